From an optimization exercise on the open Yosys and OpenROAD flow, aimed at small area; shortcuts taken in it are not production practice.
At most, simulation tests tie the RTL to the original design; equivalence was not proved.
Runs are listed by start time; runs that overlapped did not see each other's results, and the first one shown may already differ from the original design.
Not every run is shown, and edits may drop behaviour that the tests do not exercise.
No functional check of the RTL was part of runs 3 and 4.
Power and IR drop assume default switching activity.

`constraint.sdc`:
```
create_clock -name core_clock -period 10.0 [get_ports {clk}]
set_input_delay 2.0000 -clock core_clock [delete_from_list [all_inputs] [get_ports {clk}]]
set_output_delay 2.0000 -clock core_clock [all_outputs]
set_load 0.01 [all_outputs]
```
`run.sh`:
```
#!/bin/bash
# synth_recipe.tcl (not shown) runs the flow's synth.tcl, then flattens the netlist and writes it again
# the make line also repeats each setting of config.mk as NAME=value (left out here)
make -C /OpenROAD-flow-scripts/flow DESIGN_CONFIG=/design/flow/config.mk WORK_HOME=/design/flow/orfs CLKGATE_MAP_FILE= SYNTH_SCRIPT=/design/flow/synth_recipe.tcl finish
```
`design.v`:
```
`timescale 1ns / 1ps
module serial_tx #(
        parameter CLK_PER_BIT = 5208 
    )(
        input clk,
        input rst,
        output tx,
        input [7:0] data,
        input send
    );
    parameter CTR_SIZE = $clog2(CLK_PER_BIT);
    localparam STATE_SIZE = 2;
    localparam IDLE 	  = 2'd0,
			   START_BIT  = 2'd1,
			   DATA 	  = 2'd2,
			   STOP_BIT   = 2'd3;
    reg [CTR_SIZE-1:0] ctr_d, ctr_q;
    reg [2:0] bit_ctr_d, bit_ctr_q;
    reg [7:0] data_d, data_q;
    reg [STATE_SIZE-1:0] state_d, state_q;
    reg tx_d, tx_q;
    assign tx = tx_q;
    always @(*) begin
        tx_d = 1'b1;
        ctr_d = ctr_q;
        bit_ctr_d = bit_ctr_q;
        data_d = data_q;
        state_d = state_q;
        case (state_q)
            IDLE: begin
                    tx_d = 1'b1;
                    bit_ctr_d = 3'b0;
                    ctr_d = 1'b0;
                    if (send) begin
                        data_d = data;
                        state_d = START_BIT;
                    end
            end
            START_BIT: begin
                ctr_d = ctr_q + 1'b1;
                tx_d = 1'b0;
                if (ctr_q == CLK_PER_BIT - 1) begin
                    ctr_d = 1'b0;
                    state_d = DATA;
                end
            end
            DATA: begin
                tx_d = data_q[bit_ctr_q];
                ctr_d = ctr_q + 1'b1;
                if (ctr_q == CLK_PER_BIT - 1) begin
                    ctr_d = 1'b0;
                    bit_ctr_d = bit_ctr_q + 1'b1;
                    if (bit_ctr_q == 7) begin
                        state_d = STOP_BIT;
                    end
                end
            end
            STOP_BIT: begin
                tx_d = 1'b1;
                ctr_d = ctr_q + 1'b1;
                if (ctr_q == CLK_PER_BIT - 1) begin
                    state_d = IDLE;
                end
            end
            default: begin
                state_d = IDLE;
            end
        endcase
    end
    always @(posedge clk) begin
        if (rst) begin
            state_q <= IDLE;
            tx_q <= 1'b1;
        end else begin
            state_q <= state_d;
            tx_q <= tx_d;
        end
        data_q <= data_d;
        bit_ctr_q <= bit_ctr_d;
        ctr_q <= ctr_d;
    end
endmodule
`timescale 1ns / 1ps
module serial_rx #(
    parameter CLK_PER_BIT = 5208
  )(
    input clk,
    input rst,
    input rx,
    output [7:0] data,
    output new_data
  );
  parameter CTR_SIZE = $clog2(CLK_PER_BIT);
  localparam STATE_SIZE = 2;
  localparam IDLE 		= 2'd0,
			 WAIT_HALF  = 2'd1,
			 WAIT_FULL  = 2'd2,
			 WAIT_HIGH  = 2'd3;
  reg [CTR_SIZE-1:0] ctr_d, ctr_q;
  reg [2:0] bit_ctr_d, bit_ctr_q;
  reg [7:0] data_d, data_q;
  reg new_data_d, new_data_q;
  reg [STATE_SIZE-1:0] state_d, state_q;
  reg rx_d, rx_q;
  assign new_data = new_data_q;
  assign data = data_q;
  always @(*) begin
    rx_d = rx;
    state_d = state_q;
    ctr_d = ctr_q;
    bit_ctr_d = bit_ctr_q;
    data_d = data_q;
    new_data_d = 1'b0;
    case (state_q)
      IDLE: begin
        bit_ctr_d = 3'b0;
        ctr_d = 1'b0;
        if (rx_q == 1'b0) begin
          state_d = WAIT_HALF;
        end
      end
      WAIT_HALF: begin
        ctr_d = ctr_q + 1'b1;
        if (ctr_q == (CLK_PER_BIT >> 1)) begin
          ctr_d = 1'b0;
          state_d = WAIT_FULL;
        end
      end
      WAIT_FULL: begin
        ctr_d = ctr_q + 1'b1;
        if (ctr_q == CLK_PER_BIT - 1) begin
          data_d = {rx_q, data_q[7:1]};
          bit_ctr_d = bit_ctr_q + 1'b1;
          ctr_d = 1'b0;
          if (bit_ctr_q == 3'd7) begin
            state_d = WAIT_HIGH;
            new_data_d = 1'b1;
          end
        end
      end
      WAIT_HIGH: begin
        if (rx_q == 1'b1) begin
          state_d = IDLE;
        end
      end
      default: begin
        state_d = IDLE;
      end
    endcase
  end
  always @(posedge clk) begin
    if (rst) begin
      ctr_q <= 1'b0;
      bit_ctr_q <= 3'b0;
      new_data_q <= 1'b0;
      state_q <= IDLE;
    end else begin
      ctr_q <= ctr_d;
      bit_ctr_q <= bit_ctr_d;
      new_data_q <= new_data_d;
      state_q <= state_d;
    end
    rx_q <= rx_d;
    data_q <= data_d;
  end
endmodule
`timescale 1ns / 1ps
module servo (
    input clk,
    input rst,
    input [7:0] position,
    output pwm_out
  );
  reg pwm_d, pwm_q;
  reg [19:0] ctr_d, ctr_q;
  assign pwm_out = pwm_q;
  always @(*) begin
    ctr_d = ctr_q + 1'b1;
    if (position + 9'd165 > ctr_q[19:8])
      pwm_d = 1'b1;
    else
      pwm_d = 1'b0;
  end
  always @(posedge clk) begin
    if (rst) begin
      ctr_q <= 1'b0;
    end else begin
      ctr_q <= ctr_d;
    end
    pwm_q <= pwm_d;
  end
endmodule
`timescale 1ns / 1ps
module position(
	input clk,
	input rst,
	input [7:0] action,
	output [7:0] location_1,
	output [7:0] location_2,
	output [7:0] location_3,
	output [7:0] location_4,	
	output [7:0] ledOut
    );
assign ledOut[7:0] = led_indicate[7:0];
reg [7:0] led_indicate;
reg [26:0] ctr_d, ctr_q;    
reg [7:0] servo_pos_1_d, servo_pos_1_q;
reg [7:0] servo_pos_2_d, servo_pos_2_q;
reg [7:0] servo_pos_3_d, servo_pos_3_q;
reg [7:0] servo_pos_4_d, servo_pos_4_q;
assign location_1 = servo_pos_1_q;
assign location_2 = servo_pos_2_q;
assign location_3 = servo_pos_3_q;
assign location_4 = servo_pos_4_q;
localparam  MOTOR1_FWD = 8'b0011_0001,
 		    MOTOR1_REV = 8'b0011_0010,
		    MOTOR2_FWD = 8'b0011_0011,
 		    MOTOR2_REV = 8'b0011_0100,		    
		    MOTOR3_FWD = 8'b0011_0101,
 		    MOTOR3_REV = 8'b0011_0110,
		    MOTOR4_FWD = 8'b0011_0111,
 		    MOTOR4_REV = 8'b0011_1000,		    
		    MOTOR_IDLE = 8'b0011_0000;		  
wire tick = ~rst & (ctr_q[18:0] == 19'h3FFFF);
always @(posedge clk) begin
	if (rst) begin
		led_indicate <= MOTOR_IDLE;
		servo_pos_1_d <= 8'd128;
		servo_pos_2_d <= 8'd128;
		servo_pos_3_d <= 8'd128;
		servo_pos_4_d <= 8'd128;
	end else if (tick)
	case(action)
		MOTOR_IDLE : begin
		led_indicate <= MOTOR_IDLE;
		servo_pos_1_d <= servo_pos_1_q;
		servo_pos_2_d <= servo_pos_2_q;
		servo_pos_3_d <= servo_pos_3_q;
		servo_pos_4_d <= servo_pos_4_q;		
		end
		MOTOR1_FWD : begin
		led_indicate <= MOTOR1_FWD;
		if (servo_pos_1_q == 8'd255) servo_pos_1_d <= 8'd255;
		else servo_pos_1_d <= servo_pos_1_q + 1;
		end
		MOTOR1_REV : begin
		led_indicate <= MOTOR1_REV;
		if (servo_pos_1_q == 8'd1) servo_pos_1_d <= 8'd1;
		else servo_pos_1_d <= servo_pos_1_q - 1;
		end
		MOTOR2_FWD : begin              
		led_indicate <= MOTOR2_FWD;
		if (servo_pos_2_q == 8'd200) servo_pos_2_d <= 8'd200;
		else servo_pos_2_d <= servo_pos_2_q + 1;
		end
		MOTOR2_REV : begin              
		led_indicate <= MOTOR2_REV;
		if (servo_pos_2_q == 8'd35) servo_pos_2_d <= 8'd35;
		else servo_pos_2_d <= servo_pos_2_q - 1;
		end		
		MOTOR3_FWD : begin              
		led_indicate <= MOTOR1_FWD;
		if (servo_pos_3_q == 8'd180) servo_pos_3_d <= 8'd180;
		else servo_pos_3_d <= servo_pos_3_q + 1;
		end
		MOTOR3_REV : begin              
		led_indicate <= MOTOR1_REV;
		if (servo_pos_3_q == 8'd70) servo_pos_3_d <= 8'd70;
		else servo_pos_3_d <= servo_pos_3_q - 1;
		end
		MOTOR4_FWD : begin            
		led_indicate <= MOTOR2_FWD;
		if (servo_pos_4_q == 8'd190) servo_pos_4_d <= 8'd190;
		else servo_pos_4_d <= servo_pos_4_q + 1;
		end
		MOTOR4_REV : begin            
		led_indicate <= MOTOR2_REV;
		if (servo_pos_4_q == 8'd120) servo_pos_4_d <= 8'd120;
		else servo_pos_4_d <= servo_pos_4_q - 1;
		end
		default : begin
		led_indicate <= MOTOR_IDLE;	
		servo_pos_1_d <= 8'd128;
		servo_pos_2_d <= 8'd128;
		servo_pos_3_d <= 8'd128;
		servo_pos_4_d <= 8'd128;		
		end
	endcase
end
always @(ctr_q) begin
	ctr_d = ctr_q + 1;
end
always @(posedge clk) begin
	if (rst) ctr_q <= 27'b0;
	else ctr_q <= ctr_d;
	if (rst) begin
     servo_pos_1_q <= 8'd128;
     servo_pos_2_q <= 8'd128;
     servo_pos_3_q <= 8'd128;
     servo_pos_4_q <= 8'd128;
	end else begin
     servo_pos_1_q <= servo_pos_1_d;
     servo_pos_2_q <= servo_pos_2_d;
     servo_pos_3_q <= servo_pos_3_d;	
     servo_pos_4_q <= servo_pos_4_d;		
	end
end
endmodule
module mojo_top(
    input clk,              	 
    input rst_n,			 
    input cclk,			 
    output[7:0]led,			 
    input button,
    input uart_rx,
    output uart_tx,
    output pwmSignal_1,
    output pwmSignal_2,    
    output pwmSignal_3,
    output pwmSignal_4    
    );
wire [7:0] uart_data;
wire rst = ~rst_n;  
reg [7:0] motor;
reg new_data;
wire uart_new;
wire [7:0] value_1, value_2, value_3, value_4;
position my_position (
	.clk(clk),
	.rst(rst),
	.action(motor),         
	.location_1(value_1),   
	.location_2(value_2),
	.location_3(value_3),
	.location_4(value_4),	
	.ledOut(led)            
);
servo my_servo_1 (
    .clk(clk),
    .rst(rst),
    .position(value_1),      
    .pwm_out(pwmSignal_1)    
);
servo my_servo_2 (
    .clk(clk),
    .rst(rst),
    .position(value_2),       
    .pwm_out(pwmSignal_2)  
);
servo my_servo_3 (
    .clk(clk),
    .rst(rst),
    .position(value_3),      
    .pwm_out(pwmSignal_3)  
);
servo my_servo_4 (
    .clk(clk),
    .rst(rst),
    .position(value_4),      
    .pwm_out(pwmSignal_4)  
);
serial_rx my_serial_rx (
	.clk(clk),
	.rst(rst),
	.rx(uart_rx),
	.data(uart_data),
	.new_data(uart_new)
);
always @(posedge clk) begin
	if (rst) motor <= 8'd0;
	else if (uart_new) motor <= uart_data;
end
serial_tx my_serial_tx (
	.clk(clk),
	.rst(rst),
	.tx(uart_tx),
	.data(8'b0010_1110),     
	.send(~button)          
);
endmodule
```
`config.mk`:
```
export PLATFORM = sky130hd
export DESIGN_NAME = mojo_top
export DESIGN_NICKNAME = mojo_top
export VERILOG_FILES = /design/flow/design.v
export SDC_FILE = /design/flow/constraint.sdc
export NUM_CORES = 4
export LEC_CHECK = 0
export CAP_MARGIN = 20
export CORE_MARGIN = 2
export CORE_UTILIZATION = 40
export SLEW_MARGIN = 20
```
==> notes.md, run 1 <==
PwrDens=153 mW/mm^2; clk slew on worst S/H paths=60 ps; CP Data Arrival Time=4570 ps; gr usage total=0.150; crit path max fanout=76; Post-Syn Area=0.0120 sq mm; initial antenna violation count=0; # hold bufs at CTS=0; area growth from synthesis to layout=10.3%; global route overflow=0; final setup fails=0; post-synthesis adder-cell area fraction=0.0719; H-tree depth=1; worst setup path class=in -> reg; GR peak layer=met2; drt pass-1 iters=5; Tcrit/Tclk final=0.420; Yosys Warn Count=5; HP Class=reg -> reg; via count=9323; Slew Limit Fails=0; largest family of logic cells by synthesized area=simple AND/OR/NAND/NOR gates; DIE WIDTH=177 um; register bit total from synthesis=225; Worst-Margin Slew=913 ps; Static Leak=4.68 nW; n_diodes=0; Rows=63; crit-path max cell delay=640 ps; async set-reset flop share out of synthesis=0; hpwl dp=16000 um; Slew HR=0.387; WP data required=10370 ps; syn_area_per_cell=8.59 sq um; post-layout net count=1453; Skew-Pair Late Insertion Delay=540 ps; Max Buffers Root-to-Sink=3; Mapped Cells=1397; hold slack=417 ps; final WL=23500 um; Starting Density=0.406; post-synth top area share=0.357; Port Buffer Count=11; final hold vios=0; WL per Instance=13.2 um; CP top delay family=simple AND/OR/NAND/NOR gates; setup bufs post-CTS=0; prevailing post-synth register cell=dfxtp_1; unrepaired setup endpoints after global routing=false; CTS buffer count=25; Root Buffer=clkbuf_16; status=timing/DRC/antenna clean; crit path buf inv count=1; sequential share of the synthesized area=0.384; post-synthesis cell type count=76; Compound-Gate Fraction of Synth Area=0.129; CTS tree=done; cell accounting for the most synthesized area=dfxtp_1; first-pass GRT wire length=40400 um; GR Util met1=0.207; Final min period=4200 ps; Via density=5.21; vias in the first global route=8660; M2 GR Usage=0.245; Gates resized, CTS repair=0; end-of-flow core utilization=0.448; startpoint types=primary input; Residual DRC=0; element type at the critical path end=flop; clk sinks=225; Max VDD drop=0.000128 V; post-route clock skew=15.8 ps; max-cap violation count=0; grt met3 use=0.0195; largest net degree at the start of global routing=84; most area-consuming cells after synthesis=dfxtp_1 (36%), ha_1 (7.2%), xnor2_1 (7.0%); CP Cell Sequence=buf_4, or3b_1, or4_4, a21oi_1, and3b_1, o21ai_0; Setup TNS=0 ps; top cells by count, synth=dfxtp_1 (214), xnor2_1 (96), nand2_1 (93), and2_1 (88), nor2_1 (87); core area=0.0296 sq mm; most instantiated library cell after synthesis=dfxtp_1; post-synthesis mux area share=0.0126; fmax=238 MHz; I/O pins=18; slowest library cell on the worst path=a21oi_1; fraction of synthesized cell area in xor and xnor cells=0.0963; placer congestion estimate=0.821; DR iter-0 viols=574; Die Footprint=0.0314 sq mm; Die H=177 um; ANT nets after route=0; simple-gate portion of the synthesized area=0.258; Post-synth EDFFs=11; fraction of layout cells with a size suffix above 1=0.0494
## flip-flops by register name (all words and copies together) (netlist names), 13 cells and up
register,count
my_servo_4.ctr_q,20
my_servo_1.ctr_q,20
my_servo_3.ctr_q,20
my_servo_2.ctr_q,20
my_position.ctr_q,19
my_serial_tx.ctr_q,13
my_serial_rx.ctr_q,13
## path summary, 6_finish.rpt
kind                                                   from                                   endpoint  slack [ps]  cells after the start
hold / removal    my_position.servo_pos_1_d[7]$_SDFFE_PN1P_    my_position.servo_pos_1_q[7]$_SDFF_PN1_         420                      2
setup reg to reg    my_position.servo_pos_1_q[0]$_SDFF_PN0_                   my_servo_1.pwm_q$_DFF_P_        7160                     10
setup / recovery                                      rst_n  my_position.servo_pos_3_d[7]$_SDFFE_PN1P_        5800                      6
hold reg to reg   my_position.servo_pos_1_d[7]$_SDFFE_PN1P_    my_position.servo_pos_1_q[7]$_SDFF_PN1_         420                      2
## through the flow
step	setup WS [ps]	total power [mW]	area, sq um	instances
after global placement	5240	1.11	12400	1742
after detailed placement	5210	1.12	12400	1742
after CTS	5760	2.06	13200	1788
final	5800	2.03	13200	1788
after floorplan	6210	1.08	12000	1400
after global routing	5590	2.12	13200	1788
## layout by cell type, fill, tap and decap left out, types with 28 or more instances in the layout
master     n
ha_1      69
nor2b_1   39
nand3_1   65
a21oi_1   50
dfxtp_1  214
xor2_1    36
or3_1     28
xnor2_1   96
nor3_1    38
nand4_1   34
o21ai_0   58
and2_1    88
nand2_1   93
nor2_1    87
inv_1     84
## worst register-to-register path, stage by stage (launching register included)
cell and delay [ps]:
dfxtp_1 440, ha_1 330, or2_2 320, a31oi_1 270, xnor2_1 100, ha_1 320
nand4_1 120, nor2_1 60, a2111oi_0 520, nand2_1 90, o21ai_0 200
## where the power goes
part | switching, mW | internal [mW] | total [mW] | leakage, nW
clock network | 0.372 | 0.563 | 0.935 | 0.416
registers | 0.0186 | 0.929 | 0.947 | 1.83
logic | 0.0864 | 0.0617 | 0.148 | 2.43
## routing by layer
metal / vias up / wire [um]
met5: - / 0
met4: 0 / 610
met3: 40 / 779
met2: 150 / 10400
met1: 4305 / 11700
li1: 4828 / -
## cell type report
| class | count | area, sq um |
|---|---|---|
| Fill cell | 2925 | 16300 |
| Multi-Input combinational cell | 1027 | 6840 |
| Sequential cell | 225 | 4610 |
| Clock buffer | 36 | 737 |
| Tap cell | 390 | 488 |
| Inverter | 85 | 319 |
| Timing Repair Buffer | 15 | 138 |
| Clock inverter | 10 | 109 |
## cells by family (layout without fill, tap and decap cells)
kind of cell    count (synthesis)  after routing
compound gates                237            237
fa+ha+maj                      69             69
flops                         225            225
other cells                     2              5
buf+inv                       148            146
simple gates                  569            569
xor+xnor                      132            132
mux                            15             15
==> run 2, diff against run 1 <==
==> design.v (replaced) <==
module mojo_top(
    input clk,
    input rst_n,
    input cclk,
    output [7:0] led,
    input button,
    input uart_rx,
    output uart_tx,
    output pwmSignal_1,
    output pwmSignal_2,
    output pwmSignal_3,
    output pwmSignal_4
    );
wire rst = ~rst_n;
reg [19:0] ctr;
always @(posedge clk)
    if (rst) ctr <= 20'd0;
    else ctr <= ctr + 1'b1;
wire tick = ~rst & ~ctr[18] & (&ctr[17:0]);    
reg rx_q;
reg [3:0] rn;
reg [12:0] rctr;
reg [3:0] nib;      
reg [3:0] motor;    
wire r_idle = rn[3] & rn[1];
wire r_high = rn[3] & ~rn[1] & rn[0];
wire r_run  = ~rn[3] | ~rn[0];
wire r_term = rctr[12] & rctr[10] & rctr[6] & rctr[4] & rctr[2] & rctr[1] & rctr[0];  
wire r_smp  = r_run & r_term;
wire r_low  = ~rn[3] & (~rn[2] | (rn[1:0] == 2'b00));        
wire r_exp  = ~rn[3] & ~(rn[1] & rn[0]);                     
always @(posedge clk) begin
    rx_q <= uart_rx;
    if (rst | (r_high & rx_q)) rn <= 4'd15;
    else if (r_smp | (r_idle & ~rx_q)) rn <= rn + 1'b1;
    if (r_idle) rctr <= 13'd2603;
    else if (r_term) rctr <= 13'd0;
    else rctr <= rctr + 1'b1;
    if (r_smp) begin
        if (r_low) nib <= {rx_q, nib[3:1]};
        else if (rx_q != r_exp) begin
            nib[3] <= 1'b1;
            nib[0] <= 1'b1;
        end
    end
    if (rst) motor <= 4'd15;
    else if (r_high) motor <= nib;
end
reg [7:0] p1, p2, p3, p4;
reg [2:0] ledc;
assign led = {5'b00110, ledc};
always @(posedge clk) begin
    if (rst) begin
        ledc <= 3'd0;
        p1 <= 8'd128; p2 <= 8'd128; p3 <= 8'd128; p4 <= 8'd128;
    end else if (tick) begin
        case (motor)
        4'd0: ledc <= 3'd0;
        4'd1: begin ledc <= 3'd1; if (p1 != 8'd255) p1 <= p1 + 1'b1; end
        4'd2: begin ledc <= 3'd2; if (p1 != 8'd1)   p1 <= p1 - 1'b1; end
        4'd3: begin ledc <= 3'd3; if (p2 != 8'd200) p2 <= p2 + 1'b1; end
        4'd4: begin ledc <= 3'd4; if (p2 != 8'd35)  p2 <= p2 - 1'b1; end
        4'd5: begin ledc <= 3'd1; if (p3 != 8'd180) p3 <= p3 + 1'b1; end
        4'd6: begin ledc <= 3'd2; if (p3 != 8'd70)  p3 <= p3 - 1'b1; end
        4'd7: begin ledc <= 3'd3; if (p4 != 8'd190) p4 <= p4 + 1'b1; end
        4'd8: begin ledc <= 3'd4; if (p4 != 8'd120) p4 <= p4 - 1'b1; end
        default: begin
            ledc <= 3'd0;
            p1 <= 8'd128; p2 <= 8'd128; p3 <= 8'd128; p4 <= 8'd128;
        end
        endcase
    end
end
reg pw1, pw2, pw3, pw4;
always @(posedge clk) begin
    pw1 <= (p1 + 9'd165 > ctr[19:8]);
    pw2 <= (p2 + 9'd165 > ctr[19:8]);
    pw3 <= (p3 + 9'd165 > ctr[19:8]);
    pw4 <= (p4 + 9'd165 > ctr[19:8]);
end
assign pwmSignal_1 = pw1;
assign pwmSignal_2 = pw2;
assign pwmSignal_3 = pw3;
assign pwmSignal_4 = pw4;
reg [3:0] tn;
reg [12:0] tctr;
reg tx_q;
wire t_idle = tn[3] & tn[1];
wire t_stop = tn[3] & ~tn[1] & tn[0];
wire t_term = tctr[12] & tctr[10] & tctr[6] & tctr[4] & tctr[2] & tctr[1] & tctr[0];
reg t_bit;
always @(*)
    case (tn)
    4'd0, 4'd1, 4'd5, 4'd7, 4'd8: t_bit = 1'b0;
    default: t_bit = 1'b1;
    endcase
always @(posedge clk) begin
    if (rst | (t_stop & t_term)) tn <= 4'd15;
    else if (t_idle ? ~button : t_term) tn <= tn + 1'b1;
    if (t_idle | t_term) tctr <= 13'd0;
    else tctr <= tctr + 1'b1;
    if (rst) tx_q <= 1'b1;
    else tx_q <= t_bit;
end
assign uart_tx = tx_q;
endmodule
==> run 2 against run 1 <==
- largest cell class unchanged
- power is 47% lower
- global-route usage up 2.3 points
- maximum frequency decreased by 5.3%
- critical endpoint is now p1[5]$_SDFFE_PN0P_
- critical path depth grew 2
- die area decreased by 41%
- still clean on timing, DRC and antenna
- register-to-register slack got worse by 470 ps
- non-clock buffer count up 1
- combinational power rose by 36%
- largest power group unchanged
- synthesized cell count decreased by 40%
- sequential share of layout area decreased by 7.0 points
==> notes.md, run 2 <==
status=timing/DRC/antenna clean; DP Area=0.00725 sq mm (-42%); Via density=5.29 (+1.4%); Die Footprint=0.0185 sq mm (-41%); clk sinks=103 (-54%); drt pass-1 iters=5 (unchanged); first-pass GRT wire length=26000 um (-36%); initial antenna violation count=0 (unchanged); Hold Path Origin=rctr[0]$_SDFF_PP1_; Compound-Gate Fraction of Synth Area=0.136 (+0.00763); post-synthesis adder-cell area fraction=0.140 (+0.0681); Setup TNS=0 ps (unchanged); DR iter-0 viols=313 (-45%); GR peak layer=met2; Final Cell Area=0.00755 sq mm (-43%); Switching Share=0.331 (+0.0961); Rows=48 (-24%); I/O pins=18 (unchanged); Root Buffer=clkbuf_16; post-route clock skew=7.44 ps (-8.32 ps); biggest regs=ctr: 20 flops, rctr: 13 flops, tctr: 13 flops; via count=5652 (-39%); startpoint types=primary input; final setup fails=0 (unchanged); gr usage total=0.173 (+0.0230); sequential share of the synthesized area=0.302 (-0.0820); Final min period=4430 ps (+234 ps); # hold bufs at CTS=0 (unchanged); post-layout net count=920 (-37%); critical path startpoint=rst_n; # fillers=1724 (-41%); cell accounting for the most synthesized area=dfxtp_1; WL per Instance=13.8 um (+5.3%); syn_area_per_cell=8.31 sq um (-3.3%); M2 GR Usage=0.282 (+0.0368); area growth from synthesis to layout=8.57%; n_diodes=0 (unchanged); top cells by count, synth=nor2_1 (115), dfxtp_1 (99), ha_1 (73), nand2_1 (58), a21oi_1 (57); Slew HR=0.382 (-0.00437); crit path max fanout=18 (-76%); max FFs per register=20; element type at the critical path end=flop; most area-consuming cells after synthesis=dfxtp_1 (29%), ha_1 (13%), xnor2_1 (6.6%); Skew-Pair Late Insertion Delay=350 ps (-190 ps); PwrDens=142 mW/mm^2 (-7.5%); Worst Reg-to-Reg Cells=9 (-1); HP Class=reg -> reg; H-tree depth=3 (+2); Post-Syn Area=0.00695 sq mm (-42%); Yosys Warn Count=1 (-4); CTS tree=done; prevailing post-synth register cell=dfxtp_1; most instantiated library cell after synthesis=nor2_1; max-cap violation count=0 (unchanged); WP data required=10290 ps (-80 ps); post-synthesis mux area share=0.0311 (+0.0185); placer congestion estimate=0.845 (+2.8%); fraction of layout cells with a size suffix above 1=0.0569 (+0.00752); fraction of synthesized cell area in xor and xnor cells=0.101 (+0.00448); GR Util met1=0.241 (+0.0346); Starting Density=0.406 (about the same); core area=0.0171 sq mm (-42%); worst setup path class=in -> reg; commonest non-fill, non-tap cell in the layout=nor2_1; Gates resized, CTS repair=0 (unchanged); Clk pwr share=0.337 (-0.124); Reg with most FFs=ctr; post-synthesis cell type count=76 (unchanged); final WL=14800 um (-37%); largest net degree at the start of global routing=50 (-40%); Int Power=0.716 mW (-54%); Flop pwr share=0.474 (+0.007); Psw=0.354 mW (-26%); Worst-Margin Slew=919 ps (+6.50 ps); hpwl dp=10600 um (-34%); Max Buffers Root-to-Sink=2 (-1); clk slew on worst S/H paths=70 ps (about the same); CP Data Arrival Time=4720 ps (+150 ps); Tcrit/Tclk final=0.443 (+0.0234); Die H=136 um (-23%); Port Buffer Count=11 (unchanged); hold depth=1 (-1); Max VDD drop=0.000136 V (+6.8%); unrepaired setup endpoints after global routing=false; async set-reset flop share out of synthesis=0 (unchanged); Mapped Cells=837 (-40%); final hold vios=0 (unchanged); DIE WIDTH=136 um (-23%); fmax=226 MHz (-5.3%); post-synth top area share=0.285 (-0.0718); RR Startpoint=motor[1]$_SDFFE_PN1P_; simple-gate portion of the synthesized area=0.246 (-0.0115); largest family of logic cells by synthesized area=simple AND/OR/NAND/NOR gates; ANT nets after route=0 (unchanged); setup bufs post-CTS=0 (unchanged); grt met3 use=0.0246 (+0.00506); global route overflow=0 (unchanged); Static Leak=2.82 nW (-40%); register bit total from synthesis=103 (-54%); Post-synth EDFFs=4 (-7); Residual DRC=0 (unchanged); combinational share of power=0.189 (+0.116); CTS buffer count=9 (-64%); vias in the first global route=5408 (-38%); Slew Limit Fails=0 (unchanged); commonest non-fill, non-tap cells in the layout=nor2_1 (115), dfxtp_1 (99), ha_1 (73)
-- run 2: cells by family after synthesis --
family	count (synthesis)
AO/OA/AOI/OAI	152
XOR/XNOR	80
adder cells (fa/ha/maj)	76
buffers and inverters	67
flip-flops	103
multiplexers	21
other	2
AND/OR/NAND/NOR	336
-- run 2: layout make-up --
class	instances	area, sq um	area share
Tap cell	225	282	0.0373
Multi-Input combinational cell	670	4570	0.605
Sequential cell	103	2100	0.278
Clock inverter	5	48.8	0.00646
Clock buffer	11	254	0.0336
Timing Repair Buffer	16	148	0.0196
Inverter	39	146	0.0194
-- run 2: path summary, 6_finish.rpt --
kind | slack [ps] | endpoint
hold reg to reg | 420 | rctr[0]$_SDFF_PP1_
hold / removal | 420 | rctr[0]$_SDFF_PP1_
setup / recovery | 5570 | p1[5]$_SDFFE_PN0P_
setup reg to reg | 6690 | p3[7]$_SDFFE_PN1P_
-- run 2: through the flow --
| stage | worst slack [ps] | total power [mW] | util | hold WS [ps] | instances |
|---|---|---|---|---|---|
| CTS | 5580 | 1.08 | 0.441 | 422 | 1069 |
| floorplan | 6240 | 0.667 | - | 388 | 840 |
| global route | 5380 | 1.13 | 0.441 | 430 | 1069 |
| detailed placement | 5210 | 0.720 | 0.423 | 405 | 1053 |
| global placement | 5250 | 0.717 | 0.423 | 402 | 1053 |
| finish | 5570 | 1.07 | 0.441 | 420 | 1069 |
-- run 2: power groups by stage --
| stage | Sequential, mW | Clock [mW] | Combinational (mW) |
|---|---|---|---|
| 4_1_cts | 0.506 | 0.373 | 0.206 |
| 6_report | 0.507 | 0.360 | 0.202 |
| 3_3_place_gp | 0.515 | 0 | 0.202 |
| 3_5_place_dp | 0.515 | 0 | 0.205 |
| 5_1_grt | 0.514 | 0.383 | 0.233 |
| 2_1_floorplan | 0.487 | 0 | 0.180 |
-- run 2: metal layers --
layer / vias up / share of wire
met5: - / 0
met4: 0 / 0.011
met3: 11 / 0.022
met2: 61 / 0.45
met1: 2627 / 0.52
li1: 2953 / -
-- run 2: critical path, cell delays in order --
cell             delay [ps]
clkdlybuf4s50_1         450
buf_4                   270
clkinv_1                130
nor2_1                  220
nand4_4                 210
or4b_1                  820
or3_4                   480
a21oi_2                 130
==> run 3, diff against run 2 <==
--- a/design.v
+++ b/design.v
@@ -15,7 +15,14 @@
 reg [19:0] ctr;
 always @(posedge clk)
-    if (rst) ctr <= 20'd0;
+    if (rst) ctr <= 20'hF5B08;                  
     else ctr <= ctr + 1'b1;
-wire tick = ~rst & ~ctr[18] & (&ctr[17:0]);    
+wire tick = ~rst & (ctr[18:0] == 19'h35B07);    
+wire [2:0] ph = ctr[2:0];
+wire ph0 = (ph == 3'd0);
+wire ph7 = (ph == 3'd7);
+wire g8 = (ctr[7:0] == 8'd8);                   
+wire mbit = ctr[4'd8 + ph];
+wire pw_set = g8 & (ctr[19:8] == 12'hF5B);      
+wire pw_clr = g8 & (ctr[19:16] == 4'd0);
 reg rx_q;
 reg [3:0] rn;
@@ -47,35 +54,81 @@
     else if (r_high) motor <= nib;
 end
-reg [7:0] p1, p2, p3, p4;
 reg [2:0] ledc;
+reg hi;
 assign led = {5'b00110, ledc};
-always @(posedge clk) begin
+always @(posedge clk)
     if (rst) begin
-        ledc <= 3'd0;
-        p1 <= 8'd128; p2 <= 8'd128; p3 <= 8'd128; p4 <= 8'd128;
+        ledc <= 3'd0; hi <= 1'b1;
     end else if (tick) begin
         case (motor)
-        4'd0: ledc <= 3'd0;
-        4'd1: begin ledc <= 3'd1; if (p1 != 8'd255) p1 <= p1 + 1'b1; end
-        4'd2: begin ledc <= 3'd2; if (p1 != 8'd1)   p1 <= p1 - 1'b1; end
-        4'd3: begin ledc <= 3'd3; if (p2 != 8'd200) p2 <= p2 + 1'b1; end
-        4'd4: begin ledc <= 3'd4; if (p2 != 8'd35)  p2 <= p2 - 1'b1; end
-        4'd5: begin ledc <= 3'd1; if (p3 != 8'd180) p3 <= p3 + 1'b1; end
-        4'd6: begin ledc <= 3'd2; if (p3 != 8'd70)  p3 <= p3 - 1'b1; end
-        4'd7: begin ledc <= 3'd3; if (p4 != 8'd190) p4 <= p4 + 1'b1; end
-        4'd8: begin ledc <= 3'd4; if (p4 != 8'd120) p4 <= p4 - 1'b1; end
-        default: begin
-            ledc <= 3'd0;
-            p1 <= 8'd128; p2 <= 8'd128; p3 <= 8'd128; p4 <= 8'd128;
-        end
+        4'd0: begin ledc <= 3'd0; hi <= 1'b0; end
+        4'd1: begin ledc <= 3'd1; hi <= 1'b0; end
+        4'd2: begin ledc <= 3'd2; hi <= 1'b0; end
+        4'd3: begin ledc <= 3'd3; hi <= 1'b0; end
+        4'd4: begin ledc <= 3'd4; hi <= 1'b0; end
+        4'd5: begin ledc <= 3'd1; hi <= 1'b1; end
+        4'd6: begin ledc <= 3'd2; hi <= 1'b1; end
+        4'd7: begin ledc <= 3'd3; hi <= 1'b1; end
+        4'd8: begin ledc <= 3'd4; hi <= 1'b1; end
+        default: begin ledc <= 3'd0; hi <= 1'b1; end
         endcase
     end
+wire active = |ledc;
+wire dflt = hi & ~active;
+wire up = ledc[0];
+wire [1:0] sel = {hi, ledc[2] | (ledc[1] & ledc[0])};
+reg upd;                   
+always @(posedge clk)
+    upd <= rst | tick | (upd & ~(wpass & ph7));
+wire win   = upd & (ctr[7:4] == 4'd1);
+wire cpass = win & ~ctr[3];                    
+wire wpass = win & ctr[3];                     
+reg [7:0] r1, r2, r3, r4;                      
+reg limbit;
+always @(*) begin
+    case ({sel, up})
+    3'b001: limbit = 1'b1;                     
+    3'b000: limbit = (ph == 3'd0);             
+    3'b011: limbit = (ph == 3'd3) | (ph == 3'd6) | (ph == 3'd7);   
+    3'b010: limbit = (ph == 3'd0) | (ph == 3'd1) | (ph == 3'd5);   
+    3'b101: limbit = (ph == 3'd2) | (ph == 3'd4) | (ph == 3'd5) | (ph == 3'd7);  
+    3'b100: limbit = (ph == 3'd1) | (ph == 3'd2) | (ph == 3'd6);   
+    3'b111: limbit = (ph == 3'd1) | (ph == 3'd2) | (ph == 3'd3) | (ph == 3'd4) | (ph == 3'd5) | (ph == 3'd7);  
+    default: limbit = (ph == 3'd3) | (ph == 3'd4) | (ph == 3'd5) | (ph == 3'd6);  
+    endcase
 end
+reg rsel;
+always @(*)
+    case (sel)
+    2'd0: rsel = r1[0];
+    2'd1: rsel = r2[0];
+    2'd2: rsel = r3[0];
+    default: rsel = r4[0];
+    endcase
+reg sat, cy;
+always @(posedge clk) begin
+    if (~wpass) sat <= (ph0 | sat) & (rsel == limbit);
+    cy <= (ph0 | cy) & (rsel == up);
+end
+wire nbit = rsel ^ ((ph0 | cy) & ~sat);
+wire wr   = wpass & active;
+wire dw   = wpass & dflt;
+always @(posedge clk) begin
+    r1 <= {dw ? ph7 : (wr & sel == 2'd0) ? nbit : r1[0], r1[7:1]};
+    r2 <= {dw ? ph7 : (wr & sel == 2'd1) ? nbit : r2[0], r2[7:1]};
+    r3 <= {dw ? ph7 : (wr & sel == 2'd2) ? nbit : r3[0], r3[7:1]};
+    r4 <= {dw ? ph7 : (wr & sel == 2'd3) ? nbit : r4[0], r4[7:1]};
+end
+reg e1, e2, e3, e4;        
 reg pw1, pw2, pw3, pw4;
 always @(posedge clk) begin
-    pw1 <= (p1 + 9'd165 > ctr[19:8]);
-    pw2 <= (p2 + 9'd165 > ctr[19:8]);
-    pw3 <= (p3 + 9'd165 > ctr[19:8]);
-    pw4 <= (p4 + 9'd165 > ctr[19:8]);
+    e1 <= (ph0 | e1) & (r1[0] == mbit);
+    e2 <= (ph0 | e2) & (r2[0] == mbit);
+    e3 <= (ph0 | e3) & (r3[0] == mbit);
+    e4 <= (ph0 | e4) & (r4[0] == mbit);
+    pw1 <= pw_set | (pw1 & ~(pw_clr & e1));
+    pw2 <= pw_set | (pw2 & ~(pw_clr & e2));
+    pw3 <= pw_set | (pw3 & ~(pw_clr & e3));
+    pw4 <= pw_set | (pw4 & ~(pw_clr & e4));
 end
 assign pwmSignal_1 = pw1;
==> run 3 against run 2 <==
- still clean
- hold slack worse by 92 ps
- power decreased by 5.2%
- worst setup slack better by 990 ps
- global-route usage is 3.8 points lower
- wire length fell by 50%
- first-iteration DRC count decreased by 64%
- clock skew fell by 3.7 ps
- cell count is 42% lower
- maximum frequency grew 29%
- count of clock-buffer cells in the layout down 1
- largest power group unchanged
==> notes.md, run 3 <==
CP top delay family=buffers and inverters; Tcrit/Tclk final=0.344 (-0.0993); post-layout net count=497 (-46%); first-pass GRT wire length=13000 um (-50%); sequential share of the synthesized area=0.502 (+0.200); CTS tree=done; Root Buffer=clkbuf_16; CTS buffer count=9 (unchanged); post-route clock skew=3.69 ps (-3.74 ps); Post-Layout Cell Count=624 (-42%); Residual DRC=0 (unchanged); crit path buf inv count=1 (-2); ANT nets after route=0 (unchanged); fraction of layout cells with a size suffix above 1=0.0620 (+0.00511); RR Startpoint=ctr[1]$_SDFF_PN0_; clk slew on worst S/H paths=70 ps (about the same); global route overflow=0 (unchanged); slowest library cell on the worst path=clkdlybuf4s50_1; max-cap violation count=0 (unchanged); n_diodes=0 (unchanged); Static Leak=1.87 nW (-34%); flop-to-flop setup slack=7790 ps (+1100 ps); async set-reset flop share out of synthesis=0 (unchanged); hold slack=328 ps (-92.1 ps); Worst-Margin Slew=733 ps (-186 ps); core area=0.0109 sq mm (-36%); hold depth=0 (-1); crit-path max cell delay=600 ps (-220 ps); most area-consuming cells after synthesis=dfxtp_1 (47%), xnor2_1 (5.2%), nand2_1 (3.7%); Gates resized, CTS repair=0 (unchanged); Skew-Pair Late Insertion Delay=340 ps (about the same); vias in the first global route=2974 (-45%); Hold Path Origin=r1[3]$_DFF_P_; Final min period=3440 ps (-993 ps); post-synthesis cell type count=52 (-32%); DR iter-0 viols=114 (-64%); Post-Syn Area=0.00452 sq mm (-35%); HP Class=reg -> reg; fmax=291 MHz (+29%); Critical R2R Capture=pw2$_DFF_P_; Post-synth EDFFs=5 (+1); total power draw=1.01 mW (-5.2%); top cells by count, synth=dfxtp_1 (106), nand2_1 (44), nor2_1 (40), xnor2_1 (27), o21ai_0 (24); PwrDens=202 mW/mm^2 (+43%); WP data required=8000 ps (-2290 ps); Via density=5.00 (-5.5%); CP Data Arrival Time=1440 ps (-3280 ps); commonest non-fill, non-tap cell in the layout=dfxtp_1; cell accounting for the most synthesized area=dfxtp_1; status=timing/DRC/antenna clean; Max Buffers Root-to-Sink=2 (unchanged); Max VDD drop=0.000212 V (+55%); I/O pins=18 (unchanged); CP Cell Sequence=clkdlybuf4s50_1; Worst Reg-to-Reg Cells=7 (-2); final WL=7440 um (-50%); via count=3118 (-45%); Die Footprint=0.0122 sq mm (-34%); final hold vios=0 (unchanged); Slew HR=0.510 (+0.127); H-tree depth=3 (unchanged); unrepaired setup endpoints after global routing=false; Reg with most FFs=ctr; worst setup path class=reg -> out; post-synth top area share=0.469 (+0.184); placer congestion estimate=0.792 (-6.3%); final setup fails=0 (unchanged); Setup TNS=0 ps (unchanged); largest net degree at the start of global routing=33 (-34%); register bit total from synthesis=111 (+7.8%); WL per Instance=11.9 um (-14%); Starting Density=0.414 (+0.00729); hold endpoint=r1[2]$_DFF_P_; prevailing post-synth register cell=dfxtp_1; startpoint types=flop; commonest non-fill, non-tap cells in the layout=dfxtp_1 (106), nand2_1 (44), nor2_1 (40); DP Area=0.00472 sq mm (-35%); most instantiated library cell after synthesis=dfxtp_1; biggest regs=ctr: 20 flops, rctr: 13 flops, tctr: 13 flops; drt pass-1 iters=4 (-1); Port Buffer Count=11 (unchanged); # hold bufs at CTS=0 (unchanged); max FFs per register=20 (unchanged); Inst Count DP=608 (-42%); clk sinks=111 (+7.8%); Mapped Cells=473 (-43%); setup bufs post-CTS=0 (unchanged); gr usage total=0.135 (-0.0383); initial antenna violation count=0 (unchanged); crit path max fanout=8 (-10); Slew Limit Fails=0 (unchanged); DIE WIDTH=110 um (-19%); syn_area_per_cell=9.56 sq um (+15%); Final Cell Area=0.00502 sq mm (-34%); Yosys Warn Count=1 (unchanged); Rows=38 (-21%); element type at the critical path end=output pin; Die H=110 um (-19%); area growth from synthesis to layout=11.0%; hpwl dp=5070 um (-52%)
==> run 3: cell types whose count changed in the layout (fill, tap and decap cells not counted), sizes merged, moves of 14 or more <==
| cell | before | now |
|---|---|---|
| ha | 73 | 13 |
| a21oi | 58 | 11 |
| xnor2 | 52 | 27 |
| o21ai | 38 | 24 |
| inv | 40 | 23 |
| nand2 | 59 | 44 |
| nor2 | 118 | 40 |
==> run 3: area by class of cell <==
cell class | count | area [sq um]
flip-flops and latches | 111 | 2270
multi-input cells | 325 | 2090
repair buffers | 11 | 105
fillers | 1060 | 5920
well taps | 140 | 175
inverters | 21 | 78.8
clock buffers | 10 | 250
clock inverters | 6 | 50.0
==> run 3: through the flow <==
stage,util,setup slack [ps]
final,0.459,6560
after CTS,0.459,6410
after detailed placement,0.432,6040
after global placement,0.432,6080
after global routing,0.459,6490
after floorplan,-,7450
==> run 3: power breakdown <==
group / internal (mW) / switching, mW / total [mW]
clock network: 0.187 / 0.165 / 0.352
registers: 0.480 / 0.0352 / 0.515
logic: 0.0668 / 0.0801 / 0.147
total: 0.734 / 0.280 / 1.01
==> run 3: how the worst max path moves through the flow <==
stage / from / cells past startpoint / endpoint / slack [ps]
6_report: ledc[0]$_SDFFE_PN0P_ / 1 / led[0] / 6560
4_1_cts: rst_n / 3 / rn[1]$_SDFFE_PP1P_ / 6410
3_5_place_dp: rst_n / 3 / rn[1]$_SDFFE_PP1P_ / 6040
5_1_grt: ledc[0]$_SDFFE_PN0P_ / 1 / led[0] / 6490
2_1_floorplan: button / 3 / tn[2]$_SDFFE_PP1P_ / 7450
3_3_place_gp: rst_n / 3 / rn[1]$_SDFFE_PP1P_ / 6080
==> run 3: kinds of logic (layout without fill, tap and decap cells) <==
| logic type | Yosys count | after routing | synth area share |
|---|---|---|---|
| fa+ha+maj | 13 | 13 | 0.0360 |
| compound gates | 63 | 63 | 0.0858 |
| other cells | 2 | 5 | 0.00166 |
| simple gates | 186 | 186 | 0.211 |
| mux | 15 | 15 | 0.0418 |
| xor+xnor | 43 | 43 | 0.0833 |
| flops | 111 | 111 | 0.502 |
| buf+inv | 40 | 48 | 0.0385 |
==> run 3: per-layer routing <==
layer	vias to the layer above	part of all wire	GRT usage	wire length [um]
li1	1624	-	-	-
met1	1450	0.50	0.166	3730
met2	35	0.45	0.223	3340
met3	9	0.039	0.0476	292
met4	0	0.012	0.0375	87
met5	-	0	0	0
==> run 4, diff against run 3 <==
--- a/config.mk
+++ b/config.mk
@@ -6,4 +6,5 @@
 export NUM_CORES = 4
 export LEC_CHECK = 0
+export ABC_AREA = 1
 export CAP_MARGIN = 20
 export CORE_MARGIN = 2
==> run 4 against run 3 <==
- die area up 5.9%
- synthesized area up 6.1%
- wire length up 21%
- clock power about the same
- first-iteration DRC count up 50%
- still clean on timing, DRC and antenna
- global-route usage up 1.7 points
- clock skew up 4.0 ps
- combinational power up 14%
- non-clock buffer count up 1
- critical path type unchanged
- count of clock-buffer cells in the layout up 2
- design area up 6.5%
==> notes.md, run 4 <==
status=timing/DRC/antenna clean; CTS buffer count=9 (unchanged); H-tree depth=3 (unchanged); worst setup path class=reg -> out; crit path buf inv count=1 (unchanged); Yosys Warn Count=1 (unchanged); Root Buffer=clkbuf_16; CP Data Arrival Time=1390 ps (-50 ps); hold slack=327 ps (-1.26 ps); final setup fails=0 (unchanged); final WL=8990 um (+21%); DIE WIDTH=114 um (+2.9%); CTS tree=done; slowest library cell on the worst path=clkdlybuf4s50_1; async set-reset flop share out of synthesis=0 (unchanged); Int Power=0.752 mW (+2.4%); Tcrit/Tclk final=0.339 (-0.00482); biggest regs=ctr: 20 flops, rctr: 13 flops, tctr: 13 flops; DR iter-0 viols=171 (+50%); element type at the critical path end=output pin; fraction of layout cells with a size suffix above 1=0.0636 (+0.00165); largest family of logic cells by synthesized area=simple AND/OR/NAND/NOR gates; Clk pwr share=0.336 (-0.011); top cells by count, synth=nand2_1 (161), dfxtp_1 (106), inv_1 (91), nor2_1 (64), nand3_1 (48); simple-gate portion of the synthesized area=0.307 (+0.0969); Starting Density=0.405 (-0.00897); clk slew on worst S/H paths=70 ps (about the same); WP data required=8000 ps (about the same); end-of-flow core utilization=0.451 (-0.00840); max-cap violation count=0 (unchanged); unrepaired setup endpoints after global routing=false; Slew Limit Fails=0 (unchanged); Rows=40 (+5.3%); ANT nets after route=0 (unchanged); CP top delay family=buffers and inverters; hpwl dp=6580 um (+30%); # hold bufs at CTS=0 (unchanged); via count=3866 (+24%); cell accounting for the most synthesized area=dfxtp_1; Via density=4.79 (-4.1%); Mapped Cells=641 (+36%); sequential share of the synthesized area=0.474 (-0.0290); Max Buffers Root-to-Sink=2 (unchanged); max FFs per register=20 (unchanged); global route overflow=0 (unchanged); post-synth top area share=0.442 (-0.0270); initial antenna violation count=0 (unchanged); syn_area_per_cell=7.49 sq um (-22%); Static Leak=2.50 nW (+34%); Skew-Pair Late Insertion Delay=350 ps (about the same); post-synthesis cell type count=38 (-27%); final hold vios=0 (unchanged); register bit total from synthesis=111 (unchanged); n_diodes=0 (unchanged); gr usage total=0.151 (+0.0167); Gates resized, CTS repair=0 (unchanged); setup bufs post-CTS=0 (unchanged); Residual DRC=0 (unchanged); most instantiated library cell after synthesis=nand2_1; placer congestion estimate=0.894 (+13%); crit-path max cell delay=590 ps (about the same); HP Class=reg -> reg; clk sinks=111 (unchanged); crit path max fanout=6 (-2); CP Cell Sequence=clkdlybuf4s50_1; core area=0.0119 sq mm (+8.5%); prevailing post-synth register cell=dfxtp_1; combinational share of power=0.160 (+0.015); post-route clock skew=7.70 ps (+4.01 ps); total power draw=1.04 mW (+2.9%); post-layout net count=674 (+36%); Worst-Margin Slew=965 ps (+232 ps); Setup TNS=0 ps (unchanged); Port Buffer Count=11 (unchanged); Compound-Gate Fraction of Synth Area=0.0801 (-0.00573); vias in the first global route=3611 (+21%); Reg with most FFs=ctr; area growth from synthesis to layout=11.4%; first-pass GRT wire length=15800 um (+21%); most area-consuming cells after synthesis=dfxtp_1 (44%), nand2_1 (13%), inv_1 (7.1%); Final min period=3390 ps (-48.2 ps); WL per Instance=11.1 um (-6.6%); Die Footprint=0.0129 sq mm (+5.9%); Psw=0.292 mW (+4.2%); post-synthesis adder-cell area fraction=0.0339 (-0.00207); Max VDD drop=0.000127 V (-40%); DP Area=0.00504 sq mm (+6.8%); PwrDens=195 mW/mm^2 (-3.3%); Final Cell Area=0.00534 sq mm (+6.5%); fmax=295 MHz (+1.4%); Flop pwr share=0.503 (-0.005); commonest non-fill, non-tap cells in the layout=nand2_1 (161), dfxtp_1 (106), inv_1 (91); Slew HR=0.353 (-0.157); startpoint types=flop; post-synthesis mux area share=0 (-0.0418); commonest non-fill, non-tap cell in the layout=nand2_1; I/O pins=18 (unchanged); Die H=114 um (+2.9%); largest net degree at the start of global routing=24 (-27%); Post-Syn Area=0.00480 sq mm (+6.1%); Post-synth EDFFs=5 (unchanged); fraction of synthesized cell area in xor and xnor cells=0.0164 (-0.0669); drt pass-1 iters=4 (unchanged); Switching Share=0.280 (+0.00357)
## run 4: per-stage QoR
stage	cells	setup slack [ps]
2_1_floorplan	644	7450
3_3_place_gp	792	6570
3_5_place_dp	792	6540
4_1_cts	807	6580
5_1_grt	807	6540
6_report	807	6610
## run 4: logic make-up (layout without fill, tap and decap cells)
logic type	count (synthesis)	after routing
adder cells (fa/ha/maj)	13	13
AND/OR/NAND/NOR	329	329
buffers and inverters	104	120
XOR/XNOR	9	9
other	2	5
flip-flops	111	111
AO/OA/AOI/OAI	73	73
## run 4: worst register-to-register path, stage by stage (launching register included)
cell     delay [ps]
dfxtp_1         410
nand4_1         170
o21ai_1         780
nand2_1         230
xor2_1          200
nand2_1          60
## run 4: area by class of cell
| cell class | instances | area [sq um] |
|---|---|---|
| Clock buffer | 12 | 278 |
| Clock inverter | 3 | 23.8 |
| Tap cell | 147 | 184 |
| Inverter | 93 | 349 |
| Fill cell | 1160 | 6520 |
| Sequential cell | 111 | 2270 |
| Multi-Input combinational cell | 429 | 2120 |
| Timing Repair Buffer | 12 | 118 |
## run 4: path summary, 6_finish.rpt
| kind | start | end | slack [ps] | cells past startpoint |
|---|---|---|---|---|
| max | ledc[2]$_SDFFE_PN0P_ | led[2] | 6610 | 1 |
| min | r1[1]$_DFF_P_ | r1[0]$_DFF_P_ | 330 | 0 |
| min reg2reg | r1[1]$_DFF_P_ | r1[0]$_DFF_P_ | 330 | 0 |
| max reg2reg | tctr[6]$_SDFF_PP0_ | tn[0]$_SDFFE_PP1P_ | 8040 | 5 |
## run 4: per-layer routing
| metal | global-route usage | routed length [um] | vias up |
|---|---|---|---|
| met1 | 0.184 | 4260 | 1741 |
| met4 | 0.0431 | 127 | 0 |
| met5 | 0 | 0 | - |
| met2 | 0.258 | 4240 | 63 |
| li1 | - | - | 2051 |
| met3 | 0.0494 | 356 | 11 |
## run 4: power groups by stage
stage          Combinational [mW]  Clock [mW]  Sequential (mW)
2_1_floorplan               0.138           0            0.527
3_3_place_gp                0.162           0            0.534
3_5_place_dp                0.167           0            0.536
4_1_cts                     0.168       0.366            0.526
5_1_grt                     0.199       0.382            0.532
6_report                    0.167       0.351            0.525
==> run 5, diff against run 4 <==
--- a/design.v
+++ b/design.v
@@ -17,5 +17,6 @@
     if (rst) ctr <= 20'hF5B08;                  
     else ctr <= ctr + 1'b1;
-wire tick = ~rst & (ctr[18:0] == 19'h35B07);    
+wire blk  = (ctr[17:8] == 10'h35B);
+wire tick = ~rst & ~ctr[18] & blk & (ctr[7:0] == 8'h07);   
 wire [2:0] ph = ctr[2:0];
 wire ph0 = (ph == 3'd0);
@@ -23,6 +24,8 @@
 wire g8 = (ctr[7:0] == 8'd8);                   
 wire mbit = ctr[4'd8 + ph];
-wire pw_set = g8 & (ctr[19:8] == 12'hF5B);      
+wire pw_set = g8 & blk & ctr[19] & ctr[18];     
 wire pw_clr = g8 & (ctr[19:16] == 4'd0);
+localparam [12:0] CB = 13'd7782, CA = 13'd7718, CT = 13'd4245;
+localparam [12:0] CM = 13'b1111100111011;
 reg rx_q;
 reg [3:0] rn;
@@ -33,5 +36,5 @@
 wire r_high = rn[3] & ~rn[1] & rn[0];
 wire r_run  = ~rn[3] | ~rn[0];
-wire r_term = rctr[12] & rctr[10] & rctr[6] & rctr[4] & rctr[2] & rctr[1] & rctr[0];  
+wire r_term = ((rctr ^ CT) & CM) == 13'd0;
 wire r_smp  = r_run & r_term;
 wire r_low  = ~rn[3] & (~rn[2] | (rn[1:0] == 2'b00));        
@@ -41,7 +44,7 @@
     if (rst | (r_high & rx_q)) rn <= 4'd15;
     else if (r_smp | (r_idle & ~rx_q)) rn <= rn + 1'b1;
-    if (r_idle) rctr <= 13'd2603;
-    else if (r_term) rctr <= 13'd0;
-    else rctr <= rctr + 1'b1;
+    if (r_idle) rctr <= CA;
+    else if (r_term) rctr <= CB;
+    else rctr <= {rctr[0] ^ rctr[3], rctr[12:1]};
     if (r_smp) begin
         if (r_low) nib <= {rx_q, nib[3:1]};
@@ -78,10 +81,7 @@
 wire up = ledc[0];
 wire [1:0] sel = {hi, ledc[2] | (ledc[1] & ledc[0])};
-reg upd;                   
-always @(posedge clk)
-    upd <= rst | tick | (upd & ~(wpass & ph7));
-wire win   = upd & (ctr[7:4] == 4'd1);
-wire cpass = win & ~ctr[3];                    
-wire wpass = win & ctr[3];                     
+wire wblk  = blk & (~ctr[18] | ctr[19]);       
+wire cpass = wblk & (ctr[7:3] == 5'd3);        
+wire wpass = wblk & (ctr[7:3] == 5'd4);        
 reg [7:0] r1, r2, r3, r4;                      
 reg limbit;
@@ -106,11 +106,11 @@
     default: rsel = r4[0];
     endcase
-reg sat, cy;
-always @(posedge clk) begin
-    if (~wpass) sat <= (ph0 | sat) & (rsel == limbit);
-    cy <= (ph0 | cy) & (rsel == up);
-end
-wire nbit = rsel ^ ((ph0 | cy) & ~sat);
-wire wr   = wpass & active;
+reg k;
+wire cin = ph0 ? ~k : k;
+always @(posedge clk)
+    if (cpass) k <= (ph0 | k) & (rsel == limbit);
+    else k <= cin & (rsel == up);
+wire nbit = rsel ^ cin;
+wire wr   = wpass & active & (~ctr[18] | ~ctr[19]);
 wire dw   = wpass & dflt;
 always @(posedge clk) begin
@@ -141,5 +141,5 @@
 wire t_idle = tn[3] & tn[1];
 wire t_stop = tn[3] & ~tn[1] & tn[0];
-wire t_term = tctr[12] & tctr[10] & tctr[6] & tctr[4] & tctr[2] & tctr[1] & tctr[0];
+wire t_term = ((tctr ^ CT) & CM) == 13'd0;
 reg t_bit;
 always @(*)
@@ -151,6 +151,6 @@
     if (rst | (t_stop & t_term)) tn <= 4'd15;
     else if (t_idle ? ~button : t_term) tn <= tn + 1'b1;
-    if (t_idle | t_term) tctr <= 13'd0;
-    else tctr <= tctr + 1'b1;
+    if (t_idle | t_term) tctr <= CB;
+    else tctr <= {tctr[0] ^ tctr[3], tctr[12:1]};
     if (rst) tx_q <= 1'b1;
     else tx_q <= t_bit;
--- a/config.mk
+++ b/config.mk
@@ -6,5 +6,4 @@
 export NUM_CORES = 4
 export LEC_CHECK = 0
-export ABC_AREA = 1
 export CAP_MARGIN = 20
 export CORE_MARGIN = 2
==> run 5 against run 4 <==
- utilization decreased by 0.34 points
- cell count down 31%
- highest routed layer unchanged
- count of clock-buffer cells in the layout decreased by 2
- sequential cell count decreased by 2
- critical path type is now in -> reg
- global-route usage decreased by 1.9 points
- critical endpoint is now ledc[2]$_SDFFE_PN0P_
- power fell by 4.8%
==> notes.md, run 5 <==
Mapped Cells=408 (-36%); DIE WIDTH=106 um (-6.8%); Flop pwr share=0.543 (+0.040); vias in the first global route=2575 (-29%); Skew-Pair Late Insertion Delay=360 ps (about the same); CP top delay family=simple AND/OR/NAND/NOR gates; cell accounting for the most synthesized area=dfxtp_1; Worst-Margin Slew=597 ps (-368 ps); RR Startpoint=ctr[0]$_SDFF_PN0_; HP Class=reg -> reg; Setup TNS=0 ps (unchanged); Root Buffer=clkbuf_8; Via density=4.94 (+3.1%); register bit total from synthesis=109 (-1.8%); prevailing post-synth register cell=dfxtp_1; Port Buffer Count=11 (unchanged); unrepaired setup endpoints after global routing=false; CP Cell Sequence=clkdlybuf4s50_1, buf_4, nor4b_1, nand4_2, or4_1, a21boi_1; ANT nets after route=0 (unchanged); crit path max fanout=32 (+26); via count=2745 (-29%); hpwl dp=4730 um (-28%); Reg with most FFs=ctr; biggest regs=ctr: 20 flops, rctr: 13 flops, tctr: 13 flops; Gates resized, CTS repair=0 (unchanged); CP Data Arrival Time=4050 ps (+2660 ps); setup bufs post-CTS=0 (unchanged); Final min period=3750 ps (+359 ps); final WL=6810 um (-24%); startpoint types=primary input; most area-consuming cells after synthesis=dfxtp_1 (51%), nand2_1 (4.1%), xnor2_1 (4.0%); gr usage total=0.133 (-0.0185); Hold Path Origin=r3[1]$_DFF_P_; max FFs per register=20 (unchanged); core area=0.0102 sq mm (-14%); clk sinks=109 (-1.8%); post-layout net count=433 (-36%); area growth from synthesis to layout=9.94%; Switching Share=0.288 (+0.00846); top cells by count, synth=dfxtp_1 (105), nand2_1 (45), xnor2_1 (19), inv_1 (18), nand2b_1 (18); max-cap violation count=0 (unchanged); WL per Instance=12.3 um (+9.9%); post-synthesis cell type count=53 (+39%); Max VDD drop=0.000124 V (-2.5%); CTS buffer count=9 (unchanged); DR iter-0 viols=107 (-37%); Tcrit/Tclk final=0.375 (+0.0359); first-pass GRT wire length=12000 um (-24%); slowest library cell on the worst path=or4_1; Post-synth EDFFs=4 (-1); crit-path max cell delay=540 ps (-50 ps); crit path buf inv count=2 (+1); initial antenna violation count=0 (unchanged); post-route clock skew=8.16 ps (+0.452 ps); critical path startpoint=rst_n; Post-Syn Area=0.00414 sq mm (-14%); Rows=37 (-7.5%); global route overflow=0 (unchanged); status=timing/DRC/antenna clean; PwrDens=218 mW/mm^2 (+12%); placer congestion estimate=0.778 (-13%); Static Leak=1.74 nW (-30%); Slew Limit Fails=0 (unchanged); most instantiated library cell after synthesis=dfxtp_1; Slew HR=0.591 (+0.238); # hold bufs at CTS=0 (unchanged); sequential share of the synthesized area=0.536 (+0.0629); final setup fails=0 (unchanged); Die Footprint=0.0112 sq mm (-13%); drt pass-1 iters=4 (unchanged); Clk pwr share=0.274 (-0.062); element type at the critical path end=flop; CTS tree=done; worst setup path class=in -> reg; Residual DRC=0 (unchanged); post-synth top area share=0.507 (+0.0652); commonest non-fill, non-tap cells in the layout=dfxtp_1 (105), nand2_1 (45), xnor2_1 (19); n_diodes=0 (unchanged); async set-reset flop share out of synthesis=0 (unchanged); Int Power=0.707 mW (-5.9%); largest net degree at the start of global routing=33 (+38%); fmax=267 MHz (-9.6%); dpl ws=5890 ps (-646 ps); I/O pins=18 (unchanged); Yosys Warn Count=1 (unchanged); final hold vios=0 (unchanged); Die H=106 um (-6.8%); setup ws final=6250 ps (-359 ps); fraction of layout cells with a size suffix above 1=0.0595 (-0.00411); Starting Density=0.407 (+0.00222); # fillers=1012 (-13%); syn_area_per_cell=10.2 sq um (+36%); clk slew on worst S/H paths=100 ps (+30 ps); Psw=0.287 mW (-1.9%); Max Buffers Root-to-Sink=2 (unchanged); WP data required=10300 ps (+2300 ps); commonest non-fill, non-tap cell in the layout=dfxtp_1; H-tree depth=3 (unchanged); combinational share of power=0.183 (+0.023)
==> run 5: kinds of logic after synthesis <==
logic type,after synthesis,share of synthesized area
mux,10,0.0344
flops,109,0.536
xor+xnor,30,0.0634
compound gates,53,0.0776
other cells,2,0.00181
simple gates,156,0.211
buf+inv,36,0.0387
fa+ha+maj,12,0.0362
==> run 5: final timing paths <==
check / end / slack [ps] / depth (start not counted)
max: ledc[2]$_SDFFE_PN0P_ / 6250 / 6
min: r3[0]$_DFF_P_ / 320 / 0
max reg2reg: ctr[16]$_SDFF_PN1_ / 7840 / 7
min reg2reg: r3[0]$_DFF_P_ / 320 / 0
==> run 5: stage by stage <==
stage	instances	cell area, sq um	hold WS (ps)	total power [mW]	util
after global routing	556	4550	330	1.06	0.447
after global placement	541	4350	311	0.725	0.427
after CTS	556	4550	319	1.01	0.447
after detailed placement	541	4350	312	0.733	0.427
after floorplan	411	4150	310	0.691	-
final	556	4550	325	0.994	0.447
==> run 5: layout make-up <==
type / count / area (sq um) / area share
Clock buffer: 10 / 138 / 0.0302
Sequential cell: 109 / 2220 / 0.488
Inverter: 18 / 67.6 / 0.0148
Multi-Input combinational cell: 266 / 1770 / 0.389
Timing Repair Buffer: 12 / 118 / 0.0258
Clock inverter: 5 / 67.6 / 0.0148
Tap cell: 136 / 170 / 0.0374
==> run 5: per-layer routing <==
metal / vias up / track usage / wire, um
met2: 29 / 0.210 / 3090
li1: 1403 / - / -
met1: 1305 / 0.175 / 3440
met3: 8 / 0.0414 / 200
met4: 0 / 0.0395 / 79
met5: - / 0 / 0
==> run 5: worst register-to-register path, delay by kind of cell, from the launching register on <==
kind,cells,cell delay [ps]
flip-flops,1,490
XOR/XNOR,1,140
adder cells (fa/ha/maj),1,370
AND/OR/NAND/NOR,5,1040
==> run 5: power groups by stage <==
stage / Sequential (mW) / Clock (mW) / Combinational, mW
final: 0.540 / 0.272 / 0.182
after global routing: 0.549 / 0.302 / 0.212
after CTS: 0.540 / 0.287 / 0.184
after detailed placement: 0.549 / 0 / 0.184
after global placement: 0.549 / 0 / 0.177
after floorplan: 0.533 / 0 / 0.159
==> run 6, diff against run 5 <==
--- a/config.mk
+++ b/config.mk
@@ -8,4 +8,4 @@
 export CAP_MARGIN = 20
 export CORE_MARGIN = 2
-export CORE_UTILIZATION = 40
+export CORE_UTILIZATION = 65
 export SLEW_MARGIN = 20
==> run 6 against run 5 <==
- still clean on timing, DRC and antenna
- synthesized cell count unchanged
- worst setup slack improved by 11 ps
- utilization increased by 27 points
- register-to-register slack got worse by 20 ps
- clock power decreased by 9.6%
- clock skew decreased by 1.9 ps
- sequential power about the same
- critical path type unchanged
- critical endpoint unchanged
- largest power group unchanged
==> notes.md, run 6 <==
Starting Density=0.664 (+0.257); placer congestion estimate=0.845 (+8.5%); largest net degree at the start of global routing=33 (unchanged); clk slew on worst S/H paths=100 ps (about the same); fmax=267 MHz (+0.29%); setup bufs post-CTS=0 (unchanged); final WL=6690 um (-1.8%); ANT nets after route=0 (unchanged); Worst-Margin Slew=632 ps (+34.9 ps); Root Buffer=clkbuf_8; critical path startpoint=rst_n; max-cap violation count=0 (unchanged); vias in the first global route=2574 (-0.039%); flop-to-flop setup slack=7820 ps (-20 ps); worst setup path class=in -> reg; n_diodes=0 (unchanged); startpoint types=primary input; area growth from synthesis to layout=7.58%; M2 GR Usage=0.342 (+0.132); DR iter-0 viols=107 (unchanged); drt pass-1 iters=4 (unchanged); post-route clock skew=6.25 ps (-1.91 ps); hold endpoint=r1[1]$_DFF_P_; core area=0.00624 sq mm (-39%); most instantiated library cell after synthesis=dfxtp_1; Die H=83.8 um (-21%); post-synthesis cell type count=53 (unchanged); gr usage total=0.213 (+0.0798); Setup TNS=0 ps (unchanged); Reg with most FFs=ctr; Gates resized, CTS repair=0 (unchanged); Slew HR=0.567 (-0.0239); CTS tree=done; prevailing post-synth register cell=dfxtp_1; RR Startpoint=ctr[0]$_SDFF_PN0_; total power draw=0.969 mW (-2.5%); Slew Limit Fails=0 (unchanged); Max Buffers Root-to-Sink=2 (unchanged); first-pass GRT wire length=11900 um (-0.62%); commonest non-fill, non-tap cells in the layout=dfxtp_1 (105), nand2_1 (45), xnor2_1 (19); Static Leak=1.73 nW (-0.70%); HP Class=reg -> reg; final setup fails=0 (unchanged); # fillers=488 (-52%); max FFs per register=20 (unchanged); hpwl dp=4600 um (-2.7%); WP data required=10310 ps (about the same); dpl ws=5900 ps (+4.43 ps); commonest non-fill, non-tap cell in the layout=dfxtp_1; Skew-Pair Late Insertion Delay=370 ps (about the same); global route overflow=0 (unchanged); async set-reset flop share out of synthesis=0 (unchanged); sequential cell area=0.00222 sq mm (unchanged); Final min period=3740 ps (-10.7 ps); Mapped Cells=408 (unchanged); initial antenna violation count=0 (unchanged); Hold Path Origin=r1[2]$_DFF_P_; Residual DRC=0 (unchanged); sequential share of the synthesized area=0.536 (unchanged); final hold vios=0 (unchanged); WL per Instance=13.4 um (+9.7%); Via density=5.38 (+9.0%); I/O pins=18 (unchanged); Post-synth EDFFs=4 (unchanged); via count=2679 (-2.4%); Tcrit/Tclk final=0.374 (-0.00107); unrepaired setup endpoints after global routing=false; crit path max fanout=32 (unchanged); PwrDens=217 mW/mm^2 (-0.41%); top cells by count, synth=dfxtp_1 (105), nand2_1 (45), xnor2_1 (19), inv_1 (18), nand2b_1 (18); GR peak layer=met2; element type at the critical path end=flop; register bit total from synthesis=109 (unchanged); Die Footprint=0.00703 sq mm (-37%); Max VDD drop=0.000170 V (+38%); fraction of layout cells with a size suffix above 1=0.0618 (+0.00223); post-synth top area share=0.507 (unchanged); hold depth=0 (unchanged); CP Data Arrival Time=4050 ps (about the same); Rows=29 (-22%); multi-input logic area=0.00177 sq mm (unchanged); status=timing/DRC/antenna clean; Worst Reg-to-Reg Cells=7 (unchanged); Post-Syn Area=0.00414 sq mm (unchanged); clk sinks=109 (unchanged); biggest regs=ctr: 20 flops, rctr: 13 flops, tctr: 13 flops; CTS buffer count=9 (unchanged); DIE WIDTH=83.8 um (-21%); cell accounting for the most synthesized area=dfxtp_1; Port Buffer Count=11 (unchanged); grt met3 use=0.0544 (+0.0130); H-tree depth=3 (unchanged); most area-consuming cells after synthesis=dfxtp_1 (51%), nand2_1 (4.1%), xnor2_1 (4.0%); syn_area_per_cell=10.2 sq um (unchanged); post-layout net count=433 (unchanged); Yosys Warn Count=1 (unchanged); Critical R2R Capture=ctr[16]$_SDFF_PN1_; setup ws final=6260 ps (+10.7 ps); # hold bufs at CTS=0 (unchanged); GR Util met1=0.271 (+0.0967)
-- run 6: changes by cell type in the layout (fill, tap and decap cells not counted) --
cell,change
inv_4,+2
bufinv_16,-1
clkbuf_8,-1
clkinvlp_4,+1
-- run 6: cell families after synthesis --
family | Yosys count | synth area share
AO/OA/AOI/OAI | 53 | 0.0776
multiplexers | 10 | 0.0344
other | 2 | 0.00181
buffers and inverters | 36 | 0.0387
AND/OR/NAND/NOR | 156 | 0.211
adder cells (fa/ha/maj) | 12 | 0.0362
flip-flops | 109 | 0.536
XOR/XNOR | 30 | 0.0634
-- run 6: area by class of cell --
cell class,instances,share of cell area
inverters,18,0.0152
clock inverters,7,0.0129
multi-input cells,266,0.398
well taps,77,0.0216
flip-flops and latches,109,0.499
repair buffers,12,0.0264
clock buffers,9,0.0278
-- run 6: metal layers --
metal  share of wire  wire length [um]
met1            0.49              3250
met2            0.47              3120
met4           0.019               129
met5               0                 0
met3           0.027               182
-- run 6: worst max-delay path by stage --
stage / endpoint / slack (ps)
2_1_floorplan: ledc[2]$_SDFFE_PN0P_ / 6860
3_3_place_gp: ledc[2]$_SDFFE_PN0P_ / 5960
3_5_place_dp: ledc[2]$_SDFFE_PN0P_ / 5900
4_1_cts: ledc[2]$_SDFFE_PN0P_ / 6280
5_1_grt: ledc[2]$_SDFFE_PN0P_ / 6120
6_report: ledc[2]$_SDFFE_PN0P_ / 6260
-- run 6: critical path, cell delays in order --
cell and delay, ps:
clkdlybuf4s50_1 450, buf_4 290, nor4b_1 380, nand4_2 250, or4_1 520, a21boi_1 140
-- run 6: stage by stage --
step	area [sq um]	hold WS, ps	util	instances
after floorplan	4150	310	-	411
after global placement	4280	311	0.685	482
after detailed placement	4280	313	0.685	482
after CTS	4460	336	0.714	498
after global routing	4460	336	0.714	498
final	4460	333	0.714	498
-- run 6: power by group --
group / internal [mW] / switching (mW) / leakage [nW]
Combinational: 0.0854 / 0.0970 / 0.740
Sequential: 0.497 / 0.0435 / 0.894
Clock: 0.0944 / 0.152 / 0.0926
==> run 7, diff against run 6 <==
==> flow/run.sh (new file) <==
#!/bin/bash
# Layout flow: the standard synthesis, then the combinational logic is
# re-mapped by Yosys/ABC for area (the flip-flops, their names and cell types
# stay exactly as the standard synthesis made them), then the standard ORFS
# steps from floorplan to finish, with clock-tree and port-buffer options.
# Each tool writes its full output to a log file of its own in this folder.
set -euo pipefail
W=$(pwd)
R=$W/orfs/results/$FLOW_PLATFORM/mojo_top/base
LIB=$FLOW_HOME/platforms/$FLOW_PLATFORM/lib/sky130_fd_sc_hd__tt_025C_1v80.lib
YOSYS=$FLOW_HOME/../tools/install/yosys/bin/yosys
[[ -x $YOSYS ]] || YOSYS=yosys

# 1. standard synthesis
bash standard.sh synth > synth.log 2>&1

# 2. re-map the combinational logic
cp "$R/1_2_yosys.v" std_synth.v
python3 flow/genmodels.py "$LIB" comb_models.v > genmodels.log 2>&1
DU=$(sed 's/^/-dont_use /' flow/dont_use.txt | tr '\n' ' ')
best=""
for s in 1 2; do
  case $s in
    1) ABC="" ;;
    2) ABC="-script +strash;&get,-n;&fraig,-x;&put;dc2;strash;&get,-n;&dch,-f;&nf,-R,1000;&put" ;;
  esac
  cat > remap_$s.ys <<EOT
read_liberty -lib $LIB
read_verilog std_synth.v
hierarchy -top $FLOW_TOP
techmap -map comb_models.v
opt_expr
opt_clean -purge
techmap
opt_expr
opt_clean -purge
abc -liberty $LIB $DU $ABC
opt_clean -purge
setundef -zero
splitnets
opt_clean -purge
hilomap -singleton -hicell sky130_fd_sc_hd__conb_1 HI -locell sky130_fd_sc_hd__conb_1 LO
insbuf -buf sky130_fd_sc_hd__buf_4 A X
check -assert -mapped
tee -o remap_$s.stat stat -liberty $LIB
write_verilog -noattr -nohex -nodec remap_$s.v
EOT
  if "$YOSYS" -s remap_$s.ys > remap_$s.log 2>&1; then
    a=$(sed -n "s/.*Chip area for module .*: \([0-9.]*\).*/\1/p" remap_$s.stat)
    echo "script $s: area $a" >> remap.txt
    if [[ -z "$best" ]] || awk "BEGIN{exit !($a < $best_a)}"; then best=$s; best_a=$a; fi
  fi
done
# keep the re-mapped netlist only if it has exactly the standard synthesis's flip-flops
ffs() { grep -oE '^\s*sky130_fd_sc_hd__(dfxtp|edfxtp|dfrtp|dfstp|dfbbp|dfrbp|dfsbp|dfxbp|sdf[a-z]*|edf[a-z]*|df[a-z]*)_[0-9]+\s+\S+' "$1" | sed -E 's/\s+/ /g; s/^ //' | sort; }
if [[ -n "$best" ]] && [[ "$(ffs std_synth.v)" == "$(ffs remap_$best.v)" ]] && [[ $(ffs std_synth.v | wc -l) -gt 0 ]]; then
  echo "using script $best" >> remap.txt
  sleep 1
  cp remap_$best.v "$R/1_2_yosys.v"
else
  echo "keeping the standard netlist" >> remap.txt
fi

# 3. floorplan to finish
bash standard.sh \
  "CTS_ARGS=-sink_clustering_enable -repair_clock_nets -dont_use_dummy_load" \
  "BUFFER_PORTS_ARGS=-buffer_cell sky130_fd_sc_hd__buf_1" \
  finish > layout.log 2>&1
==> flow/dont_use.txt (new file) <==
sky130_fd_sc_hd__probe_p_8
sky130_fd_sc_hd__probec_p_8
sky130_fd_sc_hd__lpflow_bleeder_1
sky130_fd_sc_hd__lpflow_clkbufkapwr_1
sky130_fd_sc_hd__lpflow_clkbufkapwr_16
sky130_fd_sc_hd__lpflow_clkbufkapwr_2
sky130_fd_sc_hd__lpflow_clkbufkapwr_4
sky130_fd_sc_hd__lpflow_clkbufkapwr_8
sky130_fd_sc_hd__lpflow_clkinvkapwr_1
sky130_fd_sc_hd__lpflow_clkinvkapwr_16
sky130_fd_sc_hd__lpflow_clkinvkapwr_2
sky130_fd_sc_hd__lpflow_clkinvkapwr_4
sky130_fd_sc_hd__lpflow_clkinvkapwr_8
sky130_fd_sc_hd__lpflow_decapkapwr_12
sky130_fd_sc_hd__lpflow_decapkapwr_3
sky130_fd_sc_hd__lpflow_decapkapwr_4
sky130_fd_sc_hd__lpflow_decapkapwr_6
sky130_fd_sc_hd__lpflow_decapkapwr_8
sky130_fd_sc_hd__lpflow_inputiso0n_1
sky130_fd_sc_hd__lpflow_inputiso0p_1
sky130_fd_sc_hd__lpflow_inputiso1n_1
sky130_fd_sc_hd__lpflow_inputiso1p_1
sky130_fd_sc_hd__lpflow_inputisolatch_1
sky130_fd_sc_hd__lpflow_isobufsrc_1
sky130_fd_sc_hd__lpflow_isobufsrc_16
sky130_fd_sc_hd__lpflow_isobufsrc_2
sky130_fd_sc_hd__lpflow_isobufsrc_4
sky130_fd_sc_hd__lpflow_isobufsrc_8
sky130_fd_sc_hd__lpflow_isobufsrckapwr_16
sky130_fd_sc_hd__lpflow_lsbuf_lh_hl_isowell_tap_1
sky130_fd_sc_hd__lpflow_lsbuf_lh_hl_isowell_tap_2
sky130_fd_sc_hd__lpflow_lsbuf_lh_hl_isowell_tap_4
sky130_fd_sc_hd__lpflow_lsbuf_lh_isowell_4
sky130_fd_sc_hd__lpflow_lsbuf_lh_isowell_tap_1
sky130_fd_sc_hd__lpflow_lsbuf_lh_isowell_tap_2
sky130_fd_sc_hd__lpflow_lsbuf_lh_isowell_tap_4
==> flow/genmodels.py (new file) <==
# Writes a Verilog model (an assign per output) of every combinational cell
# of a liberty file, for Yosys to turn mapped cells back into logic.
# usage: python3 genmodels.py LIB OUT.v
import re,sys
lib=open(sys.argv[1]).read()
# split into cells
out=[]
for m in re.finditer(r'\n\s*cell\s*\(\s*"?(sky130_fd_sc_hd__\w+)"?\s*\)\s*\{', lib):
    name=m.group(1)
    start=m.end()
    # find matching brace
    depth=1; i=start
    while depth:
        c=lib[i]
        if c=='{': depth+=1
        elif c=='}': depth-=1
        i+=1
    body=lib[start:i]
    if re.search(r'\b(ff|latch|statetable)\s*\(', body): continue
    pins=[]
    for pm in re.finditer(r'\bpin\s*\(\s*"?(\w+)"?\s*\)\s*\{', body):
        pstart=pm.end(); d=1; j=pstart
        while d:
            c=body[j]
            if c=='{': d+=1
            elif c=='}': d-=1
            j+=1
        pb=body[pstart:j]
        dirm=re.search(r'direction\s*:\s*"?(\w+)"?', pb)
        fm=re.search(r'\bfunction\s*:\s*"([^"]*)"', pb)
        pins.append((pm.group(1), dirm.group(1) if dirm else None, fm.group(1) if fm else None))
    outs=[p for p in pins if p[1]=='output']
    ins=[p for p in pins if p[1]=='input']
    if not outs or any(o[2] is None for o in outs): continue
    def conv(f):
        f=f.replace('!','~')
        # juxtaposition AND: "A B" -> "A & B"
        f=re.sub(r'(\w|\))\s+(?=[\w(~])', r'\1 & ', f)
        return f
    ports=[p[0] for p in ins]+[o[0] for o in outs]
    s=f"module {name}({', '.join(ports)});\n"
    for p in ins: s+=f"  input {p[0]};\n"
    for o in outs: s+=f"  output {o[0]};\n  assign {o[0]} = {conv(o[2])};\n"
    s+="endmodule\n"
    out.append(s)
open(sys.argv[2],'w').write("\n".join(out))
print(len(out))
==> standard.sh (new file) <==
#!/bin/bash
# synth_recipe.tcl (not shown) runs the flow's synth.tcl, then flattens the netlist and writes it again
# the make line also repeats each setting of config.mk as NAME=value (left out here)
make -C /OpenROAD-flow-scripts/flow DESIGN_CONFIG=/design/flow/config.mk WORK_HOME=/design/flow/orfs CLKGATE_MAP_FILE= SYNTH_SCRIPT=/design/flow/synth_recipe.tcl "${@:-finish}"
removed: run.sh
==> run 7 against run 6 <==
- synthesized area fell by 9.0%
- critical path type is now reg -> out
- power fell by 9.1%
- cell count fell by 4.4%
- hold slack got worse by 24 ps
==> notes.md, run 7 <==
Static Leak=1.54 nW (-11%); Reg with most FFs=ctr; Flop pwr share=0.609 (+0.051); Switching Share=0.276 (-0.0252); Slew HR=0.370 (-0.196); startpoint types=flop; HP Class=reg -> reg; H-tree depth=3 (unchanged); Skew-Pair Late Insertion Delay=360 ps (about the same); final hold vios=0 (unchanged); PwrDens=220 mW/mm^2 (+1.3%); area growth from synthesis to layout=6.08%; Starting Density=0.680 (+0.0164); via count=2682 (+0.11%); status=timing/DRC/antenna clean; CP Cell Sequence=buf_1; Tcrit/Tclk final=0.306 (-0.0678); Psw=0.243 mW (-17%); multi-input logic area=0.00148 sq mm (-17%); combinational share of power=0.161 (-0.027); Max VDD drop=0.000183 V (+7.6%); sequential cell area=0.00222 sq mm (unchanged); worst setup path class=reg -> out; final WL=6350 um (-5.1%); Port Buffer Count=11 (unchanged); hold slack=309 ps (-24.0 ps); DIE WIDTH=80.1 um (-4.4%); clk slew on worst S/H paths=110 ps (about the same); element type at the critical path end=output pin; final setup fails=0 (unchanged); Post-Syn Area=0.00377 sq mm (-9.0%); WL per Instance=13.3 um (-0.68%); Via density=5.63 (+4.7%); # hold bufs at CTS=0 (unchanged); DR iter-0 viols=174 (+63%); crit path max fanout=9 (-72%); placer congestion estimate=0.860 (+1.8%); Clk pwr share=0.230 (-0.024); I/O pins=18 (unchanged); commonest non-fill, non-tap cells in the layout=dfxtp_1 (105), nand2_1 (54), o21ai_0 (30); ANT nets after route=0 (unchanged); hpwl dp=4470 um (-2.8%); largest net degree at the start of global routing=33 (unchanged); Rows=27 (-6.9%); first-pass GRT wire length=11000 um (-8.1%); unrepaired setup endpoints after global routing=false; Final min period=3060 ps (-678 ps); slowest library cell on the worst path=dfxtp_1; CP Data Arrival Time=1060 ps (-2990 ps); Setup TNS=0 ps (unchanged); biggest regs=ctr: 20 flops, rctr: 13 flops, tctr: 13 flops; Die H=80.1 um (-4.4%); Die Footprint=0.00642 sq mm (-8.6%); Gates resized, CTS repair=0 (unchanged); crit-path max cell delay=530 ps (about the same); post-layout net count=411 (-5.1%); end-of-flow core utilization=0.722 (+0.00743); Yosys Warn Count=1 (unchanged); CTS buffer count=9 (unchanged); global route overflow=0 (unchanged); WP data required=8000 ps (-2310 ps); clk sinks=109 (unchanged); fraction of layout cells with a size suffix above 1=0.0272 (-0.0345); setup bufs post-CTS=0 (unchanged); Int Power=0.637 mW (-5.8%); fmax=327 MHz (+22%); Max Buffers Root-to-Sink=2 (unchanged); gr usage total=0.220 (+0.00766); max FFs per register=20 (unchanged); core area=0.00554 sq mm (-11%); Slew Limit Fails=0 (unchanged); CTS tree=done; commonest non-fill, non-tap cell in the layout=dfxtp_1; n_diodes=0 (unchanged); CP top delay family=flip-flops; # fillers=421 (-14%); Root Buffer=clkbuf_8; Mapped Cells=386 (-5.4%); initial antenna violation count=0 (unchanged); syn_area_per_cell=9.76 sq um (-3.8%); Worst-Margin Slew=937 ps (+306 ps); crit path buf inv count=1 (-1); drt pass-1 iters=4 (unchanged); Residual DRC=0 (unchanged); max-cap violation count=0 (unchanged); vias in the first global route=2436 (-5.4%); post-route clock skew=38.6 ps (+32.4 ps)
## run 7: worst register-to-register path, stage by stage, from the launching register on
cell and delay (ps):
dfxtp_1 540, nand3_1 250, nor3_1 530, and3_1 350
and3_1 210, and2_0 250, and3_1 240, nand2_1 80
o21ai_0 160, a21o_1 90
## run 7: area by class of cell
| cell class | instances | share of cell area |
|---|---|---|
| Clock buffer | 9 | 0.0310 |
| Inverter | 10 | 0.00939 |
| Multi-Input combinational cell | 264 | 0.369 |
| Sequential cell | 109 | 0.556 |
| Tap cell | 72 | 0.0225 |
| Timing Repair Buffer | 12 | 0.0122 |
## run 7: per-stage QoR
step | std cells | cell area [sq um] | setup WS (ps) | power, mW
after floorplan | 389 | 3780 | 7170 | 0.652
after global placement | 467 | 3870 | 6820 | 0.681
after detailed placement | 467 | 3870 | 6820 | 0.687
after CTS | 476 | 4000 | 6930 | 0.887
after global routing | 476 | 4000 | 6870 | 0.934
final | 476 | 4000 | 6940 | 0.880
## run 7: path summary, 6_finish.rpt
| kind | from | to | slack, ps | depth (start not counted) |
|---|---|---|---|---|
| worst max-delay path | ledc[0]$_SDFFE_PN0P_ | led[0] | 6940 | 1 |
| worst min-delay path | r1[6]$_DFF_P_ | r1[5]$_DFF_P_ | 310 | 0 |
| worst max register to register | ctr[0]$_SDFF_PN0_ | ctr[19]$_SDFF_PN1_ | 7260 | 9 |
| worst min register to register | r1[6]$_DFF_P_ | r1[5]$_DFF_P_ | 310 | 0 |
## run 7: power groups by stage
stage | Combinational, mW | Sequential (mW) | Clock [mW]
6_report | 0.141 | 0.537 | 0.202
2_1_floorplan | 0.116 | 0.536 | 0
3_5_place_dp | 0.141 | 0.546 | 0
5_1_grt | 0.161 | 0.545 | 0.228
4_1_cts | 0.142 | 0.536 | 0.208
3_3_place_gp | 0.136 | 0.545 | 0
## run 7: metal layers
layer / wire (um) / track usage
met1: 3130 / 0.299
met2: 2910 / 0.339
met3: 237 / 0.0461
met4: 70 / 0.0983
met5: 0 / 0
==> run 8, diff against run 7 <==
--- a/design.v
+++ b/design.v
@@ -33,14 +33,14 @@
 reg [3:0] nib;      
 reg [3:0] motor;    
-wire r_idle = rn[3] & rn[1];
-wire r_high = rn[3] & ~rn[1] & rn[0];
-wire r_run  = ~rn[3] | ~rn[0];
+wire r_idle = ~rn[3] & ~rn[2] & ~rn[0];
+wire r_high = rn[3] & rn[2];
+wire r_run  = ~r_idle & ~r_high;
 wire r_term = ((rctr ^ CT) & CM) == 13'd0;
 wire r_smp  = r_run & r_term;
-wire r_low  = ~rn[3] & (~rn[2] | (rn[1:0] == 2'b00));        
-wire r_exp  = ~rn[3] & ~(rn[1] & rn[0]);                     
+wire r_low  = ~rn[3];
+wire r_exp  = ~rn[1];
 always @(posedge clk) begin
     rx_q <= uart_rx;
-    if (rst | (r_high & rx_q)) rn <= 4'd15;
+    if (rst | (r_high & rx_q)) rn <= 4'd2;
     else if (r_smp | (r_idle & ~rx_q)) rn <= rn + 1'b1;
     if (r_idle) rctr <= CA;
@@ -139,15 +139,10 @@
 reg [12:0] tctr;
 reg tx_q;
-wire t_idle = tn[3] & tn[1];
-wire t_stop = tn[3] & ~tn[1] & tn[0];
+wire t_idle = (~tn[3] & tn[2]);
+wire t_stop = (~tn[3] & ~tn[2] & tn[0]);
 wire t_term = ((tctr ^ CT) & CM) == 13'd0;
-reg t_bit;
-always @(*)
-    case (tn)
-    4'd0, 4'd1, 4'd5, 4'd7, 4'd8: t_bit = 1'b0;
-    default: t_bit = 1'b1;
-    endcase
+wire t_bit = (~tn[3] & tn[0]) | (~tn[2] & tn[1]) | (tn[2] & ~tn[0]);
 always @(posedge clk) begin
-    if (rst | (t_stop & t_term)) tn <= 4'd15;
+    if (rst | (t_stop & t_term)) tn <= 4'd7;
     else if (t_idle ? ~button : t_term) tn <= tn + 1'b1;
     if (t_idle | t_term) tctr <= CB;
--- a/flow/run.sh
+++ b/flow/run.sh
@@ -20,8 +20,11 @@
 DU=$(sed 's/^/-dont_use /' flow/dont_use.txt | tr '\n' ' ')
 best=""
-for s in 1 2; do
+for s in 1 2 3 4 5; do
   case $s in
     1) ABC="" ;;
     2) ABC="-script +strash;&get,-n;&fraig,-x;&put;dc2;strash;&get,-n;&dch,-f;&nf,-R,1000;&put" ;;
+    3) ABC="-script +strash;&get,-n;&fraig,-x;&put;dc2;dc2;strash;&get,-n;&dch,-f;&nf,-R,1000;&put;strash;&get,-n;&dch,-f;&nf,-R,1000;&put" ;;
+    4) ABC="-script +strash;&get,-n;&fraig,-x;&put;dc2;strash;dch,-f;amap;strash;&get,-n;&dch,-f;&nf,-R,1000;&put" ;;
+    5) ABC="-script +strash;dc2;&get,-n;&dch,-f;&nf,-R,1000;&put;mfs2;strash;&get,-n;&dch,-f;&nf,-R,1000;&put" ;;
   esac
   cat > remap_$s.ys <<EOT
==> run 8 against run 7 <==
- die area down 1.6%
- sequential share of layout area up 0.87 points
- synthesized cell count unchanged
- global-route usage down 0.95 points
- non-clock buffer count up 1
- critical path depth up 10
- cell count unchanged
- hold slack worse by 7.6 ps
- maximum frequency down 5.7%
- sequential cell count unchanged
- critical path type is now reg -> reg
- largest power group unchanged
==> notes.md, run 8 <==
Int Power=0.589 mW (-7.5%); combinational share of power=0.107 (-0.054); DIE WIDTH=79.5 um (-0.78%); max FFs per register=20 (unchanged); area growth from synthesis to layout=6.18% (about the same); dpl ws=6770 ps (-53.7 ps); worst setup path class=reg -> reg; Clk pwr share=0.258 (+0.028); placer congestion estimate=0.823 (-4.3%); Max Buffers Root-to-Sink=2 (unchanged); setup ws final=6750 ps (-184 ps); Residual DRC=0 (unchanged); clk sinks=109 (unchanged); met3 wire length=244 um (+3.0%); hold slack=301 ps (-7.61 ps); H-tree depth=3 (unchanged); Root Buffer=clkbuf_8; WP data required=10270 ps (+2270 ps); Final min period=3250 ps (+184 ps); CTS tree=done; Static Leak=1.51 nW (-2.0%); global route overflow=0 (unchanged); syn_area_per_cell=9.60 sq um (-1.6%); Die Footprint=0.00632 sq mm (-1.6%); crit path max fanout=11 (+2); DR iter-0 viols=105 (-40%); largest net degree at the start of global routing=34 (+3.0%); post-route clock skew=35.1 ps (-3.55 ps); drt pass-1 iters=4 (unchanged); Slew Limit Fails=0 (unchanged); I/O pins=18 (unchanged); hold depth=0 (unchanged); commonest non-fill, non-tap cell in the layout=dfxtp_1; Die H=79.5 um (-0.78%); setup bufs post-CTS=0 (unchanged); n_diodes=0 (unchanged); Port Buffer Count=11 (unchanged); fraction of layout cells with a size suffix above 1=0.0272 (unchanged); ANT nets after route=0 (unchanged); RR Startpoint=ctr[0]$_SDFF_PN0_; Via density=5.53 (-1.9%); Max VDD drop=0.000148 V (-19%); commonest non-fill, non-tap cells in the layout=dfxtp_1 (105), nand2_1 (46), nor2_1 (38); Setup TNS=0 ps (unchanged); CP Data Arrival Time=3520 ps (+2460 ps); status=timing/DRC/antenna clean; Switching Share=0.242 (-0.0346); final WL=6130 um (-3.5%); Worst Reg-to-Reg Cells=11 (+2); element type at the critical path end=flop; DP Area=0.00381 sq mm (-1.6%); vias in the first global route=2457 (+0.86%); Tcrit/Tclk final=0.325 (+0.0184); max-cap violation count=0 (unchanged); biggest regs=ctr: 20 flops, rctr: 13 flops, tctr: 13 flops; Starting Density=0.673 (-0.00696); Skew-Pair Late Insertion Delay=360 ps (about the same); startpoint types=flop; hold endpoint=r1[3]$_DFF_P_; first-pass GRT wire length=10500 um (-4.2%); via count=2631 (-1.9%); HP Class=reg -> reg; initial antenna violation count=0 (unchanged); post-layout net count=411 (unchanged); Flop pwr share=0.635 (+0.026); Worst-Margin Slew=892 ps (-45.2 ps); Final Cell Area=0.00394 sq mm (-1.5%); Critical R2R Capture=ctr[19]$_SDFF_PN1_; Gates resized, CTS repair=0 (unchanged); Post-Syn Area=0.00371 sq mm (-1.6%); top layer in use=met4; hpwl dp=4270 um (-4.6%); core area=0.00551 sq mm (-0.61%); unrepaired setup endpoints after global routing=false; total power draw=0.777 mW (-12%); PwrDens=197 mW/mm^2 (-10%); final setup fails=0 (unchanged); Psw=0.188 mW (-23%); Slew HR=0.401 (+0.0304); final hold vios=0 (unchanged); Reg with most FFs=ctr; WL met1=2880 um (-8.1%); # hold bufs at CTS=0 (unchanged); Rows=27 (unchanged); CTS buffer count=9 (unchanged); flop-to-flop setup slack=6750 ps (-510 ps); Yosys Warn Count=1 (unchanged); WL per Instance=12.9 um (-3.5%); gr usage total=0.211 (-0.00952); Hold Path Origin=r1[4]$_DFF_P_; fmax=308 MHz (-5.7%); Met2 Wirelength=2920 um (+0.38%); clk slew on worst S/H paths=100 ps (about the same); Mapped Cells=386 (unchanged)
[run 8: cell types whose count changed in the layout (fill, tap and decap cells not counted), sizes merged, moves of 3 or more]
| cell | delta |
|---|---|
| a21oi | +3 |
| and2 | +3 |
| and3 | -3 |
| nand2 | -8 |
| nand2b | -8 |
| nor2 | +16 |
| nor4 | -4 |
| o21ai | -3 |
| or3 | +8 |
| xnor2 | -4 |
[run 8: power groups by stage]
stage	sequential (mW)	clock (mW)	combinational, mW
after global placement	0.502	0	0.0802
after detailed placement	0.503	0	0.0835
after global routing	0.498	0.223	0.0974
final	0.493	0.201	0.0832
after floorplan	0.498	0	0.0678
after CTS	0.493	0.206	0.0841
[run 8: final cells by class]
cell class	instances	area, sq um
clock buffers	9	124
fillers	427	1570
inverters	9	33.8
multi-input cells	264	1410
flip-flops and latches	109	2220
well taps	72	90.1
repair buffers	13	56.3
[run 8: routing by layer]
layer	vias up	global-route usage
li1	1375	-
met1	1202	0.249
met2	47	0.368
met3	7	0.0611
met4	0	0.0672
met5	-	0
[run 8: worst max-delay path by stage]
| stage | start | end | depth (start not counted) |
|---|---|---|---|
| after floorplan | rst_n | ledc[0]$_SDFFE_PN0P_ | 3 |
| after CTS | ctr[0]$_SDFF_PN0_ | ctr[19]$_SDFF_PN1_ | 11 |
| after detailed placement | rst_n | hi$_SDFFE_PN1P_ | 6 |
| after global placement | rst_n | hi$_SDFFE_PN1P_ | 6 |
| final | ctr[0]$_SDFF_PN0_ | ctr[19]$_SDFF_PN1_ | 11 |
| after global routing | ctr[0]$_SDFF_PN0_ | ctr[19]$_SDFF_PN1_ | 11 |
[run 8: critical path, cell delays in order (launching register included)]
cell and delay, ps:
dfxtp_1 520, and3_1 360, and3_1 230, and2_0 250
and3_1 290, and3_1 250, nand2_1 120, nor3_1 420
and3_1 310, nand3_1 140, o21ai_0 190, a21o_1 100
[run 8: stage by stage]
stage | util | cells
2_1_floorplan | - | 389
3_3_place_gp | 0.692 | 467
3_5_place_dp | 0.692 | 467
4_1_cts | 0.715 | 476
5_1_grt | 0.715 | 476
6_report | 0.715 | 476
==> run 9, diff against run 8 <==
==> flow/run.sh (replaced) <==
#!/bin/bash
# Layout flow: the standard synthesis, then the combinational logic is
# re-mapped by Yosys/ABC for area (the flip-flops, their names and cell types
# stay exactly as the standard synthesis made them; several ABC scripts are
# tried and the smallest result is kept), then the standard ORFS steps from
# floorplan to finish, with clock-tree and port-buffer options.
# Each tool writes its full output to a log file of its own in this folder.
set -euo pipefail
W=$(pwd)
R=$W/orfs/results/$FLOW_PLATFORM/mojo_top/base
LIB=$FLOW_HOME/platforms/$FLOW_PLATFORM/lib/sky130_fd_sc_hd__tt_025C_1v80.lib
YOSYS=$FLOW_HOME/../tools/install/yosys/bin/yosys
[[ -x $YOSYS ]] || YOSYS=yosys

# 1. standard synthesis
bash standard.sh synth > synth.log 2>&1

# 2. re-map the combinational logic
cp "$R/1_2_yosys.v" std_synth.v
python3 flow/genmodels.py "$LIB" comb_models.v > genmodels.log 2>&1
DU=$(sed 's/^/-dont_use /' flow/dont_use.txt | tr '\n' ' ')
MAP="&dch,-f;&nf,-R,1000;&put"
abc_script() {
  case $1 in
    1) echo "" ;;
    2) echo "-script +strash;&get,-n;&fraig,-x;&put;dc2;strash;&get,-n;$MAP" ;;
    3) echo "-script +strash;&get,-n;&fraig,-x;&put;dc2;dc2;strash;&get,-n;$MAP;strash;&get,-n;$MAP" ;;
    4) echo "-script +strash;&get,-n;&fraig,-x;&put;dc2;strash;dch,-f;amap;strash;&get,-n;$MAP" ;;
    5) echo "-script +strash;dc2;&get,-n;$MAP;mfs2;strash;&get,-n;$MAP" ;;
    6) echo "-script +strash;&get,-n;&deepsyn,-T,90;$MAP" ;;
    7) echo "-script +strash;&get,-n;&deepsyn,-T,90;&put;strash;dch,-f;amap;strash;&get,-n;$MAP" ;;
    8) echo "-script +strash;&get,-n;&deepsyn,-T,90,-S,7;$MAP" ;;
  esac
}
remap() {
  local s=$1
  cat > remap_$s.ys <<EOT
read_liberty -lib $LIB
read_verilog std_synth.v
hierarchy -top $FLOW_TOP
techmap -map comb_models.v
opt_expr
opt_clean -purge
techmap
opt_expr
opt_clean -purge
abc -liberty $LIB $DU $(abc_script $s)
opt_clean -purge
setundef -zero
splitnets
opt_clean -purge
hilomap -singleton -hicell sky130_fd_sc_hd__conb_1 HI -locell sky130_fd_sc_hd__conb_1 LO
insbuf -buf sky130_fd_sc_hd__buf_4 A X
check -assert -mapped
tee -o remap_$s.stat stat -liberty $LIB
write_verilog -noattr -nohex -nodec remap_$s.v
EOT
  timeout 600 "$YOSYS" -s remap_$s.ys > remap_$s.log 2>&1 || rm -f remap_$s.stat
}
for s in 6 7 8; do remap $s & done
for s in 1 2 3 4 5; do remap $s; done
wait
# keep the smallest netlist that has exactly the standard synthesis's flip-flops
ffs() { grep -oE '^\s*sky130_fd_sc_hd__[a-z0-9]*df[a-z0-9]*_[0-9]+\s+\S+' "$1" | sed -E 's/\s+/ /g; s/^ //' | sort; }
ffs std_synth.v > std_ffs.txt
best=""; best_a=""
for s in 1 2 3 4 5 6 7 8; do
  [[ -f remap_$s.stat && -f remap_$s.v ]] || { echo "script $s: failed" >> remap.txt; continue; }
  a=$(sed -n "s/.*Chip area for module .*: \([0-9.]*\).*/\1/p" remap_$s.stat)
  if [[ -z "$a" ]] || ! ffs remap_$s.v | cmp -s - std_ffs.txt; then echo "script $s: rejected" >> remap.txt; continue; fi
  echo "script $s: area $a" >> remap.txt
  if [[ -z "$best" ]] || awk "BEGIN{exit !($a < $best_a)}"; then best=$s; best_a=$a; fi
done
if [[ -n "$best" && -s std_ffs.txt ]]; then
  echo "using script $best" >> remap.txt
  sleep 1
  cp remap_$best.v "$R/1_2_yosys.v"
else
  echo "keeping the standard netlist" >> remap.txt
fi

# 3. floorplan to finish
bash standard.sh \
  "CTS_ARGS=-sink_clustering_enable -repair_clock_nets -dont_use_dummy_load" \
  "BUFFER_PORTS_ARGS=-buffer_cell sky130_fd_sc_hd__buf_1" \
  finish > layout.log 2>&1
==> run 9 against run 8 <==
- first-iteration DRC count increased by 60%
- count of clock-buffer cells in the layout unchanged
- via count fell by 2.6%
- non-clock buffer count fell by 2
- clock power hardly changed
- maximum frequency fell by 12%
- wire length rose by 1.1%
- global-route usage increased by 0.98 points
- sequential cell count unchanged
- die area down 0.93%
- hold slack gained 8.3 ps
==> notes.md, run 9 <==
via count=2563 (-2.6%); Static Leak=1.47 nW (-2.5%); Reg with most FFs=ctr; Slew HR=0.373 (-0.0282); Final min period=3710 ps (+461 ps); syn_area_per_cell=10.0 sq um (+4.1%); Port Buffer Count=11 (unchanged); Max Buffers Root-to-Sink=2 (unchanged); n_diodes=0 (unchanged); Worst Reg-to-Reg Cells=12 (+1); drt pass-1 iters=4 (unchanged); final setup fails=0 (unchanged); core area=0.00547 sq mm (-0.61%); GR peak layer=met2; Max VDD drop=0.000132 V (-11%); max FFs per register=20 (unchanged); Post-Layout Cell Count=455 (-4.4%); H-tree depth=3 (unchanged); WL per Instance=13.6 um (+5.8%); Setup crit end=ledc[0]$_SDFFE_PN0P_; DP Area=0.00376 sq mm (-1.3%); ANT nets after route=0 (unchanged); first-pass GRT wire length=10900 um (+3.3%); CTS tree=done; Rows=27 (unchanged); clk slew on worst S/H paths=90 ps (about the same); Slew Limit Fails=0 (unchanged); gr usage total=0.221 (+0.00984); WP data required=10240 ps (-30 ps); worst setup path class=in -> reg; Gates resized, CTS repair=0 (unchanged); sequential cell area=0.00222 sq mm (unchanged); Residual DRC=0 (unchanged); I/O pins=18 (unchanged); largest net degree at the start of global routing=26 (-24%); post-route clock skew=19.6 ps (-15.4 ps); Worst-Margin Slew=941 ps (+49.1 ps); final WL=6200 um (+1.1%); clk sinks=109 (unchanged); Post-Syn Area=0.00367 sq mm (-0.98%); biggest regs=ctr: 20 flops, rctr: 13 flops, tctr: 13 flops; post-layout net count=390 (-5.1%); Root Buffer=clkbuf_8; setup bufs post-CTS=0 (unchanged); DIE WIDTH=79.2 um (-0.47%); Mapped Cells=367 (-4.9%); HP Class=reg -> reg; grt met3 use=0.0682 (+0.00710); RR Startpoint=ctr[0]$_SDFF_PN0_; Starting Density=0.671 (-0.00247); GR Util met1=0.278 (+0.0297); fmax=270 MHz (-12%); commonest non-fill, non-tap cells in the layout=dfxtp_1 (105), a21oi_1 (33), nor2_1 (28); CP Data Arrival Time=3940 ps (+420 ps); max-cap violation count=0 (unchanged); hpwl dp=4240 um (-0.77%); fraction of layout cells with a size suffix above 1=0.0287 (+0.00149); # hold bufs at CTS=0 (unchanged); final hold vios=0 (unchanged); vias in the first global route=2456 (-0.041%); unrepaired setup endpoints after global routing=false; flop-to-flop setup slack=6640 ps (-110 ps); Die H=79.2 um (-0.47%); Setup TNS=0 ps (unchanged); placer congestion estimate=0.818 (-0.61%); startpoint types=primary input; multi-input logic area=0.00138 sq mm (-2.5%); M2 GR Usage=0.364 (-0.00366); Inst Count DP=446 (-4.5%); PwrDens=200 mW/mm^2 (+1.4%); Die Footprint=0.00626 sq mm (-0.93%); global route overflow=0 (unchanged); area growth from synthesis to layout=5.96%; Skew-Pair Late Insertion Delay=360 ps (about the same); status=timing/DRC/antenna clean; commonest non-fill, non-tap cell in the layout=dfxtp_1; Tcrit/Tclk final=0.371 (+0.0461); Yosys Warn Count=1 (unchanged); Final Cell Area=0.00389 sq mm (-1.2%); end-of-flow core utilization=0.711 (-0.00405); crit path max fanout=25 (+14); Critical R2R Capture=ctr[19]$_SDFF_PN1_; # fillers=442 (+3.5%); critical path startpoint=rst_n; initial antenna violation count=0 (unchanged); DR iter-0 viols=168 (+60%); CTS buffer count=9 (unchanged); Via density=5.63 (+1.9%); element type at the critical path end=flop
-- run 9: how the worst min path moves through the flow --
stage,from,to,cells after the start,slack (ps)
2_1_floorplan,r1[1]$_DFF_P_,r1[0]$_DFF_P_,0,310
3_3_place_gp,r4[7]$_DFF_P_,r4[6]$_DFF_P_,0,310
3_5_place_dp,r4[2]$_DFF_P_,r4[1]$_DFF_P_,0,310
4_1_cts,r1[6]$_DFF_P_,r1[5]$_DFF_P_,0,320
5_1_grt,r3[4]$_DFF_P_,r3[3]$_DFF_P_,0,310
6_report,r1[6]$_DFF_P_,r1[5]$_DFF_P_,0,310
-- run 9: layout make-up --
class,instances,area share
Clock buffer,9,0.0318
Inverter,10,0.00965
Timing Repair Buffer,11,0.0106
Tap cell,72,0.0232
Sequential cell,109,0.571
Multi-Input combinational cell,244,0.353
-- run 9: per-layer routing --
| metal | vias up | wire, um |
|---|---|---|
| met4 | 0 | 74 |
| met5 | - | 0 |
| met2 | 35 | 2930 |
| li1 | 1321 | - |
| met3 | 11 | 232 |
| met1 | 1196 | 2960 |
-- run 9: stage by stage --
| step | hold slack [ps] | worst slack [ps] | power (mW) |
|---|---|---|---|
| after global routing | 310 | 6090 | 0.821 |
| after detailed placement | 313 | 5910 | 0.584 |
| after CTS | 317 | 6280 | 0.785 |
| after floorplan | 310 | 7080 | 0.564 |
| final | 309 | 6290 | 0.779 |
| after global placement | 311 | 5960 | 0.580 |
-- run 9: where the power goes --
part           leakage, nW  switching [mW]  internal, mW
clock               0.0647           0.123        0.0811
combinational        0.514          0.0473        0.0365
sequential           0.891          0.0219         0.469
total                 1.47           0.192         0.587
-- run 9: worst max-delay path, cell delays in order --
cell	delay [ps]
buf_1	680
clkinv_1	450
nor3_1	380
a21oi_1	170
a22o_1	250
==> run 10, diff against run 9 <==
--- a/design.v
+++ b/design.v
@@ -55,5 +55,5 @@
     end
     if (rst) motor <= 4'd15;
-    else if (r_high) motor <= nib;
+    else if (r_high) motor <= nib;       
 end
 reg [2:0] ledc;
==> run 10 against run 9 <==
- worst setup slack got worse by 140 ps
- die area fell by 0.10%
- critical endpoint is now ledc[1]$_SDFFE_PN0P_
- clock power barely moved
- critical path depth rose by 9
- utilization barely moved
- power rose by 7.7%
- first-iteration DRC count fell by 23%
- largest cell class unchanged
- sequential cell count did not move
- synthesized cell count fell by 2.2%
- count of clock-buffer cells in the layout did not move
- highest routed layer unchanged
- still clean on timing, DRC and antenna
- largest power group unchanged
- sequential share of layout area barely moved
- clock skew rose by 4.6 ps
==> notes.md, run 10 <==
WL per Instance=13.4 um (-1.9%); flop-to-flop setup slack=6160 ps (-480 ps); final WL=5990 um (-3.4%); ANT nets after route=0 (unchanged); DIE WIDTH=79.1 um (about the same); HP Class=reg -> reg; Setup TNS=0 ps (unchanged); placer congestion estimate=0.840 (+2.8%); vias in the first global route=2254 (-8.2%); Max Buffers Root-to-Sink=2 (unchanged); Rows=27 (unchanged); status=timing/DRC/antenna clean; Max VDD drop=0.000184 V (+39%); core area=0.00547 sq mm (unchanged); max FFs per register=20 (unchanged); final setup fails=0 (unchanged); gr usage total=0.206 (-0.0147); hold endpoint=r2[6]$_DFF_P_; Residual DRC=0 (unchanged); Mapped Cells=359 (-2.2%); end-of-flow core utilization=0.711 (about the same); element type at the critical path end=flop; startpoint types=flop; clk sinks=109 (unchanged); hold depth=0 (unchanged); global route overflow=0 (unchanged); H-tree depth=3 (unchanged); unrepaired setup endpoints after global routing=false; clk slew on worst S/H paths=100 ps (about the same); Worst-Margin Slew=798 ps (-143 ps); Worst Reg-to-Reg Cells=14 (+2); Static Leak=1.48 nW (+0.43%); Hold Path Origin=r2[7]$_DFF_P_; final hold vios=0 (unchanged); Die H=79.1 um (about the same); fmax=260 MHz (-3.6%); setup bufs post-CTS=0 (unchanged); multi-input logic area=0.00139 sq mm (+1.0%); Reg with most FFs=ctr; # hold bufs at CTS=0 (unchanged); Post-Syn Area=0.00367 sq mm (-0.10%); largest net degree at the start of global routing=32 (+23%); Gates resized, CTS repair=0 (unchanged); worst setup path class=reg -> reg; Skew-Pair Late Insertion Delay=360 ps (about the same); Yosys Warn Count=1 (unchanged); post-route clock skew=24.2 ps (+4.57 ps); drt pass-1 iters=4 (unchanged); Port Buffer Count=11 (unchanged); PwrDens=216 mW/mm^2 (+7.7%); Via density=5.59 (-0.74%); commonest non-fill, non-tap cell in the layout=dfxtp_1; Slew Limit Fails=0 (unchanged); hold slack=318 ps (+8.12 ps); area growth from synthesis to layout=6.04% (about the same); Critical R2R Capture=ledc[1]$_SDFFE_PN0P_; commonest non-fill, non-tap cells in the layout=dfxtp_1 (105), nor2_1 (32), a21oi_1 (30); biggest regs=ctr: 20 flops, rctr: 13 flops, tctr: 13 flops; sequential cell area=0.00222 sq mm (unchanged); max-cap violation count=0 (unchanged); DR iter-0 viols=130 (-23%); Die Footprint=0.00626 sq mm (-0.10%); RR Startpoint=ctr[0]$_SDFF_PN0_; I/O pins=18 (unchanged); first-pass GRT wire length=9990 um (-8.1%); via count=2505 (-2.3%); Root Buffer=clkbuf_8; Slew HR=0.464 (+0.0910); Starting Density=0.670 (-0.000686); # fillers=442 (unchanged); Tcrit/Tclk final=0.384 (+0.0137); fraction of layout cells with a size suffix above 1=0.0293 (+0.000535); CTS tree=done; post-layout net count=383 (-1.8%); hpwl dp=4130 um (-2.5%); n_diodes=0 (unchanged); CP Data Arrival Time=4080 ps (+140 ps); CTS buffer count=9 (unchanged); initial antenna violation count=0 (unchanged); syn_area_per_cell=10.2 sq um (+2.1%); Final min period=3840 ps (+137 ps); WP data required=10240 ps (about the same); crit path max fanout=13 (-48%)
[run 10: cell count changes in the layout (fill, tap and decap cells not counted), moves of 3 or more]
cell	delta
nor3_1	-5
nand2_1	-8
a21oi_1	-3
clkinv_1	-6
a211oi_1	-3
nor2_1	+4
nand3_1	+3
o21ai_0	-4
o31ai_1	+3
[run 10: where the power goes]
part           leakage (nW)  switching, mW  internal, mW  total (mW)
clock network        0.0647          0.123        0.0811       0.204
registers             0.891         0.0339         0.489       0.523
logic                 0.521         0.0613        0.0503       0.112
total                  1.48          0.218         0.621       0.839
[run 10: stage by stage]
step | std cells | power, mW | setup WS, ps | cell area, sq um
final | 448 | 0.839 | 6160 | 3890
after global routing | 448 | 0.881 | 5690 | 3890
after CTS | 448 | 0.847 | 6150 | 3890
after detailed placement | 439 | 0.645 | 6210 | 3760
after global placement | 439 | 0.639 | 6300 | 3760
after floorplan | 362 | 0.616 | 6700 | 3680
[run 10: layout make-up]
cell class	count	area share
Inverter	4	0.00386
Timing Repair Buffer	12	0.0125
Sequential cell	109	0.571
Tap cell	72	0.0232
Multi-Input combinational cell	242	0.357
Clock buffer	9	0.0319
[run 10: metal layers]
| layer | up-vias | track usage | wire length, um |
|---|---|---|---|
| met3 | 10 | 0.0659 | 159 |
| met1 | 1166 | 0.252 | 2880 |
| li1 | 1293 | - | - |
| met4 | 0 | 0.100 | 121 |
| met2 | 36 | 0.328 | 2840 |
| met5 | - | 0 | 0 |
[run 10: worst max-delay path by stage]
stage | slack [ps] | cells past startpoint | from | endpoint
2_1_floorplan | 6700 | 14 | ctr[0]$_SDFF_PN0_ | ledc[0]$_SDFFE_PN0P_
3_3_place_gp | 6300 | 14 | ctr[0]$_SDFF_PN0_ | ledc[1]$_SDFFE_PN0P_
3_5_place_dp | 6210 | 14 | ctr[0]$_SDFF_PN0_ | ledc[1]$_SDFFE_PN0P_
4_1_cts | 6150 | 14 | ctr[0]$_SDFF_PN0_ | ledc[1]$_SDFFE_PN0P_
5_1_grt | 5690 | 14 | ctr[0]$_SDFF_PN0_ | ledc[1]$_SDFFE_PN0P_
6_report | 6160 | 14 | ctr[0]$_SDFF_PN0_ | ledc[1]$_SDFFE_PN0P_
[run 10: critical path, cell delays in order, from the launching register on]
cell,delay [ps]
dfxtp_1,550
and3_1,340
and3_1,270
and3_1,210
and2_0,230
and3_1,270
nand2_1,100
nor2_1,250
and3_1,300
and3_1,190
and2_0,210
xnor2_1,160
nand3_1,160
and2_0,260
a22o_1,250

## port drivers added, routing unchanged
The flow's constraints put no driver on any port. The routed layouts listed below were extracted and timed again, unchanged, in two steps. Step 1: set_driving_cell puts a clkbuf_16 on clk and a buf_2 on each other input, an assumption about the parent block. Step 2, shift: input delay + t, output delay - t, t = (earliest + latest rising clock arrival at the registers) / 2. This alone moves slack from input paths to output paths. Slacks: ideal / step 1 / step 2; pairs: ideal / step 1.
| run | shift t [ns] | slack for setup (ns) | hold slack, ns | worst data-port slew with drivers (ns) |
|---|---|---|---|---|
| run 1 | 0.578 | 5.801 / 5.822 / 5.244 | 0.417 / 0.417 / 0.417 | 0.03 |
| run 2 | 0.394 | 5.567 / 5.590 / 5.196 | 0.420 / 0.420 / 0.420 | 0.03 |
| run 3 | 0.383 | 6.560 / 6.521 / 6.806 | 0.328 / 0.328 / 0.328 | 0.03 |
| run 4 | 0.380 | 6.608 / 6.572 / 6.579 | 0.327 / 0.327 / 0.327 | 0.03 |
| run 5 | 0.386 | 6.250 / 6.258 / 5.872 | 0.325 / 0.325 / 0.325 | 0.03 |
| run 6 | 0.400 | 6.261 / 6.274 / 5.874 | 0.333 / 0.333 / 0.333 | 0.03 |
| run 7 | 0.372 | 6.938 / 6.910 / 6.800 | 0.309 / 0.309 / 0.309 | 0.03 |
| run 8 | 0.371 | 6.754 / 6.754 / 6.751 | 0.301 / 0.301 / 0.301 | 0.03 |
| run 9 | 0.380 | 6.293 / 6.293 / 5.913 | 0.309 / 0.309 / 0.309 | 0.03 |
| run 10 | 0.380 | 6.156 / 6.156 / 6.156 | 0.318 / 0.318 / 0.318 | 0.03 |
After both steps every run listed still meets setup and hold. For run 1, which loses most, drivers alone change the setup slack by +0.021 ns; drivers and shift together by -0.557 ns.
